This design comes from an exercise in tuning for small area and a short achievable clock period on the open sky130 flow, not from production work. At most, simulation tests tie the RTL to the original design; equivalence was not proved. Order is by start time. A run may have started before the one above it ended, and the first run may already hold edits. Not every run is shown, and edits may drop behaviour that the tests do not exercise. The RTL of runs 1 to 3 was laid out without a check of its function. Power is estimated from default activity; no workload was simulated.

`design/flow/constraint.sdc`:
```
create_clock -name core_clock -period 10.0 [get_ports {clk}]
set_input_delay 2.0000 -clock core_clock [delete_from_list [all_inputs] [get_ports {clk}]]
set_output_delay 2.0000 -clock core_clock [all_outputs]
set_load 0.01 [all_outputs]
```
`design/flow/config.mk`:
```
export PLATFORM = sky130hd
export DESIGN_NAME = non_blocking_cache
export DESIGN_NICKNAME = non_blocking_cache
export VERILOG_FILES = /design/flow/design.v
export SDC_FILE = /design/flow/constraint.sdc
export NUM_CORES = 4
export LEC_CHECK = 0
export CAP_MARGIN = 20
export CORE_MARGIN = 2
export CORE_UTILIZATION = 40
export SLEW_MARGIN = 20
```
`design/flow/run.sh`:
```
#!/bin/bash
# synth_recipe.tcl (not shown) runs the flow's synth.tcl, then flattens the netlist and writes it again
# the make line also repeats each setting of config.mk as NAME=value (left out here)
make -C /OpenROAD-flow-scripts/flow DESIGN_CONFIG=/design/flow/config.mk WORK_HOME=/design/flow/orfs CLKGATE_MAP_FILE= SYNTH_SCRIPT=/design/flow/synth_recipe.tcl finish
```
`design/flow/design.v`:
```
module cache #(
    parameter DATA_WIDTH  = 32,
    parameter ADDR_WIDTH  = 16,
    parameter NUM_BLOCKS  = 8,
	parameter NUM_OPS     = 32,
    parameter BLOCK_DEPTH = 64   
) (
    input  logic clk,
    input  logic reset,
    input  logic read_enable,
    input  logic write_enable,
	input  logic received_request,
	input  logic [$clog2(NUM_OPS)-1:0] w_op,
	input  logic [$clog2(NUM_OPS)-1:0] r_op,
    input  logic [ADDR_WIDTH-1:0] w_address,
	input  logic [ADDR_WIDTH-1:0] r_address,
    input  logic [DATA_WIDTH-1:0] write_data,
	output logic [$clog2(NUM_OPS)-1:0]                    req_op,
	output logic [(ADDR_WIDTH - $clog2(NUM_BLOCKS))-1: 0] req_tag,
	output logic [$clog2(NUM_BLOCKS)-1: 0]                req_index,
	output logic                                          valid_request,
	output logic [DATA_WIDTH-1:0]      data_out,
	output logic [$clog2(NUM_OPS)-1:0] op_out,
	output logic                       stall_out,  
    output logic                       hit,
	output logic                       miss
);
    localparam BLOCK_INDEX_BITS = $clog2(NUM_BLOCKS);
    localparam TAG_BITS = ADDR_WIDTH - BLOCK_INDEX_BITS;
    logic [BLOCK_INDEX_BITS-1:0] w_index, r_index;
    logic [TAG_BITS-1:0] w_tag, r_tag;
    assign w_index = w_address[BLOCK_INDEX_BITS-1:0];
    assign w_tag = w_address[ADDR_WIDTH-1:ADDR_WIDTH-TAG_BITS];
	assign r_index = r_address[BLOCK_INDEX_BITS-1:0];
    assign r_tag = r_address[ADDR_WIDTH-1:ADDR_WIDTH-TAG_BITS];
    logic [DATA_WIDTH-1:0]        BLOCK_data[NUM_BLOCKS-1:0];
    logic [TAG_BITS-1:0]          BLOCK_tags[NUM_BLOCKS-1:0];
	logic [$clog2(NUM_OPS)-1:0]   BLOCK_ops [NUM_BLOCKS-1:0];
    logic valid[NUM_BLOCKS-1:0];  
	logic [BLOCK_INDEX_BITS-1:0] index_r;
    logic [TAG_BITS-1:0]         tag_r;
	logic [$clog2(NUM_OPS)-1:0]  op_r;
	logic received_request_r;
	logic sent_request;
	logic read_stall;
	logic stall_on_write;
	assign stall_out = read_stall || stall_on_write;
    always_ff @(posedge clk) begin
        if (reset) begin
            for (int i = 0; i < NUM_BLOCKS; i++) begin
                valid[i] <= 0;
            end
			hit           <= 1'b0;
            miss          <= 1'b0;
			index_r       <= '0;
			op_r          <= '0;
			tag_r         <= '0;
			data_out      <= '0;
			op_out        <= '0;
			read_stall    <= '0;
			stall_on_write <= '0;
			req_index     <= '0;
			req_op        <= '0;
			req_tag       <= '0;
			received_request_r = 1'b0;
			sent_request  <= 1'b0;
			valid_request <= 1'b0;
        end 
		else begin
            hit <= 0;
            miss <= 0;
			valid_request <= 0;
			stall_on_write <= 0;
			if (received_request) begin
				sent_request <= 1'b0;
				received_request_r = 1'b1;
			end
            if (write_enable) begin
				stall_on_write <= 1'b1;
                BLOCK_data[w_index%NUM_BLOCKS] <= write_data;
                BLOCK_tags[w_index%NUM_BLOCKS] <= w_tag;
				BLOCK_ops [w_index%NUM_BLOCKS] <= w_op;
                valid[w_index] <= 1;
				data_out <= write_data;
				op_out   <= w_op;
            end 
			else if (read_enable || read_stall) begin
				if (read_stall) begin
					if (received_request_r) begin
						read_stall    <= 1'b0;
						req_index     <= index_r;
						req_op        <= op_r;
						req_tag       <= tag_r;
						sent_request  <= 1'b1;
						valid_request <= 1'b1;
						received_request_r  = 1'b0;
					end
				end
				else begin
					tag_r   <= r_tag;
					op_r    <= r_op;
					index_r <= r_index;
					if (valid[r_index%NUM_BLOCKS] && BLOCK_tags[r_index%NUM_BLOCKS] == r_tag) begin
						hit <= 1;
						data_out <= BLOCK_data[r_index%NUM_BLOCKS];
						op_out   <= BLOCK_ops [r_index%NUM_BLOCKS];
					end 
					else begin
						miss <= 1;
						if (!received_request_r && sent_request)
							read_stall <= 1'b1;
						else begin
							req_index     <= r_index;
							req_op        <= r_op;
							req_tag       <= r_tag;
							sent_request  <= 1'b1;
							valid_request <= 1'b1;
							received_request_r  = 1'b0;
						end
					end
				end
            end
        end
    end
endmodule
module mshr #(parameter TAG_WIDTH = 8, INDEX_WIDTH = 4, DATA_WIDTH = 16, 
					    NUM_OPS = 32, NUM_MISSES = 4) 
	(
	input  logic                             clk, rst, valid_request,
	input  logic [TAG_WIDTH-1:0]             requested_tag,
	input  logic [INDEX_WIDTH-1:0]           requested_index,
	input  logic [$clog2(NUM_OPS)-1:0]       requested_operation,
	input  logic [DATA_WIDTH-1:0]            mm_ret_data,
	input  logic [$clog2(NUM_OPS)-1:0]       mm_ret_operation,
	input  logic 							 mm_ret_valid,
	output logic 							 received_request,
	output logic                             miss_returned,              
	output logic                             stall,                      
	output logic [DATA_WIDTH-1:0]            miss_data,
	output logic [TAG_WIDTH-1:0]             miss_tag,
	output logic [INDEX_WIDTH-1:0]           miss_index,
	output logic [$clog2(NUM_OPS)-1:0]       miss_operation,
	output logic [TAG_WIDTH+INDEX_WIDTH-1:0] mm_req,
	output logic [$clog2(NUM_OPS)-1:0]       mm_req_operation,
	output logic 							 mm_req_valid
	);
	logic [NUM_MISSES-1:0]                      valid_r;
	logic [NUM_MISSES-1:0][TAG_WIDTH-1:0]       tag_r;
	logic [NUM_MISSES-1:0][INDEX_WIDTH-1:0]     index_r;
	logic [NUM_MISSES-1:0][$clog2(NUM_OPS)-1:0] op_r;
	logic [$clog2(NUM_MISSES)-1:0]              avail_index;
	logic [$clog2(NUM_MISSES)-1:0]              ret_index;
	logic                                       stall_on_next;
	logic                                       clear_row;
	logic                                       update_index;
	logic [$clog2(NUM_MISSES)-1:0]              avail_n;
	logic [$clog2(NUM_MISSES)-1:0]              ret_n;
	logic                                       stall_n;
	logic                                       found;
	always_ff @(posedge clk) begin
		if (rst) begin
			valid_r          <= '0;
			tag_r            <= '0;
			index_r          <= '0;
			op_r             <= '0;
			avail_index      <= '0;
			update_index     <= 1'b0;
			ret_index        <= 'd0;
			clear_row 		 <= 1'b0;
			stall_on_next	 <= 1'b0;
			miss_returned    <= 1'b0;
			miss_data        <= 'd0;
			miss_tag	     <= 'd0;
			miss_index       <= 'd0;
			miss_operation   <= 'd0;
			mm_req_valid     <= '0;
			mm_req	         <= '0;
			mm_req_operation <= '0;
			received_request <= 1'b0;
		end
		else begin
			avail_n = avail_index;
			ret_n   = ret_index;
			stall_n = stall_on_next;
			if (clear_row) begin
				valid_r [ret_index] <= '0;
				tag_r   [ret_index] <= '0;
				index_r [ret_index] <= '0;
				op_r    [ret_index] <= '0;
			end
			if (clear_row) begin
				clear_row <= 1'b0;
				stall_n = 1'b0;
			end
			if (mm_ret_valid) begin
				for (int i=0; i < NUM_MISSES; i++) begin
					if (mm_ret_operation == op_r[i]) begin
						ret_n = i;
						clear_row <= 1'b1;
						avail_n = i;
						miss_returned <= 1'b1;
						miss_data <= mm_ret_data;
						miss_operation <= op_r[i];
						miss_index <= index_r[i];
						miss_tag <= tag_r[i];
					end
				end
			end
			else begin
				miss_returned <= 1'b0;
				clear_row <= 1'b0;
			end
			if (update_index) begin
				if (valid_r == '1)
					stall_n = 1'b1;
				else begin
					found = 1'b0;
					for (int i=0; i<NUM_MISSES; i++) begin
						if (valid_r[i] == 1'b0 && !found) begin
							avail_n = i;
							found = 1'b1;
						end
					end
				end
			end
			if (valid_r == '1 && !clear_row)
				stall_n = 1'b1;
			if (valid_request && !stall_n && !mm_ret_valid) begin
				valid_r[avail_n] <= 1'b1;
				tag_r  [avail_n] <= requested_tag;
				index_r[avail_n] <= requested_index;
				op_r   [avail_n] <= requested_operation;
				update_index     <= 1'b1;
				received_request <= 1'b1;
				mm_req_valid <= 1'b1;
				mm_req_operation <= requested_operation;
				mm_req[TAG_WIDTH+INDEX_WIDTH-1:INDEX_WIDTH] <= requested_tag;
				mm_req[INDEX_WIDTH-1:0] <= requested_index;
			end
			else begin
				received_request <= 1'b0;
				mm_req_valid     <= 1'b0;
				update_index     <= 1'b0;
			end
			avail_index   <= avail_n;
			ret_index     <= ret_n;
			stall_on_next <= stall_n;
		end
	end	
	assign stall = stall_on_next && valid_request;
endmodule
module non_blocking_cache #(
    parameter DATA_WIDTH  = 32,
    parameter ADDR_WIDTH  = 16,
    parameter NUM_BLOCKS  = 64,
	parameter NUM_OPS     = 32,
	parameter NUM_MISSES  = 32,
    parameter BLOCK_DEPTH = 64   
) (
    input  logic clk,
    input  logic reset,
    input  logic read_enable,
	input  logic [ADDR_WIDTH-1:0] read_address,
	input  logic [$clog2(NUM_OPS)-1:0] read_op,
	output logic [DATA_WIDTH-1:0]      data_out,
	output logic [$clog2(NUM_OPS)-1:0] op_out,
	output logic                       stall,  
    output logic                       hit,
	output logic                       miss,
	input  logic [DATA_WIDTH-1:0]            mm_ret_data,
	input  logic [$clog2(NUM_OPS)-1:0]       mm_ret_op,
	input  logic 							 mm_ret_valid,
	output logic [ADDR_WIDTH-1:0] mm_req,
	output logic [$clog2(NUM_OPS)-1:0]       mm_req_op,
	output logic 							 mm_req_valid
);
	localparam BLOCK_INDEX_BITS = $clog2(NUM_BLOCKS);
    localparam TAG_BITS = ADDR_WIDTH - BLOCK_INDEX_BITS;
	logic cache_write_enable, cache_stall, mshr_stall;
    logic [$clog2(NUM_OPS)-1:0] write_op;
    logic [ADDR_WIDTH-1:0] write_address;
	logic [DATA_WIDTH-1:0] write_data;
	logic [$clog2(NUM_OPS)-1:0]                    req_op;
	logic [(ADDR_WIDTH - $clog2(NUM_BLOCKS))-1: 0] req_tag;
	logic [$clog2(NUM_BLOCKS)-1: 0]                req_index;
	logic [(ADDR_WIDTH - $clog2(NUM_BLOCKS))-1: 0] miss_tag;
	logic [$clog2(NUM_BLOCKS)-1: 0]                miss_index;
	logic                                          valid_request;
	logic                                          received_request;
	assign write_address[BLOCK_INDEX_BITS-1:0]             = miss_index;
	assign write_address[ADDR_WIDTH-1:ADDR_WIDTH-TAG_BITS] = miss_tag;
	assign stall 										   = cache_stall || mshr_stall;
	cache #(.DATA_WIDTH(DATA_WIDTH),
		    .ADDR_WIDTH(ADDR_WIDTH),
		    .NUM_BLOCKS(NUM_BLOCKS),
		    .NUM_OPS(NUM_OPS),
		    .BLOCK_DEPTH(BLOCK_DEPTH))
	DM_CACHE
    (.clk             (clk),
	 .reset           (reset),
	 .read_enable     (read_enable),
	 .write_enable    (cache_write_enable),
	 .received_request(received_request),
	 .w_op            (write_op),
	 .r_op			  (read_op),
	 .w_address       (write_address),
	 .r_address       (read_address),
	 .write_data      (write_data),
	 .req_op          (req_op),
	 .req_tag         (req_tag),
	 .req_index       (req_index),
	 .valid_request   (valid_request),
	 .data_out        (data_out),
	 .op_out          (op_out),
	 .stall_out      (cache_stall),
	 .hit             (hit),
	 .miss            (miss)
    );
	mshr #(.TAG_WIDTH(ADDR_WIDTH - $clog2(NUM_BLOCKS)),
		   .INDEX_WIDTH($clog2(NUM_BLOCKS)),
		   .DATA_WIDTH(DATA_WIDTH),
		   .NUM_OPS(NUM_OPS),
		   .NUM_MISSES(NUM_MISSES)) 
	MSHR
	(.clk(clk),
	 .rst(reset),
	 .valid_request(valid_request),
	 .requested_tag(req_tag),
	 .requested_index(req_index),
	 .requested_operation(req_op),
	 .mm_ret_data(mm_ret_data),
	 .mm_ret_operation(mm_ret_op),
	 .mm_ret_valid(mm_ret_valid),
	 .mm_req(mm_req),
	 .mm_req_operation(mm_req_op),
	 .mm_req_valid(mm_req_valid),
	 .received_request(received_request),
	 .miss_returned(cache_write_enable),
	 .miss_data(write_data),
	 .miss_tag(miss_tag),
	 .miss_index(miss_index),
	 .miss_operation(write_op),
	 .stall(mshr_stall)
	);
endmodule
```
==> results.py, run 1 <==
metrics = {
    "synth": {
        "netlist_area_um2": 165000,
        "syn_nets": 10808,
        "yosysTopAreaCellShare_pct": 54.6,
        "yosys.area.top_type": "edfxtp_1",
        "synth_cells": 10701,
        "yosysMostFrequentCell": "edfxtp_1",
        "yosys_warnings": 2,
        "synthArstFlopShare_pct": 0,
        "synth-seq-cells": 3950,
        "synthTopCellsByCount": "3008 x edfxtp_1, 1001 x mux4_2, 942 x dfxtp_1, 758 x nand2_1, 681 x nor2_1",
        "synth-seq-area-share_pct": 66.0,
        "ys_dominant_reg_cell": "edfxtp_1",
        "synth_area_per_cell_um2": 15.4,
        "netlist_top_cells_area": "edfxtp_1 55%, mux4_2 14%, dfxtp_1 11%, nand2_1 1.7%, nor2_1 1.5%",
        "synth_edf_count": 3008,
        "yosysUniqueCellTypes": 109,
    },
    "placement": {
        "io_buffers": 123,
        "place_hpwl_mm": 427,
        "pre_cts_ws_ns": 0.759,
        "gp_congestion": 1.02,
    },
    "critical_path": {
        "cp-start-kind": "input port",
        "cp_common_cell": "buf_4",
        "slowest_stage": "a211oi_1",
        "cpPeakStageDelay_ns": 0.71,
        "path_class": "in -> reg",
        "required_ns": 10.90,
        "cp_max_fo": 35,
        "arrival_ns": 9.45,
        "end_kind": "flop",
    },
    "timing": {
        "rsz0062_at_grt": "false",
        "fin_setup_tns_ns": 0,
        "fin_ws_ns": 1.45,
        "fin_crit_ns": 8.55,
        "fin_crit_sh_pct": 85.5,
        "max_freq_mhz": 117,
        "hold_viol": 0,
        "clock_skew_ns": 0.0911,
        "drv_slew": 0,
        "relSlewSlack_pct": 19.0,
        "setup_viol": 0,
        "timing_worst_slew_pin_value_ns": 1.21,
    },
    "drt": {
        "drcViolationCount": 0,
        "drt-total-wl_mm": 656,
        "wl_per_cell_um": 38.0,
        "viasPerCell": 6.45,
        "vias": 111378,
        "ant_nets": 0,
        "dr.pass1.iters": 9,
        "drt_iter0_drc": 16058,
    },
    "floorplanning": {
        "dieWidth_um": 647,
        "ios": 124,
        "coreArea_um2": 412000,
        "die_h_um": 647,
        "initial_core_util_pct": 40.1,
        "rows": 236,
        "die-area_um2": 418000,
    },
    "global_route": {
        "grt_use_total_pct": 30.7,
        "grt_overflow_total": 0,
        "grt_pass1_wl_mm": 889,
        "grt_max_degree": 132,
        "grt_pass1_vias": 107506,
        "antenna_found_initial": 50,
    },
    "power": {
        "irDropWorstVdd_uv": 164,
        "p_leak_nw": 61.2,
        "powerDensity_nw_per_um2": 210,
        "power_w": 0.0403,
    },
    "clock_tree": {
        "root_buffer": "clkbuf_16",
        "numCtsBuffers": 411,
        "postCtsSetupBuffers": 0,
        "cts_resized": 0,
        "cts.path.max_buffers": 4,
        "ctsHtreeMaxLevel": 5,
        "cts_num_sinks": 3950,
        "ctsHoldBuffers": 0,
        "clkTransAtPathRegs_ns": 0.06,
        "cts_tree": "built",
        "clock_latency_ns": 1.02,
    },
    "layout": {
        "syn_to_final_growth_pct": 16.2,
        "fin_nets": 11502,
        "drive_gt1_share_pct": 23.7,
        "nFillCells": 35716,
    },
    "outcome": {
        "status": "timing/DRC/antenna clean",
    },
    "min_path": {
        "hold_class": "reg -> reg",
    },
    "job": {
        "maxCapViolCount": 0,
    },
}
critical path, delay by kind of cell:
kind | cells | cell delay [ns]
and+or+nand+nor | 11 | 2.00
xor gates and xnor gates | 2 | 0.28
AOI/OAI and AO/OA | 7 | 2.38
adders and majority gates | 2 | 0.51
buffers and inverters | 7 | 2.19
placed cells by master, fill, tap and decap left out, types with 204 or more instances in the layout:
master     count
edfxtp_1    3008
mux4_2      1001
dfxtp_1      907
buf_4        821
nand2_1      756
nor2_1       613
clkbuf_16    420
a21oi_1      415
o21ai_0      357
nand3_1      280
o22ai_1      204
through the flow:
step	hold slack, ns	util [%]	cell area, um2	instances
floorplan	0.421	-	165000	10701
global placement	0.427	43.3	178000	16454
detailed placement	0.437	43.3	178000	16455
CTS	0.451	46.6	192000	17218
global route	0.459	46.6	192000	17220
finish	0.451	46.6	192000	17256
where the power goes:
| group | leakage [nW] | switching, W | internal, W |
|---|---|---|---|
| Sequential | 33.2 | 0.000273 | 0.0179 |
| Clock | 6.60 | 0.00662 | 0.00890 |
| Combinational | 21.5 | 0.00473 | 0.00194 |
per-layer routing:
| metal | GRT usage, % | wire (um) | vias to the layer above |
|---|---|---|---|
| met5 | 0.0231 | 61 | - |
| li1 | - | - | 44558 |
| met1 | 41.6 | 260000 | 58705 |
| met4 | 14.5 | 35700 | 8 |
| met3 | 6.13 | 61600 | 1379 |
| met2 | 47.6 | 298000 | 6728 |
worst paths after layout:
kind	slack (ns)	cells after the start	startpoint	endpoint
hold reg to reg	0.45	1	DM_CACHE.valid[5]	DM_CACHE.valid[5]
setup / recovery	1.45	29	mm_ret_op[1]	MSHR.index_r[81]
setup reg to reg	2.49	25	MSHR.valid_r[4]	MSHR.index_r[81]
hold / removal	0.45	1	DM_CACHE.valid[5]	DM_CACHE.valid[5]
logic make-up after synthesis:
kind of cell	after synthesis	synth area share, %
xor gates and xnor gates	215	1.14
and+or+nand+nor	2220	6.06
DFF	3950	66.0
muxes	1112	14.3
buffers and inverters	870	2.16
adders and majority gates	45	0.359
AOI/OAI and AO/OA	2289	9.89
layout make-up:
| cell class | count | area (um2) | area share (%) |
|---|---|---|---|
| diodes | 37 | 92.6 | 0.0482 |
| clock buffers | 562 | 11400 | 5.95 |
| clock inverters | 201 | 2090 | 1.09 |
| inverters | 149 | 567 | 0.295 |
| multi-input cells | 5881 | 53300 | 27.7 |
| flip-flops and latches | 3950 | 109000 | 56.9 |
| well taps | 5474 | 6850 | 3.56 |
| repair buffers | 1002 | 8570 | 4.46 |
state kept, by name (all words and copies together) (netlist names), 16 cells and up:
signal and cells:
MSHR.mm_req 16, DM_CACHE.data_out 32, MSHR.index_r 192, DM_CACHE.valid 64
MSHR.valid_r 32, MSHR.op_r 160, MSHR.miss_data 32, MSHR.tag_r 320
DM_CACHE.BLOCK_tags 640, DM_CACHE.BLOCK_ops 320, DM_CACHE.BLOCK_data 2048
==> run 2: changes to the inputs <==
==> design/flow/design.v (replaced) <==
module cache #(
    parameter DATA_WIDTH  = 32,
    parameter ADDR_WIDTH  = 16,
    parameter NUM_BLOCKS  = 64,
    parameter NUM_OPS     = 32
) (
    input  logic clk,
    input  logic reset,
    input  logic read_enable,
    input  logic write_enable,
    input  logic received_request,
    input  logic [$clog2(NUM_OPS)-1:0] w_op,
    input  logic [$clog2(NUM_OPS)-1:0] r_op,
    input  logic [ADDR_WIDTH-1:0] w_address,
    input  logic [ADDR_WIDTH-1:0] r_address,
    input  logic [DATA_WIDTH-1:0] write_data,
    input  logic mshr_stall_next,    
    output logic [$clog2(NUM_OPS)-1:0]                    req_op,
    output logic [(ADDR_WIDTH - $clog2(NUM_BLOCKS))-1: 0] req_tag,
    output logic [$clog2(NUM_BLOCKS)-1: 0]                req_index,
    output logic                                          valid_request,
    output logic [DATA_WIDTH-1:0]      data_out,
    output logic [$clog2(NUM_OPS)-1:0] op_out,
    output logic                       stall,
    output logic                       hit,
    output logic                       miss
);
    localparam IB = $clog2(NUM_BLOCKS);
    localparam TB = ADDR_WIDTH - IB;
    localparam OB = $clog2(NUM_OPS);
    localparam LW = DATA_WIDTH + TB + OB;
    logic [IB-1:0] w_index, r_index;
    logic [TB-1:0] w_tag, r_tag;
    assign w_index = w_address[IB-1:0];
    assign w_tag   = w_address[ADDR_WIDTH-1:IB];
    assign r_index = r_address[IB-1:0];
    assign r_tag   = r_address[ADDR_WIDTH-1:IB];
    logic [NUM_BLOCKS-1:0][LW-1:0] line;
    logic [NUM_BLOCKS-1:0]         valid;
    logic [TB-1:0] tag_q;
    logic [IB-1:0] index_q;
    logic [OB-1:0] op_q;
    logic rrr, sent_request, read_stall, stall_on_write;
    assign req_op    = op_q;
    assign req_tag   = tag_q;
    assign req_index = index_q;
    logic [NUM_BLOCKS-1:0] rsel;
    always_comb
        for (int i = 0; i < NUM_BLOCKS; i++) rsel[i] = (r_index == i);
    logic [LW-1:0] rline;
    logic          rvalid;
    always_comb begin
        rline  = '0;
        rvalid = 1'b0;
        for (int i = 0; i < NUM_BLOCKS; i++) begin
            rline  = rline  | (line[i] & {LW{rsel[i]}});
            rvalid = rvalid | (valid[i] & rsel[i]);
        end
    end
    logic [TB-1:0]         rd_tag;
    logic [OB-1:0]         rd_op;
    logic [DATA_WIDTH-1:0] rd_data;
    assign {rd_tag, rd_op, rd_data} = rline;
    wire is_hit  = rvalid && (rd_tag == r_tag);
    wire rrr_upd = rrr || received_request;
    always_ff @(posedge clk) begin
        for (int i = 0; i < NUM_BLOCKS; i++)
            if (write_enable && w_index == i)
                line[i] <= {w_tag, w_op, write_data};
    end
    logic hit_n, miss_n, vr_n, rs_n, sow_n;
    always_comb begin
        hit_n  = 1'b0;
        miss_n = 1'b0;
        vr_n   = 1'b0;
        rs_n   = read_stall;
        sow_n  = write_enable;
        if (!write_enable && (read_enable || read_stall)) begin
            if (read_stall) begin
                if (rrr_upd) begin
                    rs_n = 1'b0;
                    vr_n = 1'b1;
                end
            end else if (is_hit) begin
                hit_n = 1'b1;
            end else begin
                miss_n = 1'b1;
                if (!rrr_upd && sent_request) rs_n = 1'b1;
                else                          vr_n = 1'b1;
            end
        end
    end
    always_ff @(posedge clk) begin
        if (reset) begin
            valid          <= '0;
            hit            <= 1'b0;
            miss           <= 1'b0;
            data_out       <= '0;
            op_out         <= '0;
            read_stall     <= 1'b0;
            stall_on_write <= 1'b0;
            stall          <= 1'b0;
            rrr            <= 1'b0;
            sent_request   <= 1'b0;
            valid_request  <= 1'b0;
        end else begin
            hit            <= hit_n;
            miss           <= miss_n;
            valid_request  <= vr_n;
            read_stall     <= rs_n;
            stall_on_write <= sow_n;
            stall          <= rs_n || sow_n || (mshr_stall_next && vr_n);
            rrr            <= rrr_upd && !vr_n;
            if (vr_n)                  sent_request <= 1'b1;
            else if (received_request) sent_request <= 1'b0;
            if (write_enable) begin
                valid[w_index] <= 1'b1;
                data_out       <= write_data;
                op_out         <= w_op;
            end else if (hit_n) begin
                data_out       <= rd_data;
                op_out         <= rd_op;
            end
        end
    end
    always_ff @(posedge clk)
        if (!write_enable && read_enable && !read_stall) begin
            tag_q   <= r_tag;
            index_q <= r_index;
            op_q    <= r_op;
        end
endmodule
module mshr #(parameter TAG_WIDTH = 10, INDEX_WIDTH = 6, DATA_WIDTH = 32,
              NUM_OPS = 32, NUM_MISSES = 32)
(
    input  logic                             clk, rst, valid_request,
    input  logic [TAG_WIDTH-1:0]             requested_tag,
    input  logic [INDEX_WIDTH-1:0]           requested_index,
    input  logic [$clog2(NUM_OPS)-1:0]       requested_operation,
    input  logic [DATA_WIDTH-1:0]            mm_ret_data,
    input  logic [$clog2(NUM_OPS)-1:0]       mm_ret_operation,
    input  logic                             mm_ret_valid,
    output logic                             received_request,
    output logic                             miss_returned,
    output logic                             stall_next,
    output logic [DATA_WIDTH-1:0]            miss_data,
    output logic [TAG_WIDTH-1:0]             miss_tag,
    output logic [INDEX_WIDTH-1:0]           miss_index,
    output logic [$clog2(NUM_OPS)-1:0]       miss_operation,
    output logic [TAG_WIDTH+INDEX_WIDTH-1:0] mm_req,
    output logic [$clog2(NUM_OPS)-1:0]       mm_req_operation,
    output logic                             mm_req_valid
);
    localparam OB = $clog2(NUM_OPS);
    localparam NB = $clog2(NUM_MISSES);
    localparam AW = TAG_WIDTH + INDEX_WIDTH;
    logic [NUM_MISSES-1:0]          valid_r;
    logic [NUM_MISSES-1:0][AW-1:0]  addr_r;    
    logic [NUM_MISSES-1:0][OB-1:0]  op_r;
    logic [NB-1:0] avail_index, ret_index;
    logic          stall_on_next, clear_row, update_index;
    wire full = &valid_r;
    logic [NUM_MISSES-1:0] match;
    always_comb
        for (int i = 0; i < NUM_MISSES; i++)
            match[i] = valid_r[i] ? (op_r[i] == mm_ret_operation) : (mm_ret_operation == '0);
    logic [NUM_MISSES-1:0] hi_sel;
    logic                  any_match;
    always_comb begin
        logic above;
        above = 1'b0;
        for (int i = NUM_MISSES-1; i >= 0; i--) begin
            hi_sel[i] = match[i] && !above;
            above     = above || match[i];
        end
        any_match = above;
    end
    logic [NB-1:0] hi_index;
    logic [AW-1:0] hi_addr;
    always_comb begin
        hi_index = '0;
        hi_addr  = '0;
        for (int i = 0; i < NUM_MISSES; i++) begin
            hi_index = hi_index | (NB'(i) & {NB{hi_sel[i]}});
            hi_addr  = hi_addr  | (addr_r[i] & {AW{hi_sel[i] && valid_r[i]}});
        end
    end
    logic [NB-1:0] low_free;
    always_comb begin
        low_free = '0;
        for (int i = NUM_MISSES-1; i >= 0; i--)
            if (!valid_r[i]) low_free = NB'(i);
    end
    wire           ret_hit  = mm_ret_valid && any_match;
    wire           stall_n  = (full && (update_index || !clear_row)) || (stall_on_next && !clear_row);
    wire [NB-1:0]  wr_index = (update_index && !full) ? low_free : avail_index;
    wire           accept   = valid_request && !stall_n && !mm_ret_valid;
    assign stall_next = stall_n;
    always_ff @(posedge clk) begin
        if (rst) begin
            valid_r          <= '0;
            avail_index      <= '0;
            update_index     <= 1'b0;
            clear_row        <= 1'b0;
            stall_on_next    <= 1'b0;
            miss_returned    <= 1'b0;
            mm_req_valid     <= 1'b0;
            mm_req           <= '0;
            mm_req_operation <= '0;
            received_request <= 1'b0;
        end else begin
            if (clear_row) valid_r[ret_index] <= 1'b0;
            if (accept)    valid_r[wr_index]  <= 1'b1;
            clear_row     <= ret_hit;
            stall_on_next <= stall_n;
            if (!mm_ret_valid)  miss_returned <= 1'b0;
            else if (any_match) miss_returned <= 1'b1;
            if (update_index && !full) avail_index <= low_free;
            else if (ret_hit)          avail_index <= hi_index;
            update_index     <= accept;
            received_request <= accept;
            mm_req_valid     <= accept;
            if (accept) begin
                mm_req           <= {requested_tag, requested_index};
                mm_req_operation <= requested_operation;
            end
        end
    end
    always_ff @(posedge clk) begin
        if (ret_hit) begin
            ret_index      <= hi_index;
            miss_data      <= mm_ret_data;
            miss_operation <= mm_ret_operation;
            {miss_tag, miss_index} <= hi_addr;
        end
        for (int i = 0; i < NUM_MISSES; i++)
            if (accept && wr_index == i) begin
                addr_r[i] <= {requested_tag, requested_index};
                op_r[i]   <= requested_operation;
            end
    end
endmodule
module non_blocking_cache #(
    parameter DATA_WIDTH  = 32,
    parameter ADDR_WIDTH  = 16,
    parameter NUM_BLOCKS  = 64,
    parameter NUM_OPS     = 32,
    parameter NUM_MISSES  = 32,
    parameter BLOCK_DEPTH = 64   
) (
    input  logic clk,
    input  logic reset,
    input  logic read_enable,
    input  logic [ADDR_WIDTH-1:0] read_address,
    input  logic [$clog2(NUM_OPS)-1:0] read_op,
    output logic [DATA_WIDTH-1:0]      data_out,
    output logic [$clog2(NUM_OPS)-1:0] op_out,
    output logic                       stall,  
    output logic                       hit,
    output logic                       miss,
    input  logic [DATA_WIDTH-1:0]            mm_ret_data,
    input  logic [$clog2(NUM_OPS)-1:0]       mm_ret_op,
    input  logic                             mm_ret_valid,
    output logic [ADDR_WIDTH-1:0]            mm_req,
    output logic [$clog2(NUM_OPS)-1:0]       mm_req_op,
    output logic                             mm_req_valid
);
    localparam IB = $clog2(NUM_BLOCKS);
    localparam TB = ADDR_WIDTH - IB;
    localparam OB = $clog2(NUM_OPS);
    logic            write_enable, received_request, valid_request, stall_next;
    logic [OB-1:0]   write_op, req_op;
    logic [DATA_WIDTH-1:0] write_data;
    logic [TB-1:0]   req_tag, miss_tag;
    logic [IB-1:0]   req_index, miss_index;
    cache #(.DATA_WIDTH(DATA_WIDTH), .ADDR_WIDTH(ADDR_WIDTH),
            .NUM_BLOCKS(NUM_BLOCKS), .NUM_OPS(NUM_OPS))
    DM_CACHE (
        .clk             (clk),
        .reset           (reset),
        .read_enable     (read_enable),
        .write_enable    (write_enable),
        .received_request(received_request),
        .w_op            (write_op),
        .r_op            (read_op),
        .w_address       ({miss_tag, miss_index}),
        .r_address       (read_address),
        .write_data      (write_data),
        .mshr_stall_next (stall_next),
        .req_op          (req_op),
        .req_tag         (req_tag),
        .req_index       (req_index),
        .valid_request   (valid_request),
        .data_out        (data_out),
        .op_out          (op_out),
        .stall           (stall),
        .hit             (hit),
        .miss            (miss)
    );
    mshr #(.TAG_WIDTH(TB), .INDEX_WIDTH(IB), .DATA_WIDTH(DATA_WIDTH),
           .NUM_OPS(NUM_OPS), .NUM_MISSES(NUM_MISSES))
    MSHR (
        .clk                (clk),
        .rst                (reset),
        .valid_request      (valid_request),
        .requested_tag      (req_tag),
        .requested_index    (req_index),
        .requested_operation(req_op),
        .mm_ret_data        (mm_ret_data),
        .mm_ret_operation   (mm_ret_op),
        .mm_ret_valid       (mm_ret_valid),
        .received_request   (received_request),
        .miss_returned      (write_enable),
        .stall_next         (stall_next),
        .miss_data          (write_data),
        .miss_tag           (miss_tag),
        .miss_index         (miss_index),
        .miss_operation     (write_op),
        .mm_req             (mm_req),
        .mm_req_operation   (mm_req_op),
        .mm_req_valid       (mm_req_valid)
    );
endmodule
==> run 2 against run 1 <==
First-iteration DRC count up 25%. Routed wire length shrank 7.6%. Sequential share of layout area is 12 points higher. Global-route usage is 1.1 points higher. Critical path depth shrank 16. Hold slack better by 0.0087 ns. Worst setup slack improved by 1.8 ns. Highest routed layer unchanged. Clock skew rose by 0.00099 ns. Still clean.
==> results.py, run 2 <==
metrics = {
    "outcome": {
        "status": "timing/DRC/antenna clean",
    },
    "clock_tree": {
        "ctsHoldBuffers": 0,
        "cts_num_sinks": 3929,
        "cts_resized": 0,
        "ctsHtreeMaxLevel": 5,
        "clkTransAtPathRegs_ns": 0.06,
        "numCtsBuffers": 395,
        "clock_latency_ns": 1.02,
        "cts.path.max_buffers": 4,
        "postCtsSetupBuffers": 0,
        "root_buffer": "clkbuf_16",
        "cts_tree": "built",
    },
    "timing": {
        "fin_setup_tns_ns": 0,
        "fin_ws_ns": 3.23,
        "setup_viol": 0,
        "timing_worst_slew_pin_value_ns": 1.29,
        "fin_crit_sh_pct": 67.7,
        "relSlewSlack_pct": 14.3,
        "drv_slew": 0,
        "rsz0062_at_grt": "false",
        "max_freq_mhz": 148,
        "fin_crit_ns": 6.77,
        "hold_viol": 0,
        "clock_skew_ns": 0.0921,
    },
    "synth": {
        "synth_area_per_cell_um2": 16.5,
        "synth-seq-cells": 3929,
        "yosys.area.top_type": "edfxtp_1",
        "yosysTopAreaCellShare_pct": 77.1,
        "ys_dominant_reg_cell": "edfxtp_1",
        "netlist_top_cells_area": "edfxtp_1 77%, a22oi_1 6.9%, dfxtp_1 2.3%, nand2_1 2.0%, and3_1 1.2%",
        "synth_cells": 8881,
        "yosys_warnings": 2,
        "synth-seq-area-share_pct": 79.4,
        "netlist_area_um2": 146000,
        "synthArstFlopShare_pct": 0,
        "yosysMostFrequentCell": "edfxtp_1",
        "synth_edf_count": 3759,
        "yosysUniqueCellTypes": 99,
        "synthTopCellsByCount": "3759 x edfxtp_1, 1336 x a22oi_1, 777 x nand2_1, 336 x clkbuf_1, 333 x nor2_1",
        "syn_nets": 8958,
    },
    "critical_path": {
        "cp_max_fo": 33,
        "cp-start-kind": "input port",
        "arrival_ns": 7.64,
        "cpPeakStageDelay_ns": 0.82,
        "cp_num_buf_inv": 3,
        "cp_top_family": "simple AND/OR/NAND/NOR gates",
        "rr_worst_depth": 15,
        "end_kind": "flop",
        "path_depth": 13,
        "required_ns": 10.87,
        "path_class": "in -> reg",
        "crit_chain": "buf_2 -> buf_4 -> nand2b_2 -> nor2_4 -> a2111oi_0 -> nand4_1 -> or4_1 -> xor2_1 -> nor4_2 -> nand3_1 -> or2_4 -> buf_4 -> a211oi_1",
        "cp_common_cell": "buf_4",
        "slowest_stage": "nand2b_2",
    },
    "global_route": {
        "met2_usage_pct": 46.5,
        "grt_busiest_layer": "met2",
        "grt_overflow_total": 0,
        "antenna_found_initial": 39,
        "use_met3_pct": 9.14,
        "grt_pass1_wl_mm": 801,
        "grt_use_total_pct": 31.8,
        "grt_max_degree": 80,
        "grt_use_met1_pct": 42.6,
        "grt_pass1_vias": 89719,
    },
    "floorplanning": {
        "dieWidth_um": 609,
        "coreArea_um2": 365000,
        "rows": 222,
        "ios": 124,
        "die-area_um2": 371000,
        "initial_core_util_pct": 40.1,
        "die_h_um": 609,
    },
    "layout": {
        "drive_gt1_share_pct": 13.2,
        "final_common_cell": "edfxtp_1",
        "finalNonFillerCells": 14449,
        "nFillCells": 30999,
        "largest_reg_flops": 3008,
        "reg_top3": "DM_CACHE.line x3008, MSHR.addr_r x512, MSHR.op_r x160",
        "largest_register": "DM_CACHE.line",
        "final_cell_mix": "3759 x edfxtp_1, 1336 x a22oi_1, 777 x nand2_1, 403 x buf_4, 401 x clkbuf_16",
        "final_util_pct": 46.2,
        "syn_to_final_growth_pct": 15.3,
        "fin_nets": 9356,
    },
    "drt": {
        "dr.pass1.iters": 8,
        "vias": 97897,
        "wl_per_cell_um": 41.9,
        "ant_nets": 0,
        "drcViolationCount": 0,
        "drt-total-wl_mm": 606,
        "viasPerCell": 6.78,
        "drt_iter0_drc": 19993,
    },
    "placement": {
        "placed_cells": 13696,
        "io_buffers": 123,
        "place_hpwl_mm": 323,
        "pre_cts_ws_ns": 2.25,
        "gp_congestion": 0.948,
    },
    "min_path": {
        "worst_hold_path.num_cells": 2,
        "hold_class": "reg -> reg",
    },
    "power": {
        "power_w": 0.0347,
        "irDropWorstVdd_uv": 148,
        "p_leak_nw": 55.3,
        "powerDensity_nw_per_um2": 205,
    },
    "job": {
        "maxCapViolCount": 0,
    },
}
[run 2: changes by cell type in the layout (fill, tap and decap cells not counted), moves of 117 or more]
| cell | previous run | this run |
|---|---|---|
| buf_4 | 821 | 403 |
| and3_1 | 64 | 291 |
| a22o_1 | 175 | 26 |
| o21ai_0 | 357 | 55 |
| mux4_2 | 1001 | 0 |
| o22ai_1 | 204 | 16 |
| nor4_1 | 26 | 160 |
| a22oi_1 | 75 | 1336 |
| a21oi_1 | 415 | 121 |
| dfxtp_1 | 907 | 169 |
| edfxtp_1 | 3008 | 3759 |
| inv_1 | 141 | 24 |
| nor2_1 | 613 | 181 |
| nand4_1 | 55 | 201 |
[run 2: kinds of logic after synthesis]
kind of cell / synth area share (%)
AOI/OAI and AO/OA: 9.57
and+or+nand+nor: 7.99
xor gates and xnor gates: 1.08
buffers and inverters: 1.62
DFF: 79.4
muxes: 0.178
adders and majority gates: 0.128
[run 2: layer usage]
layer	share of wire (%)	up-vias
met3	16	2070
met2	43	9366
met4	6.8	16
met5	0.017	-
li1	-	36700
met1	35	49745
[run 2: worst paths after layout]
check                           slack [ns]                       end                      from
worst max-delay path                  3.23      DM_CACHE.data_out[0]           read_address[0]
worst min-delay path                  0.46  MSHR.mm_req_operation[1]  MSHR.mm_req_operation[1]
worst max register to register        4.31          MSHR.valid_r[28]          MSHR.valid_r[25]
worst min register to register        0.46  MSHR.mm_req_operation[1]  MSHR.mm_req_operation[1]
[run 2: area by class of cell]
cell class | count | area (um2) | area share [%]
sequential | 3929 | 116000 | 68.9
antenna | 22 | 55.1 | 0.0326
multi-input combinational | 4396 | 29000 | 17.2
clock buffer | 496 | 10600 | 6.29
timing repair buffer | 530 | 4310 | 2.55
clock inverter | 233 | 2350 | 1.39
inverter | 27 | 106 | 0.0630
tap | 4816 | 6030 | 3.57
[run 2: metrics by stage]
stage          hold WS, ns  area [um2]
4_1_cts              0.459      169000
3_5_place_dp         0.451      156000
5_1_grt              0.467      169000
6_report             0.460      169000
2_1_floorplan        0.437      146000
3_3_place_gp         0.444      156000
[run 2: power breakdown]
group	switching, W	internal [W]
Clock	0.00651	0.00848
Combinational	0.00110	0.000275
Sequential	0.0000679	0.0183
Total	0.00767	0.0270
[run 2: worst min-delay path, stage by stage, from the launching register on]
cell,delay [ns]
dfxtp_1,0.31
nand2_1,0.05
a21oi_1,0.05
==> run 3: changes to the inputs <==
--- a/design/flow/config.mk
+++ b/design/flow/config.mk
@@ -10,2 +10,3 @@
 export CORE_UTILIZATION = 40
+export SETUP_SLACK_MARGIN = 5
 export SLEW_MARGIN = 20
==> run 3 against run 2 <==
Combinational power rose by 9%. Via count rose by 0.94%. Largest power group unchanged. Worst setup slack improved by 1.7 ns. Still clean on timing, DRC and antenna. Critical path type unchanged. Critical path depth rose by 2. First-iteration DRC count rose by 4.2%. Total power fell by 0.39%.
==> results.py, run 3 <==
metrics = {
    "outcome": {
        "status": "timing/DRC/antenna clean",
    },
    "power": {
        "irDropWorstVdd_uv": 143,
        "powerDensity_nw_per_um2": 201,
        "p_leak_nw": 56.5,
        "power_w": 0.0345,
    },
    "critical_path": {
        "path_class": "in -> reg",
        "cpPeakStageDelay_ns": 0.49,
        "cp_common_cell": "buf_6",
        "path_depth": 15,
        "cp-start-kind": "input port",
        "cp_max_fo": 47,
        "cp_top_family": "simple AND/OR/NAND/NOR gates",
        "cp_num_buf_inv": 5,
        "slowest_stage": "a2111oi_0",
        "crit_chain": "buf_16 -> nor4b_2 -> buf_4 -> buf_6 -> and3_1 -> a2111oi_0 -> nand4_1 -> nor4_4 -> xnor2_1 -> nor3_1 -> nand3_2 -> buf_12 -> or2_4 -> buf_6 -> a211oi_2",
        "arrival_ns": 5.98,
        "required_ns": 10.89,
        "end_kind": "flop",
        "rr_worst_depth": 13,
    },
    "timing": {
        "clock_skew_ns": 0.0749,
        "setup_viol": 0,
        "max_freq_mhz": 196,
        "fin_setup_tns_ns": 0,
        "fin_hold_ws_ns": 0.456,
        "hold_viol": 0,
        "drv_slew": 0,
        "fin_crit_sh_pct": 50.9,
        "relSlewSlack_pct": 15.2,
        "timing_worst_slew_pin_value_ns": 1.27,
        "rsz0062_at_grt": "true",
        "fin_crit_ns": 5.09,
    },
    "clock_tree": {
        "clkTransAtPathRegs_ns": 0.07,
        "cts.path.max_buffers": 4,
        "cts_num_sinks": 3929,
        "clock_latency_ns": 1.00,
        "numCtsBuffers": 393,
        "ctsHtreeMaxLevel": 5,
        "root_buffer": "clkbuf_16",
        "cts_tree": "built",
    },
    "layout": {
        "largest_register": "DM_CACHE.line",
        "fin_nets": 9505,
        "final_common_cell": "edfxtp_1",
        "final_util_pct": 47.1,
        "syn_to_final_growth_pct": 17.4,
        "reg_top3": "DM_CACHE.line x3008, MSHR.addr_r x512, MSHR.op_r x160",
        "drive_gt1_share_pct": 15.6,
        "largest_reg_flops": 3008,
        "nFillCells": 30889,
        "final_cell_mix": "3759 x edfxtp_1, 1333 x a22oi_1, 776 x nand2_1, 446 x buf_4, 407 x clkbuf_16",
    },
    "floorplanning": {
        "rows": 222,
        "dieWidth_um": 609,
        "initial_core_util_pct": 40.1,
        "die_h_um": 609,
        "die-area_um2": 371000,
        "ios": 124,
        "coreArea_um2": 365000,
    },
    "global_route": {
        "antenna_found_initial": 46,
        "grt_use_total_pct": 32.3,
        "grt_pass1_wl_mm": 811,
        "grt_pass1_vias": 90338,
        "grt_max_degree": 72,
        "grt_overflow_total": 0,
    },
    "synth": {
        "synth_edf_count": 3759,
        "netlist_area_um2": 146000,
        "netlist_top_cells_area": "edfxtp_1 77%, a22oi_1 6.9%, dfxtp_1 2.3%, nand2_1 2.0%, and3_1 1.2%",
        "synth_cells": 8881,
        "synth_area_per_cell_um2": 16.5,
        "ys_dominant_reg_cell": "edfxtp_1",
        "synthTopCellsByCount": "3759 x edfxtp_1, 1336 x a22oi_1, 777 x nand2_1, 336 x clkbuf_1, 333 x nor2_1",
        "yosys.area.top_type": "edfxtp_1",
        "synthArstFlopShare_pct": 0,
        "yosysTopAreaCellShare_pct": 77.1,
        "yosys_warnings": 2,
        "yosysMostFrequentCell": "edfxtp_1",
        "syn_nets": 8958,
        "synth-seq-cells": 3929,
        "synth-seq-area-share_pct": 79.4,
        "yosysUniqueCellTypes": 99,
    },
    "drt": {
        "drcViolationCount": 0,
        "drt_iter0_drc": 20827,
        "drt-total-wl_mm": 620,
        "wl_per_cell_um": 42.5,
        "vias": 98814,
        "ant_nets": 0,
        "dr.pass1.iters": 8,
        "viasPerCell": 6.77,
    },
    "placement": {
        "place_hpwl_mm": 328,
        "gp_congestion": 0.934,
        "io_buffers": 123,
    },
    "min_path": {
        "worst_hold_path.num_cells": 2,
        "hold_class": "reg -> reg",
    },
    "job": {
        "maxCapViolCount": 0,
    },
}
[run 3: cell counts after synthesis]
No cell type changed its count.
[run 3: cells by family after synthesis]
family	count (synthesis)	share of synthesized area [%]
AO/OA/AOI/OAI	1864	9.57
AND/OR/NAND/NOR	2313	7.99
XOR/XNOR	180	1.08
flip-flops	3929	79.4
buffers and inverters	556	1.62
multiplexers	24	0.178
adder cells (fa/ha/maj)	15	0.128
[run 3: final cells by class]
class | instances | area (um2) | share of cell area [%]
diodes | 29 | 72.6 | 0.0422
clock buffers | 498 | 10500 | 6.10
clock inverters | 227 | 2160 | 1.26
inverters | 27 | 109 | 0.0634
multi-input cells | 4405 | 30200 | 17.6
flip-flops and latches | 3929 | 116000 | 67.7
well taps | 4816 | 6030 | 3.51
repair buffers | 672 | 6460 | 3.76
[run 3: path summary, 6_finish.rpt]
check,endpoint,startpoint,slack [ns]
worst max-delay path,DM_CACHE.op_out[0],read_address[2],4.91
worst min register to register,MSHR.mm_req[0],MSHR.mm_req[0],0.46
worst max register to register,MSHR.valid_r[28],MSHR.valid_r[19],5.24
worst min-delay path,MSHR.mm_req[0],MSHR.mm_req[0],0.46
[run 3: routing by layer]
layer | GRT usage (%) | vias to the layer above | wire, um
li1 | - | 37060 | -
met1 | 42.9 | 50076 | 212000
met2 | 47.7 | 9565 | 266000
met3 | 9.48 | 2097 | 98600
met4 | 17.4 | 16 | 43400
met5 | 0 | - | 373
[run 3: repair_timing]
action                                  4_1_cts  5_1_grt
endpoints found under the hold margin         0        0
gates resized for setup                     219      143
setup buffers                                78       49
cloned                                       11       14
pin swaps                                    48       40
endpoints found under the setup margin      818       88
hold buffers                                  0        0
[run 3: worst reg2reg max path: cells and delay by family (launching register included)]
kind                     cells  cell delay [ns]
adder cells (fa/ha/maj)      1             0.36
AND/OR/NAND/NOR              8             2.72
buffers and inverters        2             0.30
AO/OA/AOI/OAI                2             0.75
flip-flops                   1             0.58
[run 3: metrics by stage]
step | area [um2] | setup WS, ns | cells
finish | 172000 | 4.91 | 14603
floorplan | 147000 | 4.37 | 8881
detailed placement | 156000 | 2.05 | 13695
CTS | 170000 | 5.00 | 14509
global placement | 156000 | 1.99 | 13689
global route | 172000 | 4.76 | 14576
[run 3: power breakdown]
part	internal, W	switching (W)	total, W
clock	0.00828	0.00646	0.0147
sequential	0.0183	0.0000652	0.0183
combinational	0.000338	0.00115	0.00149
==> run 4: changes to the inputs <==
--- a/design/flow/design.v
+++ b/design/flow/design.v
@@ -9,3 +9,4 @@
     input  logic read_enable,
-    input  logic write_enable,
+    input  logic write_enable,       
+    input  logic write_fresh,        
     input  logic received_request,
@@ -49,17 +50,34 @@
         for (int i = 0; i < NUM_BLOCKS; i++) rsel[i] = (r_index == i);
-    logic [LW-1:0] rline;
-    logic          rvalid;
+    logic [OB+DATA_WIDTH-1:0] rline;
     always_comb begin
-        rline  = '0;
-        rvalid = 1'b0;
-        for (int i = 0; i < NUM_BLOCKS; i++) begin
-            rline  = rline  | (line[i] & {LW{rsel[i]}});
-            rvalid = rvalid | (valid[i] & rsel[i]);
-        end
+        rline = '0;
+        for (int i = 0; i < NUM_BLOCKS; i++)
+            rline = rline | (line[i][OB+DATA_WIDTH-1:0] & {(OB+DATA_WIDTH){rsel[i]}});
     end
-    logic [TB-1:0]         rd_tag;
     logic [OB-1:0]         rd_op;
     logic [DATA_WIDTH-1:0] rd_data;
-    assign {rd_tag, rd_op, rd_data} = rline;
-    wire is_hit  = rvalid && (rd_tag == r_tag);
+    assign {rd_op, rd_data} = rline;
+    localparam NL = 8;
+    localparam NG = NUM_BLOCKS / NL;
+    localparam LB = $clog2(NL);
+    logic [NL-1:0] lo_sel;
+    logic [NG-1:0] hi_sel;
+    always_comb begin
+        for (int j = 0; j < NL; j++) lo_sel[j] = (r_index[LB-1:0] == j);
+        for (int g = 0; g < NG; g++) hi_sel[g] = (r_index[IB-1:LB] == g);
+    end
+    logic [NG-1:0][TB-1:0] gtag;
+    logic [NG-1:0]         gvalid, ghit;
+    always_comb begin
+        for (int g = 0; g < NG; g++) begin
+            gtag[g]   = '0;
+            gvalid[g] = 1'b0;
+            for (int j = 0; j < NL; j++) begin
+                gtag[g]   = gtag[g]   | (line[g*NL+j][LW-1:LW-TB] & {TB{lo_sel[j]}});
+                gvalid[g] = gvalid[g] | (valid[g*NL+j] & lo_sel[j]);
+            end
+            ghit[g] = gvalid[g] && (gtag[g] == r_tag);
+        end
+    end
+    wire is_hit  = |(ghit & hi_sel);
     wire rrr_upd = rrr || received_request;
@@ -67,3 +85,3 @@
         for (int i = 0; i < NUM_BLOCKS; i++)
-            if (write_enable && w_index == i)
+            if (write_fresh && w_index == i)
                 line[i] <= {w_tag, w_op, write_data};
@@ -115,3 +133,3 @@
             else if (received_request) sent_request <= 1'b0;
-            if (write_enable) begin
+            if (write_fresh) begin
                 valid[w_index] <= 1'b1;
@@ -119,3 +137,3 @@
                 op_out         <= w_op;
-            end else if (hit_n) begin
+            end else if (!write_enable && hit_n) begin
                 data_out       <= rd_data;
@@ -144,2 +162,3 @@
     output logic                             miss_returned,
+    output logic                             miss_fresh,
     output logic                             stall_next,
@@ -161,3 +180,2 @@
     logic          stall_on_next, clear_row, update_index;
-    wire full = &valid_r;
     logic [NUM_MISSES-1:0] match;
@@ -166,23 +184,38 @@
             match[i] = valid_r[i] ? (op_r[i] == mm_ret_operation) : (mm_ret_operation == '0);
+    logic [NUM_MISSES:0]   above;    
     logic [NUM_MISSES-1:0] hi_sel;
     logic                  any_match;
-    always_comb begin
-        logic above;
-        above = 1'b0;
-        for (int i = NUM_MISSES-1; i >= 0; i--) begin
-            hi_sel[i] = match[i] && !above;
-            above     = above || match[i];
+    assign above[NUM_MISSES] = 1'b0;
+    generate
+        for (genvar i = 0; i < NUM_MISSES; i++) begin : g_hi
+            assign above[i]  = above[i+1] | match[i];
+            assign hi_sel[i] = match[i] & ~above[i+1];
         end
-        any_match = above;
-    end
+    endgenerate
+    assign any_match = above[0];
     logic [NB-1:0] hi_index;
-    logic [AW-1:0] hi_addr;
     always_comb begin
         hi_index = '0;
-        hi_addr  = '0;
-        for (int i = 0; i < NUM_MISSES; i++) begin
+        for (int i = 0; i < NUM_MISSES; i++)
             hi_index = hi_index | (NB'(i) & {NB{hi_sel[i]}});
-            hi_addr  = hi_addr  | (addr_r[i] & {AW{hi_sel[i] && valid_r[i]}});
-        end
     end
+    logic          ret_valid;
+    wire           hi_valid = |(hi_sel & valid_r);
+    logic [AW-1:0] ret_addr;
+    always_comb begin
+        ret_addr = '0;
+        for (int i = 0; i < NUM_MISSES; i++)
+            ret_addr = ret_addr | (addr_r[i] & {AW{ret_valid && ret_index == i}});
+    end
+    assign {miss_tag, miss_index} = ret_addr;
+    logic [NUM_MISSES:0]   below_valid;
+    logic [NUM_MISSES-1:0] free_sel;
+    assign below_valid[0] = 1'b1;
+    generate
+        for (genvar i = 0; i < NUM_MISSES; i++) begin : g_free
+            assign below_valid[i+1] = below_valid[i] & valid_r[i];
+            assign free_sel[i]      = below_valid[i] & ~valid_r[i];
+        end
+    endgenerate
+    wire full = below_valid[NUM_MISSES];
     logic [NB-1:0] low_free;
@@ -190,10 +223,15 @@
         low_free = '0;
-        for (int i = NUM_MISSES-1; i >= 0; i--)
-            if (!valid_r[i]) low_free = NB'(i);
+        for (int i = 0; i < NUM_MISSES; i++)
+            low_free = low_free | (NB'(i) & {NB{free_sel[i]}});
     end
+    wire                   use_free = update_index && !full;
+    logic [NUM_MISSES-1:0] wr_sel;
+    always_comb
+        for (int i = 0; i < NUM_MISSES; i++)
+            wr_sel[i] = use_free ? free_sel[i] : (avail_index == i);
     wire           ret_hit  = mm_ret_valid && any_match;
     wire           stall_n  = (full && (update_index || !clear_row)) || (stall_on_next && !clear_row);
-    wire [NB-1:0]  wr_index = (update_index && !full) ? low_free : avail_index;
     wire           accept   = valid_request && !stall_n && !mm_ret_valid;
     assign stall_next = stall_n;
+    assign miss_fresh = clear_row;
     always_ff @(posedge clk) begin
@@ -211,4 +249,6 @@
         end else begin
-            if (clear_row) valid_r[ret_index] <= 1'b0;
-            if (accept)    valid_r[wr_index]  <= 1'b1;
+            for (int i = 0; i < NUM_MISSES; i++) begin
+                if (clear_row && ret_index == i) valid_r[i] <= 1'b0;
+                if (accept && wr_sel[i])         valid_r[i] <= 1'b1;    
+            end
             clear_row     <= ret_hit;
@@ -217,3 +257,3 @@
             else if (any_match) miss_returned <= 1'b1;
-            if (update_index && !full) avail_index <= low_free;
+            if (use_free)              avail_index <= low_free;
             else if (ret_hit)          avail_index <= hi_index;
@@ -230,9 +270,9 @@
         if (ret_hit) begin
-            ret_index      <= hi_index;
-            miss_data      <= mm_ret_data;
-            miss_operation <= mm_ret_operation;
-            {miss_tag, miss_index} <= hi_addr;
+            ret_index <= hi_index;
+            ret_valid <= hi_valid;
         end
+        miss_data      <= mm_ret_data;
+        miss_operation <= mm_ret_operation;
         for (int i = 0; i < NUM_MISSES; i++)
-            if (accept && wr_index == i) begin
+            if (accept && wr_sel[i]) begin
                 addr_r[i] <= {requested_tag, requested_index};
@@ -270,3 +310,3 @@
     localparam OB = $clog2(NUM_OPS);
-    logic            write_enable, received_request, valid_request, stall_next;
+    logic            write_enable, write_fresh, received_request, valid_request, stall_next;
     logic [OB-1:0]   write_op, req_op;
@@ -282,2 +322,3 @@
         .write_enable    (write_enable),
+        .write_fresh     (write_fresh),
         .received_request(received_request),
@@ -313,2 +354,3 @@
         .miss_returned      (write_enable),
+        .miss_fresh         (write_fresh),
         .stall_next         (stall_next),
==> run 4 against run 3 <==
Still clean on timing, DRC and antenna. Sequential share of layout area grew 0.074 points. Combinational power grew 31%. Hold slack gained 0.0046 ns. Non-clock buffer count shrank 51. First-iteration DRC count shrank 11%. Highest routed layer unchanged.
==> results.py, run 4 <==
metrics = {
    "job": {
        "maxCapViolCount": 0,
    },
    "clock_tree": {
        "clock_latency_ns": 1.02,
        "cts.path.max_buffers": 4,
        "root_buffer": "clkbuf_16",
        "cts_tree": "built",
        "ctsHoldBuffers": 0,
        "cts_num_sinks": 3914,
        "numCtsBuffers": 393,
        "ctsHtreeMaxLevel": 5,
        "clkTransAtPathRegs_ns": 0.06,
    },
    "floorplanning": {
        "ios": 124,
        "dieWidth_um": 608,
        "die-area_um2": 369000,
        "rows": 221,
        "initial_core_util_pct": 40.2,
        "die_h_um": 608,
        "coreArea_um2": 363000,
    },
    "critical_path": {
        "cp_top_family": "buffers and inverters",
        "cpPeakStageDelay_ns": 0.71,
        "cp_max_fo": 20,
        "cp_common_cell": "buf_4",
        "end_kind": "flop",
        "slowest_stage": "nor3_1",
        "crit_chain": "dlygate4sd2_1 -> nor2_1 -> nand2_1 -> buf_4 -> nor2_4 -> buf_4 -> buf_4 -> a22oi_1 -> nand4_1 -> nor3_1 -> nand4_1 -> o32ai_1 -> o32ai_2",
        "cp-start-kind": "input port",
        "required_ns": 10.86,
        "path_class": "in -> reg",
        "cp_num_buf_inv": 4,
        "arrival_ns": 6.11,
    },
    "layout": {
        "fin_nets": 8908,
        "drive_gt1_share_pct": 16.4,
        "largest_register": "DM_CACHE.line",
        "final_util_pct": 47.0,
        "nFillCells": 30145,
        "syn_to_final_growth_pct": 16.9,
        "final_common_cell": "edfxtp_1",
        "reg_top3": "DM_CACHE.line x3008, MSHR.addr_r x512, MSHR.op_r x160",
        "largest_reg_flops": 3008,
        "final_cell_mix": "3707 x edfxtp_1, 786 x a22oi_1, 408 x clkbuf_16, 379 x a221oi_1, 368 x a22o_1",
    },
    "drt": {
        "ant_nets": 0,
        "vias": 96219,
        "drcViolationCount": 0,
        "wl_per_cell_um": 42.9,
        "drt_iter0_drc": 18475,
        "viasPerCell": 6.87,
        "drt-total-wl_mm": 601,
        "dr.pass1.iters": 7,
    },
    "power": {
        "switching_share_pct": 22.8,
        "powerDensity_nw_per_um2": 204,
        "internal_power_w": 0.0269,
        "p_switching_w": 0.00796,
        "sequentialPowerShare_pct": 52.6,
        "p_leak_nw": 53.3,
        "clkPwrFrac_pct": 41.8,
        "irDropWorstVdd_uv": 165,
        "power_frac_comb_pct": 5.6,
    },
    "timing": {
        "fin_crit_ns": 5.25,
        "max_freq_mhz": 191,
        "fin_crit_sh_pct": 52.5,
        "fin_ws_ns": 4.75,
        "setup_viol": 0,
        "timing_worst_slew_pin_value_ns": 1.19,
        "rsz0062_at_grt": "true",
        "relSlewSlack_pct": 20.5,
        "fin_setup_tns_ns": 0,
        "drv_slew": 0,
        "clock_skew_ns": 0.148,
        "hold_viol": 0,
    },
    "synth": {
        "synthTopCellsByCount": "3707 x edfxtp_1, 786 x a22oi_1, 381 x a221oi_1, 368 x a22o_1, 343 x clkbuf_1",
        "yosys.area.top_type": "edfxtp_1",
        "ys_dominant_reg_cell": "edfxtp_1",
        "synthArstFlopShare_pct": 0,
        "yosys_warnings": 2,
        "yosysTopAreaCellShare_pct": 76.3,
        "netlist_area_um2": 146000,
        "syn_nets": 8359,
        "synthAdderAreaFrac_pct": 0.0343,
        "synth-seq-cells": 3914,
        "synth_area_per_cell_um2": 17.6,
        "synth_xor_xnor_area_share_pct": 1.42,
        "synth_edf_count": 3707,
        "synth-seq-area-share_pct": 79.2,
        "yosysMostFrequentCell": "edfxtp_1",
        "synthMuxAreaShare_pct": 1.74,
        "yosys.area_share.simple_pct": 4.79,
        "synth_cells": 8293,
        "netlist_top_cells_area": "edfxtp_1 76%, a22oi_1 4.0%, dfxtp_1 2.8%, a221oi_1 2.3%, a22o_1 2.2%",
        "synth_compound_area_share_pct": 11.4,
        "yosysUniqueCellTypes": 84,
        "synth_top_family_by_area": "compound AO/OA/AOI/OAI gates",
    },
    "placement": {
        "place_hpwl_mm": 320,
        "pre_cts_ws_ns": 2.67,
        "io_buffers": 123,
        "gp_congestion": 0.882,
    },
    "global_route": {
        "grt_max_degree": 90,
        "grt_overflow_total": 0,
        "grt_pass1_wl_mm": 791,
        "grt_pass1_vias": 89020,
        "antenna_found_initial": 36,
        "grt_use_total_pct": 31.4,
    },
    "outcome": {
        "status": "timing/DRC/antenna clean",
    },
    "min_path": {
        "hold_class": "reg -> reg",
    },
}
## run 4: changes by cell type in the layout (fill, tap and decap cells not counted), moves of 52 or more
cell | before | now
a22oi_1 | 1333 | 786
a221oi_1 | 27 | 379
edfxtp_1 | 3759 | 3707
buf_4 | 446 | 367
nor4_1 | 143 | 47
a22o_1 | 26 | 368
and3_1 | 283 | 33
mux2i_1 | 8 | 97
nand4_1 | 201 | 286
o2bb2ai_1 | 0 | 55
nand3_1 | 275 | 198
nand2_1 | 776 | 159
## run 4: per-stage QoR
| step | power (W) | instance area, um2 | hold slack, ns | instances |
|---|---|---|---|---|
| 6_report | 0.0348 | 170000 | 0.461 | 14001 |
| 4_1_cts | 0.0348 | 170000 | 0.465 | 13949 |
| 5_1_grt | 0.0355 | 170000 | 0.479 | 13977 |
| 2_1_floorplan | 0.0196 | 146000 | 0.427 | 8293 |
| 3_3_place_gp | 0.0204 | 156000 | 0.441 | 13137 |
| 3_5_place_dp | 0.0205 | 156000 | 0.447 | 13138 |
## run 4: path summary, 6_finish.rpt
kind,startpoint,to,slack (ns),cells after the start
max reg2reg,MSHR.ret_valid,DM_CACHE.line[1422],4.92,12
max,read_address[5],DM_CACHE.data_out[4],4.75,13
min,MSHR.mm_req[8],MSHR.mm_req[8],0.46,2
min reg2reg,MSHR.mm_req[8],MSHR.mm_req[8],0.46,2
## run 4: cell families (layout without fill, tap and decap cells)
logic type	after synthesis	after routing
DFF	3914	3914
AOI/OAI and AO/OA	2087	2087
and+or+nand+nor	1339	1339
buffers and inverters	521	1409
xor gates and xnor gates	236	236
muxes	192	192
adders and majority gates	4	4
other	0	26
## run 4: per-layer routing
metal / GRT usage (%) / up-vias / routed length (um)
met1: 39.4 / 49148 / 203000
met5: 0 / - / 129
met3: 9.49 / 2353 / 87100
met4: 19.9 / 20 / 49100
met2: 47.5 / 8975 / 261000
li1: - / 35723 / -
## run 4: area by class of cell
type / count / area, um2 / share of cell area [%]
diodes: 26 / 65.1 / 0.0382
clock buffers: 521 / 10700 / 6.26
clock inverters: 213 / 1880 / 1.10
inverters: 54 / 215 / 0.126
multi-input cells: 3858 / 29800 / 17.5
flip-flops and latches: 3914 / 116000 / 67.8
well taps: 4794 / 6000 / 3.52
repair buffers: 621 / 6310 / 3.70
## run 4: what timing repair did
item | 4_1_cts | 5_1_grt
gates resized for setup | 197 | 69
cloned | 5 | 10
buffers inserted | 72 | 12
pin swaps | 47 | 9
endpoints found under the setup margin | 3140 | 1067
## run 4: power by group through the flow
stage	logic (W)	registers, W	clock network [W]
floorplan	0.000842	0.0187	0
global placement	0.00174	0.0187	0
detailed placement	0.00177	0.0187	0
CTS	0.00183	0.0183	0.0146
global route	0.00199	0.0183	0.0152
finish	0.00195	0.0183	0.0146
## run 4: worst reg2reg max path: stages, from the launching register on
cell      delay (ns)
edfxtp_1        0.53
buf_4           0.21
and4b_2         0.39
nand3_1         0.17
nand4_1         0.13
nor4_2          0.49
nand2_1         0.34
inv_1           0.24
ha_1            0.45
nand3_1         0.45
nor2_4          0.24
buf_4           0.50
buf_8           0.52
==> run 5: changes to the inputs <==
==> design/flow/flow/run.sh (new file) <==
#!/bin/bash
set -euo pipefail
bash standard.sh SETUP_SLACK_MARGIN=5.7 finish > standard_flow.log 2>&1
==> design/flow/standard.sh (new file) <==
#!/bin/bash
# synth_recipe.tcl (not shown) runs the flow's synth.tcl, then flattens the netlist and writes it again
# the make line also repeats each setting of config.mk as NAME=value (left out here)
make -C /OpenROAD-flow-scripts/flow DESIGN_CONFIG=/design/flow/config.mk WORK_HOME=/design/flow/orfs CLKGATE_MAP_FILE= SYNTH_SCRIPT=/design/flow/synth_recipe.tcl "${@:-finish}"
--- a/design/flow/config.mk
+++ b/design/flow/config.mk
@@ -10,3 +10,2 @@
 export CORE_UTILIZATION = 40
-export SETUP_SLACK_MARGIN = 5
 export SLEW_MARGIN = 20
removed: design/flow/run.sh
==> run 5 against run 4 <==
Still clean on timing, DRC and antenna. Clock skew down 0.046 ns. Synthesized cell count unchanged. Maximum frequency up 9.7%. Hold slack worse by 0.0043 ns. Via count up 3.4%. Clock-buffer cell count down 1. Largest cell class unchanged. Highest routed layer unchanged.
==> results.py, run 5 <==
metrics = {
    "synth": {
        "synthMuxAreaShare_pct": 1.74,
        "syn_nets": 8359,
        "yosys.area_share.simple_pct": 4.79,
        "yosysUniqueCellTypes": 84,
        "ys_dominant_reg_cell": "edfxtp_1",
        "synth_xor_xnor_area_share_pct": 1.42,
        "synth_cells": 8293,
        "netlist_area_um2": 146000,
        "synth_edf_count": 3707,
        "synth_compound_area_share_pct": 11.4,
        "yosys.area.top_type": "edfxtp_1",
        "synthArstFlopShare_pct": 0,
        "yosysMostFrequentCell": "edfxtp_1",
        "yosys_warnings": 2,
        "synth_top_family_by_area": "compound AO/OA/AOI/OAI gates",
        "synth-seq-area-share_pct": 79.2,
        "netlist_top_cells_area": "edfxtp_1 76%, a22oi_1 4.0%, dfxtp_1 2.8%, a221oi_1 2.3%, a22o_1 2.2%",
        "synth-seq-cells": 3914,
        "synth_area_per_cell_um2": 17.6,
        "synthTopCellsByCount": "3707 x edfxtp_1, 786 x a22oi_1, 381 x a221oi_1, 368 x a22o_1, 343 x clkbuf_1",
        "synthAdderAreaFrac_pct": 0.0343,
        "yosysTopAreaCellShare_pct": 76.3,
    },
    "layout": {
        "finalNonFillerCells": 14281,
        "largest_register": "DM_CACHE.line",
        "largest_reg_flops": 3008,
        "final_cell_mix": "3707 x edfxtp_1, 785 x a22oi_1, 459 x buf_4, 417 x clkbuf_16, 369 x a221oi_1",
        "reg_top3": "DM_CACHE.line x3008, MSHR.addr_r x512, MSHR.op_r x160",
        "fin_nets": 9190,
        "nFillCells": 29514,
        "drive_gt1_share_pct": 20.9,
        "final_common_cell": "edfxtp_1",
        "syn_to_final_growth_pct": 21.3,
    },
    "floorplanning": {
        "coreArea_um2": 363000,
        "die_h_um": 608,
        "dieWidth_um": 608,
        "ios": 124,
        "die-area_um2": 369000,
        "initial_core_util_pct": 40.2,
        "rows": 221,
    },
    "critical_path": {
        "arrival_ns": 5.57,
        "end_kind": "flop",
        "required_ns": 10.78,
        "cp_max_fo": 24,
        "r2r_slack_ns": 5.63,
        "crit_path_start": "read_address[2]",
        "rr_worst_depth": 15,
        "path_class": "in -> reg",
        "cp-start-kind": "input port",
        "cp-endpoint": "DM_CACHE.op_out[3]",
        "timing.rr.end": "DM_CACHE.line[1281]",
        "reg2reg_from": "MSHR.ret_index[2]",
    },
    "outcome": {
        "status": "timing/DRC/antenna clean",
    },
    "clock_tree": {
        "clock_latency_ns": 1.01,
        "ctsHtreeMaxLevel": 5,
        "cts_tree": "built",
        "root_buffer": "clkbuf_16",
        "cts.path.max_buffers": 4,
        "clkTransAtPathRegs_ns": 0.06,
        "numCtsBuffers": 392,
        "cts_num_sinks": 3914,
    },
    "timing": {
        "fin_crit_sh_pct": 47.9,
        "fin_crit_ns": 4.79,
        "fin_hold_ws_ns": 0.457,
        "fin_ws_ns": 5.21,
        "max_freq_mhz": 209,
        "rsz0062_at_grt": "true",
        "drv_slew": 0,
        "hold_viol": 0,
        "setup_viol": 0,
        "clock_skew_ns": 0.102,
        "fin_setup_tns_ns": 0,
        "relSlewSlack_pct": 18.3,
        "timing_worst_slew_pin_value_ns": 1.23,
    },
    "placement": {
        "io_buffers": 123,
        "pre_cts_ws_ns": 2.63,
        "placed_cells": 13127,
        "gp_congestion": 0.884,
        "place_hpwl_mm": 319,
    },
    "global_route": {
        "grt_overflow_total": 0,
        "grt_max_degree": 91,
        "grt_pass1_vias": 90788,
        "grt_pass1_wl_mm": 824,
        "grt_use_total_pct": 32.9,
        "antenna_found_initial": 31,
    },
    "drt": {
        "vias": 99515,
        "wl_per_cell_um": 44.2,
        "dr.pass1.iters": 7,
        "drt-total-wl_mm": 631,
        "ant_nets": 0,
        "drt_iter0_drc": 19633,
        "drcViolationCount": 0,
        "viasPerCell": 6.97,
    },
    "power": {
        "p_leak_nw": 56.1,
        "irDropWorstVdd_uv": 143,
        "powerDensity_nw_per_um2": 200,
    },
    "job": {
        "maxCapViolCount": 0,
    },
    "min_path": {
        "hold_class": "reg -> reg",
    },
}
-- run 5: cell counts after synthesis --
No cell type changed its count.
-- run 5: repair_timing --
action                                 4_1_cts  5_1_grt
endpoints found under the hold margin        0        0
setup buffers                              253       79
gates cloned                                47       10
hold buffers                                 0        0
setup endpoints to repair                 3675     2292
pin swaps                                  104       67
gates resized for setup                    497      183
-- run 5: where the power goes --
group | switching [W] | internal (W) | leakage, nW | total [W]
clock network | 0.00645 | 0.00842 | 6.28 | 0.0149
logic | 0.00161 | 0.000642 | 14.7 | 0.00225
registers | 0.0000895 | 0.0182 | 35.1 | 0.0183
total | 0.00815 | 0.0273 | 56.1 | 0.0355
-- run 5: how the worst min path moves through the flow --
stage,from,to,slack [ns],depth (start not counted)
2_1_floorplan,DM_CACHE.valid[23],DM_CACHE.valid[23],0.43,1
3_3_place_gp,DM_CACHE.valid[39],DM_CACHE.valid[39],0.44,1
3_5_place_dp,DM_CACHE.valid[51],DM_CACHE.valid[51],0.44,1
4_1_cts,MSHR.mm_req[7],MSHR.mm_req[7],0.46,2
5_1_grt,MSHR.mm_req[7],MSHR.mm_req[7],0.47,2
6_report,MSHR.mm_req[7],MSHR.mm_req[7],0.46,2
-- run 5: cells by family after synthesis --
family	Yosys count
DFF	3914
AOI/OAI and AO/OA	2087
and+or+nand+nor	1339
buffers and inverters	521
xor gates and xnor gates	236
muxes	192
adders and majority gates	4
-- run 5: routing by layer --
layer  up-vias  GRT usage, %  routed length, um
met4        14          21.1              53900
met3      2665          10.6              99900
met2     10188          49.0             270000
met5         -         0.142                 99
met1     50334          41.4             208000
li1      36314             -                  -
-- run 5: area by class of cell --
| cell class | instances | area (um2) | area share, % |
|---|---|---|---|
| antenna | 27 | 67.6 | 0.0382 |
| clock buffer | 520 | 10800 | 6.13 |
| sequential | 3914 | 116000 | 65.3 |
| tap | 4794 | 6000 | 3.39 |
| inverter | 54 | 223 | 0.126 |
| timing repair buffer | 903 | 11200 | 6.34 |
| clock inverter | 210 | 2000 | 1.13 |
| multi-input combinational | 3859 | 30900 | 17.5 |
-- run 5: critical path: stages --
cell and delay (ns):
buf_16 0.15, buf_12 0.12, buf_16 0.14, inv_2 0.18
nand2_4 0.28, nor2_4 0.17, buf_4 0.31, buf_12 0.26
a22o_1 0.27, a221oi_1 0.31, nand4_1 0.16, nor4_1 0.49
nand4_1 0.24, o21ai_0 0.23, o32ai_4 0.12
-- run 5: stage by stage --
stage,power (W),instance area [um2],utilization (%)
after floorplan,0.0196,146000,-
final,0.0355,177000,48.8
after detailed placement,0.0205,156000,43.1
after global placement,0.0204,156000,43.1
after CTS,0.0352,175000,48.2
after global routing,0.0361,177000,48.8

==> re-timing with driven ports <==
In the flow no input, the clock included, has a driving cell. The finished layouts below were timed again as built, in two steps. Step 1 sets driving cells, clkbuf_16 on the clock port and buf_2 on the other inputs (assumed; they add their load-dependent delay and slew). Step 2 times the ports against the registers' clock, not the clock port: input delays grow and output delays shrink by t, the midpoint of the rising clock arrivals with the driver on. Three values: ideal, step 1, step 2; two values: the first two.
run | t (ns) | setup WS [ns] | worst hold slack (ns) | latest minus earliest clock arrival (ns) | cell pins on the clock port's net
run 1 | 1.082 | 1.454 / 1.462 / 0.380 | 0.451 / 0.451 / 0.451 | 0.096 / 0.096 | 1
run 2 | 1.091 | 3.229 / 3.308 / 2.217 | 0.460 / 0.460 / 0.460 | 0.099 / 0.099 | 1
run 3 | 1.075 | 4.910 / 4.862 / 3.787 | 0.456 / 0.456 / 0.456 | 0.077 / 0.077 | 1
run 4 | 1.059 | 4.751 / 4.770 / 3.711 | 0.461 / 0.461 / 0.461 | 0.151 / 0.151 | 1
run 5 | 1.080 | 5.215 / 4.984 / 3.904 | 0.457 / 0.457 / 0.457 | 0.103 / 0.102 | 1
After both steps setup and hold are still met in every run listed. The setup slack of run 5, which loses most, moves by -0.231 ns with the drivers and by -1.311 ns with both steps.
